What follows belongs to an exercise in optimizing a design on an open flow for small area; a production flow would make more cautious choices.
In this exercise RTL edits were held to simulation tests only and were not proved equivalent to the original.
The runs stand in the order in which they began. Some may have run side by side, so a run need not build on the results above it, and the first need not be the original design.
Some runs may be left out. An edit can pass the tests and still lose a function that they never use.
The flow treats the clock pin as an ideal source, which a real chip does not have.

==> design.v <==
`default_nettype none
module trigger_generator(
	input 	Clock,
	input 	Resetn,
	output 	cycle_out,
	output 	trig_out
);
	localparam DIVISOR_TRIG = 500;   
	localparam DIVISOR_CYCLE = 3000000;   
	reg [21:0] counter_cycle;   
	reg led_out;   
	always @(posedge Clock, negedge Resetn)
		if(!Resetn)
		begin
			counter_cycle <= 0;
			led_out <= 0;
		end else
		begin
			if(counter_cycle == DIVISOR_CYCLE - 1)
			begin
				counter_cycle <= 0;
				led_out <= ~led_out;   
			end else
			begin
				counter_cycle <= counter_cycle + 1;
			end
		end
	assign cycle_out = led_out;
	reg trig_out_q;
	always @(posedge Clock)
		trig_out_q <= (counter_cycle < DIVISOR_TRIG);
	assign trig_out = trig_out_q;   
endmodule
`default_nettype none
module echo_ticks(
	input 				clk,
	input 				rst_n,
	input					echo_in,
	output	reg [20:0]	width_ticks,
	output	reg		valid,
	output	reg		timeout,
	output				busy
);
	localparam CLK_HZ     		= 50000000;   
	localparam TIMEOUT_TICKS 	= 2000000;    
    reg echo_meta, echo_sync, echo_prev;
    always @(posedge clk or negedge rst_n) begin
        if (!rst_n) begin
            echo_meta <= 1'b0;
            echo_sync <= 1'b0;
            echo_prev <= 1'b0;
        end else begin
            echo_meta <= echo_in;
            echo_sync <= echo_meta;
            echo_prev <= echo_sync;
        end
    end
    wire rising  =  echo_sync & ~echo_prev;
    wire falling = ~echo_sync &  echo_prev;
    reg        counting;
    reg [20:0] count;
    assign busy = counting;
    always @(posedge clk or negedge rst_n) begin
        if (!rst_n) begin
            counting     <= 1'b0;
            count        <= 21'd0;
            width_ticks  <= 21'd0;
            valid        <= 1'b0;
            timeout      <= 1'b0;
        end else begin
            valid   <= 1'b0;
            timeout <= 1'b0;
            if (!counting) begin
                if (rising) begin
                    counting <= 1'b1;
                    count    <= 21'd0;
                end
            end else begin
                count <= count + 21'd1;
                if (falling) begin
                    counting    <= 1'b0;
                    width_ticks <= count;
                    valid       <= 1'b1;
                end else if (count >= (TIMEOUT_TICKS - 1)) begin
                    counting    <= 1'b0;
                    width_ticks <= TIMEOUT_TICKS;
                    timeout     <= 1'b1;
                end
            end
        end
    end	
endmodule
`default_nettype none
module show_ticks_cm_3hex
#(
    parameter LEADING_BLANK = 1   
)
(
    input             clk,
    input             rst_n,          
    input             sample,         
    input      [20:0] ticks_20ns,     
    output reg [6:0]  HEX2,           
    output reg [6:0]  HEX1,           
    output reg [6:0]  HEX0            
);
    reg [20:0] ticks_q;
    always @(posedge clk or negedge rst_n) begin
        if (!rst_n) ticks_q <= 21'd0;
        else if (sample) ticks_q <= ticks_20ns;
    end
    function [9:0] ticks_to_cm10;   
        input [20:0] t;
        reg   [47:0] p;             
        begin
            p = (t * 16'd46282) + 48'd67108864;  
            ticks_to_cm10 = p[47:27];            
        end
    endfunction
	wire [9:0] cm_raw = ticks_to_cm10(ticks_q);
    wire [9:0] cm_clamped = (cm_raw > 10'd400) ? 10'd400 : cm_raw;
    wire [3:0] bcd_h, bcd_t, bcd_o;
	 bin_to_bcd3 u_b2b (
        .bin (cm_clamped),   
        .h   (bcd_h),
        .t   (bcd_t),
        .o   (bcd_o)
    );
    wire [6:0] seg_h = (LEADING_BLANK && (bcd_h == 4'd0)) ? 7'b1111111 : seg7(bcd_h);
    wire [6:0] seg_t = (LEADING_BLANK && (bcd_h == 4'd0) && (bcd_t == 4'd0))
                       ? 7'b1111111 : seg7(bcd_t);
    wire [6:0] seg_o = seg7(bcd_o);
    always @(posedge clk or negedge rst_n) begin
        if (!rst_n) begin
            HEX2 <= 7'b1111111;
            HEX1 <= 7'b1111111;
            HEX0 <= 7'b1111111;
        end else begin
            HEX2 <= seg_h;
            HEX1 <= seg_t;
            HEX0 <= seg_o;
        end
    end
    function [6:0] seg7;
        input [3:0] d;
        begin
            case (d)
                4'd0: seg7 = 7'b1000000;
                4'd1: seg7 = 7'b1111001;
                4'd2: seg7 = 7'b0100100;
                4'd3: seg7 = 7'b0110000;
                4'd4: seg7 = 7'b0011001;
                4'd5: seg7 = 7'b0010010;
                4'd6: seg7 = 7'b0000010;
                4'd7: seg7 = 7'b1111000;
                4'd8: seg7 = 7'b0000000;
                4'd9: seg7 = 7'b0010000;
                default: seg7 = 7'b1111111;  
            endcase
        end
    endfunction
endmodule
module bin_to_bcd3 (
    input      [9:0] bin,      
    output reg [3:0] h,
    output reg [3:0] t,
    output reg [3:0] o
);
    integer i;
    reg [21:0] shift;
    always @* begin
        shift = {12'd0, bin};
        for (i = 0; i < 10; i = i + 1) begin
            if (shift[21:18] >= 4'd5) shift[21:18] = shift[21:18] + 4'd3;
            if (shift[17:14] >= 4'd5) shift[17:14] = shift[17:14] + 4'd3;
            if (shift[13:10] >= 4'd5) shift[13:10] = shift[13:10] + 4'd3;
            shift = shift << 1;
        end
        h = shift[21:18];
        t = shift[17:14];
        o = shift[13:10];
    end
endmodule
`default_nettype none
module hc_sr04(
	input			clk,
	input			rst_n,
	input			echo_in,
	output			trig_out,
	output			cycle_out,
	output			valid,
	output			timeout,
	output			busy,
	output	[6:0]	hex2,
	output	[6:0]	hex1,
	output	[6:0]	hex0
);
	trigger_generator TG0(
		.Clock(clk),
		.Resetn(rst_n),
		.cycle_out(cycle_out),
		.trig_out(trig_out)
	);
	wire [20:0] ticks;   
	echo_ticks ET0(
		.clk(clk),
		.rst_n(rst_n),
		.echo_in(echo_in),
		.width_ticks(ticks),
		.valid(valid),
		.timeout(timeout),
		.busy(busy)
	);
	show_ticks_cm_3hex ST0(
		.clk(clk),
		.rst_n(rst_n),
		.sample(valid),
		.ticks_20ns(ticks),
		.HEX2(hex2),
		.HEX1(hex1),
		.HEX0(hex0)
	);
endmodule
==> run.sh <==
#!/bin/bash
# synth_recipe.tcl (not shown) runs the flow's synth.tcl, then flattens the netlist and writes it again
# the make line also repeats each setting of config.mk as NAME=value (left out here)
make -C /OpenROAD-flow-scripts/flow DESIGN_CONFIG=/design/flow/config.mk WORK_HOME=/design/flow/orfs CLKGATE_MAP_FILE= SYNTH_SCRIPT=/design/flow/synth_recipe.tcl finish
==> config.mk <==
export PLATFORM = sky130hd
export DESIGN_NAME = hc_sr04
export DESIGN_NICKNAME = hc_sr04
export VERILOG_FILES = /design/flow/design.v
export SDC_FILE = /design/flow/constraint.sdc
export NUM_CORES = 4
export LEC_CHECK = 0
export CAP_MARGIN = 20
export CORE_MARGIN = 2
export CORE_UTILIZATION = 40
export SLEW_MARGIN = 20
==> constraint.sdc <==
create_clock -name core_clock -period 20.0 [get_ports {clk}]
set_input_delay 4.0000 -clock core_clock [delete_from_list [all_inputs] [get_ports {clk}]]
set_output_delay 4.0000 -clock core_clock [all_outputs]
set_load 0.01 [all_outputs]
==> results of run 1 <==
==> layout make-up <==
type                       count  area, um2  area share [%]
inverter                     207        779            5.47
clock inverter                 4       21.3           0.149
timing repair buffer          31        300            2.11
multi-input combinational   1063       9150            64.2
tap                          402        503            3.53
clock buffer                  28        624            4.38
sequential                   114       2870            20.2
==> synthesized netlist by cell type (10+ instances only) <==
master / n
o21a_1: 11
and3_1: 18
and2_1: 16
nor3_1: 29
nand2_1: 133
a21o_1: 15
dfstp_2: 21
nor2_1: 65
ha_1: 176
clkbuf_1: 31
inv_1: 206
mux2_2: 22
a21oi_1: 51
a211oi_1: 12
o21ai_0: 77
xnor2_1: 29
nand3_1: 55
mux2i_1: 18
dfrtp_1: 92
fa_1: 95
o211ai_1: 12
xor2_1: 23
or3_1: 11
nand2b_1: 10
nand4_1: 24
==> sequential cells by signal, indices dropped and copies added, names as in the netlist <==
name / cells
ET0.count: 21
ET0.counting: 1
ET0.echo_meta: 1
ET0.echo_prev: 1
ET0.echo_sync: 1
ET0.timeout: 1
ET0.valid: 1
ET0.width_ticks: 21
ST0.HEX0: 7
ST0.HEX1: 7
ST0.HEX2: 7
ST0.ticks_q: 21
TG0.counter_cycle: 22
TG0.led_out: 1
TG0.trig_out_q: 1
==> worst max-delay path by stage <==
stage and end:
3_5_place_dp ST0.HEX1[1]$_DFF_PN1_, 4_1_cts ST0.HEX1[1]$_DFF_PN1_, 6_report ST0.HEX1[1]$_DFF_PN1_, 5_1_grt ST0.HEX1[1]$_DFF_PN1_, 3_3_place_gp ST0.HEX1[1]$_DFF_PN1_, 2_1_floorplan ST0.HEX1[1]$_DFF_PN1_
==> cell families (layout without fill, tap and decap cells) <==
kind of cell | count (synthesis) | count (layout) | share of synthesized area [%]
muxes | 46 | 46 | 4.08
AOI/OAI and AO/OA | 273 | 273 | 14.6
buffers and inverters | 245 | 270 | 7.32
and+or+nand+nor | 418 | 418 | 16.5
adders and majority gates | 271 | 271 | 31.6
xor gates and xnor gates | 53 | 53 | 3.64
other | 1 | 2 | 0.0289
DFF | 114 | 114 | 22.2
==> critical path, delay by kind of cell, from the launching register on <==
family                     cells  cell delay (ps)
muxes                          3              720
xor gates and xnor gates       1              290
DFF                            1              470
AOI/OAI and AO/OA             13             3280
and+or+nand+nor               20             4630
buffers and inverters          6              480
adders and majority gates     14             4650
==> through the flow <==
step	hold WS (ps)	setup slack [ps]	std cells	area, um2
floorplan	331	6890	1422	13000
global placement	346	6080	1817	13600
detailed placement	340	5490	1817	13600
CTS	357	5420	1849	14300
global route	363	4080	1849	14300
finish	357	5360	1849	14300
==> layout by cell type (no fill, tap or decap), drive strengths merged, types with 9 or more instances in the layout <==
cell type / count
inv: 208
ha: 176
nand2: 135
fa: 95
dfrtp: 92
o21ai: 80
nor2: 67
nand3: 55
a21oi: 54
nor3: 30
xnor2: 29
clkbuf: 28
clkdlybuf4s50: 27
mux2: 26
nand4: 25
xor2: 24
dfstp: 21
mux2i: 20
and3: 18
and2: 16
a21o: 15
a211oi: 14
or2: 14
o211ai: 13
or3: 13
o21a: 11
nand2b: 10
nor2b: 9
o31ai: 9
a31oi: 9
nor4: 9
==> per-layer routing <==
metal  vias up  global-route usage (%)  share of wire [%]
met2       178                    29.9                 46
met3        36                    2.10                3.3
met5         -                       0                  0
li1       4922                       -                  -
met4         0                    5.12                1.8
met1      4798                    25.6                 49
==> out/results.ini, run 1 <==
[outcome]
outcome=complete, no violations

[worst_setup_path]
endpoint_kind=flop
regToRegSetupSlack_ps=5360
crit_path_max_fanout=7
critPathKind=reg -> reg
reg2regPathDepth=57
worstReg2RegStart=ST0.ticks_q[2]$_DFFE_PN0P_
cp_common_cell=ha_1
setup.worst_path.start_class=flop
crit_slowest_cell=fa_1
crit_start=ST0.ticks_q[2]$_DFFE_PN0P_
crit_required_ps=20330
timing.rr.end=ST0.HEX1[1]$_DFF_PN1_
cp.arrival_ps=14970
critPathMaxStageDelay_ps=560

[hold_path]
hold_start=ET0.echo_meta$_DFF_PN0_
holdCritPathClass=reg -> reg
min_to=ET0.echo_sync$_DFF_PN0_
holdPathStages=0

[synthesis]
yosysWarningCount=4
syn_inst=1421
synth.area.top_cells=dfrtp_1 18%, ha_1 17%, fa_1 15%, inv_1 6.0%, dfstp_2 4.3%
synth-async-reset-ratio_pct=99.1
ys_ff_latch=114
synth-edff-count=0
syn_area_per_cell_um2=9.13
synth_cell_types=100
ys_seq_area_share_pct=22.2
synthFlopType=dfrtp_1
synth_top_cell_by_area=dfrtp_1
netlist.area_leader.share_pct=17.7
syn_area_mm2=0.0130

[placed_design]
place_congestion=0.903
port_buffers=28
hpwlAfterDp_mm=24.0

[drt]
drc=0
drtIter0Drc=610
wire_per_inst_um=15.9
vias=9934
via_per_inst=5.37
first_pass_iters=6
drtAntennaViolNets=0
drt_wl_total_mm=29.4

[cells_and_area]
fin_util_pct=44.9
area_growth_pct=9.89
drive_above_1_share_pct=8.78
nets=1708
fill_cells=3083
antenna_cells=0

[floorplan]
die_y_um=184
pin_count=29
die_area_mm2=0.0339
die_w_um=184
rows=65
start_util_pct=40.9
core_mm2=0.0317

[clock_network]
cts_sinks=114
clk_latency_ps=400
cts_hold_buf=0
h-tree-depth=4
clk_pin_slew_ps=50
postCtsSetupBuffers=0
cts_tree=yes
cts_made_buffers=17
post_cts_resized=0
root_buffer=clkbuf_16
cts.path.max_buffers=2

[global_route]
antenna_found_initial=0
grt_pass1_wl_mm=50.3
globalRouteTotalUtil_pct=18.3
grt_overflow=0
grt_max_degree=60
grt_pass1_vias=10100

[timing]
max_slew_margin_pct=36.8
fin_crit_ps=14640
fin_crit_sh_pct=73.2
hold_viol=0
setup_viol=0
slew_violations=0
tns_ps=0
worst_slew_pin_slew_ps=948
rsz0062_at_grt=false
finalClockSkew_ps=9.69
fmax_ghz=0.0683

[flow_run]
max_cap_violations=0

Power of run 1 is not shown: the default activity estimate is doubtful for this run.
==> run 2: changes to the inputs <==
==> design.v (replaced) <==
`default_nettype none
module hc_sr04(
	input			clk,
	input			rst_n,
	input			echo_in,
	output			trig_out,
	output			cycle_out,
	output			valid,
	output			timeout,
	output			busy,
	output	[6:0]	hex2,
	output	[6:0]	hex1,
	output	[6:0]	hex0
);
	reg [21:0] tpos;       
	reg        led_out;
	reg        trig_lt;    
	reg        trig_q;
	wire t_end = ~tpos[21] & ~tpos[20] & tpos[19] & tpos[18] & ~tpos[17] & ~tpos[16] & ~tpos[15] & tpos[14] & tpos[13] & ~tpos[12] & ~tpos[11] & tpos[10] & ~tpos[9] & ~tpos[7] & ~tpos[6] & ~tpos[4] & ~tpos[3] & ~tpos[2] & ~tpos[1] & ~tpos[0];
	wire t_499 = ~tpos[21] & ~tpos[20] & ~tpos[19] & ~tpos[18] & tpos[17] & tpos[16] & ~tpos[15] & ~tpos[14] & tpos[13] & ~tpos[12] & ~tpos[11] & ~tpos[10] & ~tpos[9] & ~tpos[7] & tpos[6] & tpos[5] & ~tpos[4] & ~tpos[2] & tpos[1];
	always @(posedge clk or negedge rst_n) begin
		if (!rst_n) begin
			tpos    <= 22'h184a40;
			led_out <= 1'b0;
			trig_lt <= 1'b1;
		end else begin
			tpos    <= {tpos[20:0], tpos[21] ^ tpos[20]} ^ {6'd0, t_end, 15'd0};
			if (t_end) begin
				led_out <= ~led_out;
				trig_lt <= 1'b1;
			end else if (t_499) begin
				trig_lt <= 1'b0;
			end
		end
	end
	always @(posedge clk)
		trig_q <= trig_lt;
	assign cycle_out = led_out;
	assign trig_out  = trig_q;
	reg echo_meta, echo_sync, echo_prev;
	reg counting, valid_q, timeout_q, valid_d;
	reg [11:0] ph;          
	reg [2:0]  cm_h;        
	reg [3:0]  cm_t, cm_o;
	wire rising  =  echo_sync & ~echo_prev;
	wire falling = ~echo_sync &  echo_prev;
	wire ph_end = ph[11] & ph[10] & ~ph[8] & ~ph[7] & ph[6] & ~ph[5] & ~ph[3] & ~ph[2] & ~ph[1] & ph[0];
	wire ph_449 = ph[10] & ~ph[9] & ph[8] & ph[6] & ~ph[3] & ~ph[2] & ph[1];
	wire to_hit = cm_h[2] & cm_h[1] & cm_t[3] & cm_t[0] & ph_449;
	always @(posedge clk or negedge rst_n) begin
		if (!rst_n) begin
			echo_meta <= 1'b0;
			echo_sync <= 1'b0;
			echo_prev <= 1'b0;
			counting  <= 1'b0;
			valid_q   <= 1'b0;
			timeout_q <= 1'b0;
			valid_d   <= 1'b0;
		end else begin
			echo_meta <= echo_in;
			echo_sync <= echo_meta;
			echo_prev <= echo_sync;
			valid_q   <= 1'b0;
			timeout_q <= 1'b0;
			valid_d   <= valid_q;
			if (!counting) begin
				if (rising) counting <= 1'b1;
			end else if (falling) begin
				counting <= 1'b0;
				valid_q  <= 1'b1;
			end else if (to_hit) begin
				counting  <= 1'b0;
				timeout_q <= 1'b1;
			end
		end
	end
	assign busy    = counting;
	assign valid   = valid_q;
	assign timeout = timeout_q;
	always @(posedge clk)
		if (!counting) ph <= 12'h9ca;
		else           ph <= {ph[10:0], ph[11] ^ ph[0]} ^ {6'd0, ph_end, 5'd0};
	wire cm_clr = valid_d | (~counting & ~valid_q);
	wire inc_o  = counting & ~falling & ph_end;
	wire o9     = cm_o[3] & cm_o[0];
	wire t9     = cm_t[3] & cm_t[0];
	wire inc_t  = inc_o & o9;
	wire inc_h  = inc_t & t9;
	always @(posedge clk) begin
		if (cm_clr) begin
			cm_o <= 4'd0;
			cm_t <= 4'd0;
			cm_h <= 3'd0;
		end else begin
			if (inc_o) cm_o <= o9 ? 4'd0 : cm_o + 4'd1;
			if (inc_t) cm_t <= t9 ? 4'd0 : cm_t + 4'd1;
			if (inc_h) cm_h <= cm_h + 3'd1;
		end
	end
	reg [2:0] disp_h;
	reg [3:0] disp_t, disp_o;
	wire clamp = cm_h[2];           
	wire blank = disp_o[3] & disp_o[2];
	always @(posedge clk or negedge rst_n) begin
		if (!rst_n) begin
			disp_h <= 3'd0;
			disp_t <= 4'd0;
			disp_o <= 4'hf;
		end else if (valid_d) begin
			disp_h <= clamp ? 3'd4 : cm_h;
			disp_t <= clamp ? 4'd0 : cm_t;
			disp_o <= clamp ? 4'd0 : cm_o;
		end else if (blank) begin
			disp_o <= 4'd0;
		end
	end
	function [6:0] seg7;
		input [3:0] d;
		begin
			case (d)
				4'd0: seg7 = 7'b1000000;
				4'd1: seg7 = 7'b1111001;
				4'd2: seg7 = 7'b0100100;
				4'd3: seg7 = 7'b0110000;
				4'd4: seg7 = 7'b0011001;
				4'd5: seg7 = 7'b0010010;
				4'd6: seg7 = 7'b0000010;
				4'd7: seg7 = 7'b1111000;
				4'd8: seg7 = 7'b0000000;
				4'd9: seg7 = 7'b0010000;
				default: seg7 = 7'b1111111;
			endcase
		end
	endfunction
	assign hex2 = (disp_h == 3'd0) ? 7'b1111111 : seg7({1'b0, disp_h});
	assign hex1 = (disp_h == 3'd0 && disp_t == 4'd0) ? 7'b1111111 : seg7(disp_t);
	assign hex0 = seg7(disp_o);
endmodule
==> run 2 against run 1 <==
Against the previous run: register-to-register slack improved by 13000 ps; utilization rose by 3.6 points; first-iteration DRC count fell by 83%; hold slack got worse by 5.7 ps; flip-flop and latch count fell by 48; area after synthesis fell by 77%; worst setup slack improved by 8300 ps; routed wire length fell by 82%; maximum frequency rose by 130%; global-route usage fell by 3.3 points; via count fell by 79%; still clean.
==> out/results.ini, run 2 <==
[outcome]
outcome=complete, no violations

[cells_and_area]
final_cell_mix=31 x dfrtp_1, 27 x clkdlybuf4s50_1, 24 x dfxtp_1
final-seq-area_mm2=0.00155
top_regs=tpos x22, ph x12
finalInstanceArea_mm2=0.00349
final_common_cell=dfrtp_1
area_growth_pct=19.3
antenna_cells=0
multi_input_area_mm2=0.00127
top_register=tpos
fill_cells=696
nets=332
largest_reg_flops=22
drive_above_1_share_pct=11.5

[global_route]
globalRouteTotalUtil_pct=14.9
grt_overflow=0
gr-max-usage-layer=met2
grt_pass1_vias=1957
met2_usage_pct=22.8
grt_max_degree=43
grt.met3_usage_pct=3.51
antenna_found_initial=0
grt_pass1_wl_mm=9.02
gr-usage-met1_pct=19.3

[clock_network]
clk_pin_slew_ps=70
cts_hold_buf=0
cts_tree=yes
cts_made_buffers=9
cts.path.max_buffers=2
postCtsSetupBuffers=0
cts_sinks=66
h-tree-depth=3
root_buffer=clkbuf_8
clk_latency_ps=340
post_cts_resized=0

[drt]
drtIter0Drc=106
drc=0
via_per_inst=5.04
vias=2081
wire_per_inst_um=12.5
drtAntennaViolNets=0
first_pass_iters=7
drt_wl_total_mm=5.16

[synthesis]
synth_cell_types=47
ys_ff_latch=66
synthFlopType=dfrtp_1
synth_most_common_cell=dfrtp_1
synth_top_cell_by_area=dfrtp_1
syn_area_mm2=0.00292
synth-edff-count=0
netlist.area_leader.share_pct=26.6
synth_fa_ha_area_share_pct=8.14
synth-async-reset-ratio_pct=63.6
synth.mux.area_fraction_pct=1.76
syn_inst=283
synth_commonest_cells=31 x dfrtp_1, 24 x dfxtp_1, 20 x nand2_1, 20 x nor2_1
ys_seq_area_share_pct=52.9
synth_xor_xnor_area_share_pct=0.899
synth_compound_area_share_pct=11.0
synthSimpleGateAreaFrac_pct=21.5
yosysWarningCount=1
syn_area_per_cell_um2=10.3
synth.area.top_cells=dfrtp_1 27%, dfxtp_1 16%, dfstp_2 9.9%, ha_1 8.1%, o21ai_0 3.3%
synth_top_family_by_area=simple AND/OR/NAND/NOR gates

[placed_design]
place_congestion=0.758
dp_slack_ps=14040
port_buffers=28
post_dp_cell_area_mm2=0.00327
hpwlAfterDp_mm=3.54

[timing]
fin_crit_ps=6320
tns_ps=0
slew_violations=0
rsz0062_at_grt=false
fin_crit_sh_pct=31.6
setup_viol=0
max_slew_margin_pct=41.9
setup_slack_ps=13680
holdWs_ps=351
fmax_ghz=0.158
worst_slew_pin_slew_ps=871
hold_viol=0
finalClockSkew_ps=8.41

[floorplan]
rows=31
die_w_um=89.5
start_util_pct=40.7
die_y_um=89.5
die_area_mm2=0.00800
core_mm2=0.00718
pin_count=29

[worst_setup_path]
reg2regPathDepth=3
regToRegSetupSlack_ps=18070
crit_start=disp_h[0]$_DFFE_PN0P_
endpoint_kind=output port
crit_required_ps=16000
setup.worst_path.start_class=flop
crit_end=hex1[0]
critPathKind=reg -> out
timing.rr.end=cm_t[0]$_SDFFE_PP0P_
worstReg2RegStart=counting$_DFF_PN0_
crit_path_max_fanout=5
cp.arrival_ps=2320

[hold_path]
holdCritPathClass=reg -> reg

[flow_run]
max_cap_violations=0

## run 2: cell types whose count changed after synthesis, sizes merged, moves of 37 or more
cell	before	now
o21ai	80	19
nand3	55	8
a21oi	54	17
dfrtp	92	31
nor2	67	20
ha	176	19
nand2	135	20
inv	207	14
fa	95	0
## run 2: layout make-up
type / count / area share [%]
multi-input cells: 190 / 36.3
well taps: 99 / 3.55
flip-flops and latches: 66 / 44.3
clock buffers: 13 / 4.56
inverters: 15 / 1.62
clock inverters: 2 / 1.72
repair buffers: 28 / 7.90
## run 2: cells by family (layout without fill, tap and decap cells)
logic type,count (synthesis),count (layout)
DFF,66,66
AOI/OAI and AO/OA,55,55
muxes,5,5
and+or+nand+nor,108,108
adders and majority gates,19,19
buffers and inverters,27,58
xor gates and xnor gates,3,3
## run 2: metrics by stage
stage	util (%)	std cells
2_1_floorplan	-	283
3_3_place_gp	45.5	398
3_5_place_dp	45.5	398
4_1_cts	48.6	413
5_1_grt	48.6	413
6_report	48.6	413
## run 2: worst max-delay path, stage by stage (launching register included)
cell and delay (ps):
dfrtp_1 410, inv_1 120, ha_1 270, nand3b_1 140, nor2_1 50, o21ai_0 350
o21ai_0 150, clkdlybuf4s50_1 500
## run 2: metal layers
metal / part of all wire [%] / vias to the layer above
met3: 4.0 / 10
met5: 0 / -
li1: - / 1044
met4: 2.3 / 0
met1: 50 / 988
met2: 43 / 39
## run 2: how the worst min path moves through the flow
stage / start / end / slack, ps / cells after the start
2_1_floorplan: echo_meta$_DFF_PN0_ / echo_sync$_DFF_PN0_ / 330 / 0
3_3_place_gp: echo_meta$_DFF_PN0_ / echo_sync$_DFF_PN0_ / 330 / 0
3_5_place_dp: echo_meta$_DFF_PN0_ / echo_sync$_DFF_PN0_ / 340 / 0
4_1_cts: echo_meta$_DFF_PN0_ / echo_sync$_DFF_PN0_ / 350 / 0
5_1_grt: echo_meta$_DFF_PN0_ / echo_sync$_DFF_PN0_ / 360 / 0
6_report: echo_meta$_DFF_PN0_ / echo_sync$_DFF_PN0_ / 350 / 0
Power of run 2 is not shown: the default activity estimate is doubtful for this run.
==> run 3: changes to the inputs <==
==> flow/run.sh (new file) <==
#!/bin/bash
# Own layout flow: the standard ORFS flow (standard synthesis unchanged), with
#  - port buffers of the smallest buffer cell (every input and output still gets one),
#  - clock tree synthesis without dummy loads and with small clock buffers.
# Each tool's output goes to a log of its own in this folder (ORFS keeps per-step logs
# under orfs/logs as well).
set -euo pipefail
export BUFFER_PORTS_ARGS="-buffer_cell sky130_fd_sc_hd__buf_1"
export CTS_ARGS="-sink_clustering_enable -repair_clock_nets -dont_use_dummy_load -buf_list {sky130_fd_sc_hd__clkbuf_2 sky130_fd_sc_hd__clkbuf_4 sky130_fd_sc_hd__clkbuf_8}"
bash standard.sh synth > synth.log 2>&1
bash standard.sh floorplan > floorplan.log 2>&1
bash standard.sh place > place.log 2>&1
bash standard.sh cts > cts.log 2>&1
bash standard.sh route > route.log 2>&1
bash standard.sh finish > finish.log 2>&1
==> standard.sh (new file) <==
#!/bin/bash
# synth_recipe.tcl (not shown) runs the flow's synth.tcl, then flattens the netlist and writes it again
# the make line also repeats each setting of config.mk as NAME=value (left out here)
make -C /OpenROAD-flow-scripts/flow DESIGN_CONFIG=/design/flow/config.mk WORK_HOME=/design/flow/orfs CLKGATE_MAP_FILE= SYNTH_SCRIPT=/design/flow/synth_recipe.tcl "${@:-finish}"
--- a/config.mk
+++ b/config.mk
@@ -5,6 +5,7 @@
 export SDC_FILE = /design/flow/constraint.sdc
 export NUM_CORES = 4
 export LEC_CHECK = 0
+export ABC_AREA = 1
 export CAP_MARGIN = 20
 export CORE_MARGIN = 2
 export CORE_UTILIZATION = 40
removed: run.sh
==> run 3 against run 2 <==
Against the previous run: non-clock buffer count is the same; via count down 1.0%; register-to-register slack improved by 350 ps; maximum frequency grew 7.4%; synthesized cell count grew 9.5%; critical path type unchanged; final cell count up 7.0%; global-route usage down 0.46 points; largest cell class unchanged.
==> out/results.ini, run 3 <==
[outcome]
outcome=complete, no violations

[cells_and_area]
finalInstanceArea_mm2=0.00321
top_regs=tpos x22, ph x12
drive_above_1_share_pct=13.0
area_growth_pct=12.1
final_cell_mix=52 x nand2_1, 45 x inv_1, 31 x dfrtp_1
final_common_cell=nand2_1
nets=370
largest_reg_flops=22
fin_util_pct=46.7
fill_cells=661
antenna_cells=0
top_register=tpos

[worst_setup_path]
crit_slowest_cell=dfrtp_1
cp.depth=9
critPathKind=reg -> out
reg2regPathDepth=5
critPathMaxStageDelay_ps=390
cp.arrival_ps=1890
endpoint_kind=output port
worstPathCellList=inv_1 > ha_1 > inv_1 > nor2_1 > inv_1 > nor2_1 > nor2_1 > o21ai_0 > buf_1
cp_top_family=buffers and inverters
setup.worst_path.start_class=flop
cp_num_buf_inv=4
crit_path_max_fanout=6
crit_required_ps=16000

[synthesis]
synth_top_cell_by_area=dfrtp_1
synth.area.top_cells=dfrtp_1 27%, dfxtp_1 17%, dfstp_2 10%, ha_1 8.3%, nand2_1 6.8%
syn_inst=310
syn_area_mm2=0.00286
synth_cell_types=29
synthFlopType=dfrtp_1
synth-edff-count=0
yosysWarningCount=1
synth_most_common_cell=nand2_1
synth-async-reset-ratio_pct=63.6
ys_seq_area_share_pct=54.0
syn_area_per_cell_um2=9.23
netlist.area_leader.share_pct=27.1
ys_ff_latch=66
synth_commonest_cells=52 x nand2_1, 45 x inv_1, 31 x dfrtp_1

[clock_network]
root_buffer=clkbuf_8
cts_tree=yes
cts.path.max_buffers=2
cts_hold_buf=0
clk_pin_slew_ps=70
clk_latency_ps=340
postCtsSetupBuffers=0
cts_sinks=66
post_cts_resized=0
cts_made_buffers=9
h-tree-depth=3

[timing]
finalClockSkew_ps=11.1
fin_crit_sh_pct=29.4
rsz0062_at_grt=false
holdWs_ps=343
max_slew_margin_pct=40.8
slew_violations=0
fin_crit_ps=5890
tns_ps=0
worst_slew_pin_slew_ps=888
fmax_ghz=0.170
hold_viol=0
setup_viol=0

[floorplan]
die_w_um=88.6
core_mm2=0.00687
rows=30
die_y_um=88.6
pin_count=29
die_area_mm2=0.00785
start_util_pct=41.7

[drt]
vias=2060
wire_per_inst_um=11.0
via_per_inst=4.66
drtIter0Drc=89
drtAntennaViolNets=0
drc=0
first_pass_iters=4
drt_wl_total_mm=4.85

[hold_path]
holdCritPathClass=reg -> reg
holdPathStages=0

[global_route]
antenna_found_initial=0
grt_pass1_vias=2010
grt_pass1_wl_mm=8.70
globalRouteTotalUtil_pct=14.5
grt_max_degree=43
grt_overflow=0

[flow_run]
max_cap_violations=0

[placed_design]
hpwlAfterDp_mm=3.59
post_dp_cell_area_mm2=0.00308
place_congestion=0.789
port_buffers=28

[run 3: cell types whose count changed after synthesis, sizes merged, moves of 7 or more]
cell	delta
a21oi	-7
and2	-9
clkbuf	-9
inv	+33
nand2	+36
nand2b	-8
nand3b	-9
nor2	+18
o22ai	+8
[run 3: cell type report]
cell class | instances | area [um2] | area share (%)
inverters | 47 | 176 | 5.50
flip-flops and latches | 66 | 1550 | 48.2
repair buffers | 28 | 106 | 3.32
well taps | 96 | 120 | 3.74
clock buffers | 9 | 124 | 3.86
multi-input cells | 196 | 1140 | 35.4
[run 3: cell families (layout without fill, tap and decap cells)]
| family | after synthesis | count (layout) | synth area share, % |
|---|---|---|---|
| adders and majority gates | 19 | 19 | 8.30 |
| AOI/OAI and AO/OA | 48 | 48 | 9.18 |
| DFF | 66 | 66 | 54.0 |
| buffers and inverters | 48 | 84 | 6.34 |
| and+or+nand+nor | 128 | 128 | 21.9 |
| xor gates and xnor gates | 1 | 1 | 0.306 |
[run 3: worst register-to-register path: stages, from the launching register on]
cell	delay (ps)
dfrtp_1	600
nand2_1	170
nor2_1	340
nand3b_1	160
nand2_1	150
nor2_1	50
[run 3: final timing paths]
check                                      start                    end  slack (ps)
hold / removal                 tpos[8]$_DFF_PN0_      tpos[9]$_DFF_PN1_         340
min in group asynchronous                  rst_n    led_out$_DFFE_PN0P_        3770
hold reg to reg                tpos[8]$_DFF_PN0_      tpos[9]$_DFF_PN1_         340
setup / recovery           disp_h[0]$_DFFE_PN0P_                hex1[0]       14110
max in group asynchronous                  rst_n  disp_h[0]$_DFFE_PN0P_       15650
setup reg to reg              counting$_DFF_PN0_   cm_t[1]$_SDFFE_PP0P_       18420
[run 3: stage by stage]
step | std cells | setup slack (ps)
2_1_floorplan | 310 | 14680
5_1_grt | 442 | 13940
4_1_cts | 442 | 14080
3_5_place_dp | 433 | 14440
6_report | 442 | 14110
3_3_place_gp | 433 | 14540
[run 3: metal layers]
| metal | wire [um] | GRT usage [%] | share of wire [%] |
|---|---|---|---|
| met1 | 2370 | 18.1 | 49 |
| met2 | 2200 | 23.3 | 45 |
| met3 | 172 | 3.08 | 3.5 |
| met4 | 115 | 8.26 | 2.4 |
| met5 | 0 | 0 | 0 |
Power of run 3 is not shown: the default activity estimate is doubtful for this run.
==> run 4: changes to the inputs <==
--- a/design.v
+++ b/design.v
@@ -114,25 +114,28 @@
 			disp_o <= 4'd0;
 		end
 	end
-	function [6:0] seg7;
-		input [3:0] d;
-		begin
-			case (d)
-				4'd0: seg7 = 7'b1000000;
-				4'd1: seg7 = 7'b1111001;
-				4'd2: seg7 = 7'b0100100;
-				4'd3: seg7 = 7'b0110000;
-				4'd4: seg7 = 7'b0011001;
-				4'd5: seg7 = 7'b0010010;
-				4'd6: seg7 = 7'b0000010;
-				4'd7: seg7 = 7'b1111000;
-				4'd8: seg7 = 7'b0000000;
-				4'd9: seg7 = 7'b0010000;
-				default: seg7 = 7'b1111111;
-			endcase
-		end
-	endfunction
-	assign hex2 = (disp_h == 3'd0) ? 7'b1111111 : seg7({1'b0, disp_h});
-	assign hex1 = (disp_h == 3'd0 && disp_t == 4'd0) ? 7'b1111111 : seg7(disp_t);
-	assign hex0 = seg7(disp_o);
+	wire [6:0] seg_t;
+	assign hex0[0] = (disp_o[2] & disp_o[3]) | (~disp_o[0] & ~disp_o[1] & disp_o[2]) | (disp_o[0] & ~disp_o[1] & ~disp_o[2] & ~disp_o[3]);
+	assign hex0[1] = ~((~disp_o[2]) | (disp_o[0] & disp_o[1] & ~disp_o[3]) | (~disp_o[0] & ~disp_o[1]));
+	assign hex0[2] = (disp_o[1] & disp_o[3]) | (~disp_o[0] & disp_o[1] & ~disp_o[2]);
+	assign hex0[3] = (~disp_o[0] & ~disp_o[1] & disp_o[2]) | (disp_o[0] & disp_o[1] & disp_o[2]) | (disp_o[0] & ~disp_o[1] & ~disp_o[2] & ~disp_o[3]);
+	assign hex0[4] = (disp_o[0]) | (~disp_o[1] & disp_o[2]);
+	assign hex0[5] = (disp_o[1] & ~disp_o[2]) | (disp_o[0] & disp_o[1]) | (disp_o[0] & ~disp_o[2] & ~disp_o[3]);
+	assign hex0[6] = (disp_o[0] & disp_o[1] & disp_o[2]) | (~disp_o[1] & ~disp_o[2] & ~disp_o[3]);
+	assign seg_t[0] = (~disp_t[0] & ~disp_t[1] & disp_t[2]) | (disp_t[0] & ~disp_t[1] & ~disp_t[2] & ~disp_t[3]);
+	assign seg_t[1] = (disp_t[0] & ~disp_t[1] & disp_t[2]) | (~disp_t[0] & disp_t[1] & disp_t[2]);
+	assign seg_t[2] = (~disp_t[0] & disp_t[1] & ~disp_t[2]);
+	assign seg_t[3] = (~disp_t[0] & ~disp_t[1] & disp_t[2]) | (disp_t[0] & disp_t[1] & disp_t[2]) | (disp_t[0] & ~disp_t[1] & ~disp_t[2] & ~disp_t[3]);
+	assign seg_t[4] = (disp_t[0]) | (~disp_t[1] & disp_t[2]);
+	assign seg_t[5] = (disp_t[1] & ~disp_t[2]) | (disp_t[0] & disp_t[1]) | (disp_t[0] & ~disp_t[2] & ~disp_t[3]);
+	assign seg_t[6] = (disp_t[0] & disp_t[1] & disp_t[2]) | (~disp_t[1] & ~disp_t[2] & ~disp_t[3]);
+	wire zero_ht = ~|disp_h & ~|disp_t;
+	assign hex1 = seg_t | {1'b0, {6{zero_ht}}};
+	assign hex2[0] = (~disp_h[1]);
+	assign hex2[1] = (~disp_h[0] & ~disp_h[1] & ~disp_h[2]);
+	assign hex2[2] = (~disp_h[0] & ~disp_h[2]);
+	assign hex2[3] = (~disp_h[1]);
+	assign hex2[4] = ~((~disp_h[0] & disp_h[1]));
+	assign hex2[5] = (~disp_h[2]);
+	assign hex2[6] = (~disp_h[1] & ~disp_h[2]);
 endmodule
==> flow/run.sh (replaced) <==
#!/bin/bash
# Own layout flow:
#  1. the standard synthesis, unchanged (standard.sh synth);
#  2. the combinational logic between the registers re-mapped for area with Yosys/ABC
#     (flow/reopt.ys, flow/area.abc); registers keep their instances, names and cells;
#  3. the standard floorplan, placement, CTS, routing and finish, with
#     - port buffers of the smallest buffer cell (every input and output still gets one),
#     - clock tree synthesis without dummy loads and with small clock buffers.
# Each tool's output goes to a log of its own in this folder.
set -euo pipefail
W=$(pwd)
R=$W/orfs/results/${FLOW_PLATFORM}/hc_sr04/base
LIB=$FLOW_HOME/platforms/${FLOW_PLATFORM}/lib/sky130_fd_sc_hd__tt_025C_1v80.lib
YOSYS=$FLOW_HOME/../tools/install/yosys/bin/yosys
[[ -x $YOSYS ]] || YOSYS=yosys

bash standard.sh synth > synth.log 2>&1

cp $R/1_2_yosys.v $W/synth_standard.v
sed -e "s#LIBERTY#$LIB#g" -e "s#IN_NETLIST#$W/synth_standard.v#" -e "s#OUT_NETLIST#$W/synth_reopt.v#" \
    -e "s#ABC_SCRIPT#$W/flow/area.abc#" flow/reopt.ys > reopt_run.ys
$YOSYS -s reopt_run.ys > reopt.log 2>&1
cp $W/synth_reopt.v $R/1_2_yosys.v
rm -f $R/1_synth.odb $R/1_synth.sdc
bash standard.sh synth > synth_odb.log 2>&1

export BUFFER_PORTS_ARGS="-buffer_cell sky130_fd_sc_hd__buf_1"
export CTS_ARGS="-sink_clustering_enable -repair_clock_nets -dont_use_dummy_load -buf_list {sky130_fd_sc_hd__clkbuf_2 sky130_fd_sc_hd__clkbuf_4 sky130_fd_sc_hd__clkbuf_8}"
bash standard.sh floorplan > floorplan.log 2>&1
bash standard.sh place > place.log 2>&1
bash standard.sh cts > cts.log 2>&1
bash standard.sh route > route.log 2>&1
bash standard.sh finish > finish.log 2>&1
==> flow/area.abc (new file) <==
strash; &get -n; &deepsyn -T 30; &put; dch -f; amap; topo
==> flow/reopt.ys (new file) <==
# Re-map the combinational logic of the standard synthesis netlist for area.
# Registers and tie cells are kept as black boxes: the same instances, names and cells.
read_liberty -ignore_miss_func LIBERTY
blackbox sky130_fd_sc_hd__df* sky130_fd_sc_hd__conb_1
read_verilog IN_NETLIST
hierarchy -top hc_sr04
flatten
opt_clean -purge
abc -script ABC_SCRIPT -liberty LIBERTY -dont_use *lpflow* -dont_use *probe*
opt_clean -purge
hilomap -singleton -hicell sky130_fd_sc_hd__conb_1 HI -locell sky130_fd_sc_hd__conb_1 LO
splitnets
opt_clean -purge
insbuf -buf sky130_fd_sc_hd__buf_1 A X
rename -enumerate -pattern _rn%_ w:*.*
stat -liberty LIBERTY
write_verilog -noattr -nohex -nodec OUT_NETLIST
==> run 4 against run 3 <==
Against the previous run: final cell count is 26% lower; clock skew increased by 2.4 ps; register-to-register slack got worse by 1000 ps; critical path depth fell by 1; routed wire length fell by 21%; cell area decreased by 18%; via count down 24%; critical endpoint is now hex1[4]; flip-flop and latch count unchanged; utilization increased by 0.79 points; worst setup slack improved by 31 ps; non-clock buffer count is the same; synthesized cell count shrank 30%.
==> out/results.ini, run 4 <==
[outcome]
outcome=complete, no violations

[drt]
drt_wl_total_mm=3.81
drc=0
drtAntennaViolNets=0
via_per_inst=4.81
vias=1563
drtIter0Drc=58
first_pass_iters=4
wire_per_inst_um=11.7

[placed_design]
dp_cells=316
place_congestion=0.802
port_buffers=28
post_dp_cell_area_mm2=0.00251
hpwlAfterDp_mm=2.71

[global_route]
globalRouteTotalUtil_pct=13.8
antenna_found_initial=0
grt_overflow=0
grt_max_degree=43
grt_pass1_vias=1407
grt_pass1_wl_mm=6.60

[floorplan]
core_mm2=0.00554
die_area_mm2=0.00641
rows=27
die_w_um=80.1
die_y_um=80.1
start_util_pct=41.8
pin_count=29

[cells_and_area]
finalInstanceArea_mm2=0.00263
nets=258
drive_above_1_share_pct=8.30
top_register=tpos
area_growth_pct=13.7
multi_input_area_um2=657
final_cell_mix=31 x dfrtp_1, 29 x clkinv_1, 27 x buf_1
fill_cells=568
antenna_cells=0
final_common_cell=dfrtp_1
largest_reg_flops=22
final-seq-area_mm2=0.00155
top_regs=tpos x22, ph x12
fin_cells=325

[timing]
hold_viol=0
worst_slew_pin_slew_ps=882
tns_ps=0
rsz0062_at_grt=false
fin_crit_sh_pct=29.3
slew_violations=0
fin_crit_ps=5860
fmax_ghz=0.171
finalClockSkew_ps=13.5
max_slew_margin_pct=41.2
holdWs_ps=349
setup_viol=0

[clock_network]
cts_tree=yes
postCtsSetupBuffers=0
cts_sinks=66
cts.path.max_buffers=2
post_cts_resized=0
cts_made_buffers=9
cts_hold_buf=0
clk_pin_slew_ps=60
root_buffer=clkbuf_8
clk_latency_ps=320
h-tree-depth=3

[worst_setup_path]
endpoint_kind=output port
cp.arrival_ps=1860
setup.worst_path.start_class=flop
critPathKind=reg -> out
regToRegSetupSlack_ps=17390
crit_required_ps=16000
crit_path_max_fanout=5

[synthesis]
syn_area_mm2=0.00231
yosysWarningCount=1
syn_inst=217
syn_area_per_cell_um2=10.7

[flow_run]
max_cap_violations=0

[hold_path]
holdCritPathClass=reg -> reg

==> run 4: final cells by class <==
cell class	count	area share (%)
Tap cell	72	3.42
Clock buffer	9	4.71
Timing Repair Buffer	28	4.04
Inverter	29	4.14
Sequential cell	66	58.7
Multi-Input combinational cell	121	25.0
==> run 4: metrics by stage <==
stage | util, % | setup WS [ps]
6_report | 47.5 | 14140
3_5_place_dp | 45.3 | 14510
2_1_floorplan | - | 14520
5_1_grt | 47.5 | 14010
3_3_place_gp | 45.3 | 14600
4_1_cts | 47.5 | 14150
==> run 4: final timing paths <==
kind	startpoint	end	depth (start not counted)
min in group asynchronous	rst_n	tpos[13]$_DFF_PN0_	1
max	disp_t[0]$_DFFE_PN0P_	hex1[4]	8
min reg2reg	echo_meta$_DFF_PN0_	echo_sync$_DFF_PN0_	0
max reg2reg	ph[8]$_SDFF_PN1_	cm_t[3]$_SDFFE_PP0P_	13
max in group asynchronous	rst_n	echo_meta$_DFF_PN0_	1
min	echo_meta$_DFF_PN0_	echo_sync$_DFF_PN0_	0
==> run 4: critical path: stages, from the launching register on <==
cell and delay, ps:
dfrtp_1 420, clkinv_1 150, o22ai_1 170, o21a_1 150, o21ai_0 140, nand2_1 120, clkinv_1 70, o21ai_0 150
buf_1 170
==> run 4: layer usage <==
metal | wire length [um] | share of wire, % | global-route usage (%)
met1 | 2010 | 53 | 19.7
met2 | 1580 | 41 | 18.8
met3 | 143 | 3.8 | 3.37
met4 | 78 | 2.0 | 8.14
met5 | 0 | 0 | 0
Power of run 4 is not shown: the default activity estimate is doubtful for this run.
==> run 5: changes to the inputs <==
--- a/flow/run.sh
+++ b/flow/run.sh
@@ -25,7 +25,7 @@
 bash standard.sh synth > synth_odb.log 2>&1
 
 export BUFFER_PORTS_ARGS="-buffer_cell sky130_fd_sc_hd__buf_1"
-export CTS_ARGS="-sink_clustering_enable -repair_clock_nets -dont_use_dummy_load -buf_list {sky130_fd_sc_hd__clkbuf_2 sky130_fd_sc_hd__clkbuf_4 sky130_fd_sc_hd__clkbuf_8}"
+export CTS_ARGS="-sink_clustering_enable -repair_clock_nets -dont_use_dummy_load -buf_list {sky130_fd_sc_hd__clkbuf_4} -root_buf sky130_fd_sc_hd__clkbuf_4 -sink_clustering_size 30 -sink_clustering_max_diameter 100"
 bash standard.sh floorplan > floorplan.log 2>&1
 bash standard.sh place > place.log 2>&1
 bash standard.sh cts > cts.log 2>&1
==> run 5 against run 4 <==
Against the previous run: cell area fell by 2.1%; critical endpoint unchanged; utilization shrank 1.0 points; first-iteration DRC count is 3.4% higher; area after synthesis unchanged; maximum frequency fell by 1.1%; count of clock-buffer cells in the layout did not move; largest cell class unchanged; non-clock buffer count did not move; synthesized cell count did not move; register-to-register slack is essentially flat.
==> out/results.ini, run 5 <==
[clock_network]
cts_hold_buf=0
cts_tree=yes
clk_latency_ps=380
clk_pin_slew_ps=100
root_buffer=clkbuf_4
post_cts_resized=0
postCtsSetupBuffers=0
cts.path.max_buffers=2
cts_sinks=66
h-tree-depth=3
cts_made_buffers=9

[timing]
worst_slew_pin_slew_ps=886
hold_viol=0
tns_ps=0
slew_violations=0
finalClockSkew_ps=20.7
fin_crit_sh_pct=29.6
setup_viol=0
fin_crit_ps=5930
fmax_ghz=0.169
max_slew_margin_pct=40.9
rsz0062_at_grt=false

[worst_setup_path]
worstPathCellList=clkinv_1 > o22ai_1 > o21a_1 > o21ai_0 > nand2_1 > clkinv_1 > o21ai_0 > buf_1
cp_num_buf_inv=3
setup.worst_path.start_class=flop
crit_slowest_cell=dfrtp_1
crit_path_max_fanout=5
cp_top_family=compound AO/OA/AOI/OAI gates
cp.arrival_ps=1930
critPathMaxStageDelay_ps=430
critPathKind=reg -> out
crit_required_ps=16000
endpoint_kind=output port

[global_route]
antenna_found_initial=0
grt_max_degree=43
grt_pass1_vias=1417
globalRouteTotalUtil_pct=13.7
grt_overflow=0
grt_pass1_wl_mm=6.58

[cells_and_area]
fin_cells=325
nets=258
antenna_cells=0
drive_above_1_share_pct=8.30
final_common_cell=dfrtp_1
largest_reg_flops=22
area_growth_pct=11.2
top_register=tpos
top_regs=tpos x22, ph x12
final_cell_mix=31 x dfrtp_1, 29 x clkinv_1, 27 x buf_1

[drt]
via_per_inst=4.84
drc=0
vias=1573
wire_per_inst_um=11.7
drt_wl_total_mm=3.81
drtAntennaViolNets=0
first_pass_iters=4
drtIter0Drc=60

[floorplan]
die_w_um=80.1
pin_count=29
die_area_mm2=0.00641
start_util_pct=41.8
core_mm2=0.00554
rows=27
die_y_um=80.1

[hold_path]
holdCritPathClass=reg -> reg

[synthesis]
syn_area_mm2=0.00231
syn_area_per_cell_um2=10.7
syn_inst=217
yosysWarningCount=1

[outcome]
outcome=complete, no violations

[placed_design]
place_congestion=0.802
dp_cells=316
port_buffers=28
hpwlAfterDp_mm=2.71

[flow_run]
max_cap_violations=0

==> run 5: worst paths after layout <==
kind | cells after the start | end | slack (ps) | from
max reg2reg | 13 | cm_t[3]$_SDFFE_PP0P_ | 17400 | ph[8]$_SDFF_PN1_
min reg2reg | 0 | echo_sync$_DFF_PN0_ | 350 | echo_meta$_DFF_PN0_
max in group asynchronous | 1 | echo_meta$_DFF_PN0_ | 15690 | rst_n
min | 0 | echo_sync$_DFF_PN0_ | 350 | echo_meta$_DFF_PN0_
min in group asynchronous | 1 | tpos[13]$_DFF_PN0_ | 3730 | rst_n
max | 8 | hex1[4] | 14070 | disp_t[0]$_DFFE_PN0P_
==> run 5: area by class of cell <==
cell class | instances | area [um2]
Inverter | 29 | 109
Fill cell | 572 | 2970
Tap cell | 72 | 90.1
Sequential cell | 66 | 1550
Timing Repair Buffer | 28 | 106
Clock buffer | 9 | 67.6
Multi-Input combinational cell | 121 | 657
==> run 5: worst reg2reg max path, delay by kind of cell (launching register included) <==
family        cells  cell delay, ps
buf+inv           1             100
flops             1             330
simple gates     12            2150
==> run 5: layer usage <==
layer  vias up  wire length (um)  track usage (%)
met3        10               140             3.03
met1       709              2010             19.7
met4         0                94             8.64
li1        818                 -                -
met5         -                 0                0
met2        36              1570             18.6
==> run 5: stage by stage <==
step | setup slack, ps | util [%] | hold WS (ps) | cell area, um2
after global routing | 13930 | 46.5 | 368 | 2570
final | 14070 | 46.5 | 354 | 2570
after global placement | 14600 | 45.3 | 334 | 2510
after CTS | 14070 | 46.5 | 354 | 2570
after detailed placement | 14510 | 45.3 | 337 | 2510
after floorplan | 14520 | - | 331 | 2310
Power of run 5 is not shown: the default activity estimate is doubtful for this run.
==> run 6: changes to the inputs <==
--- a/flow/run.sh
+++ b/flow/run.sh
@@ -25,7 +25,7 @@
 bash standard.sh synth > synth_odb.log 2>&1
 
 export BUFFER_PORTS_ARGS="-buffer_cell sky130_fd_sc_hd__buf_1"
-export CTS_ARGS="-sink_clustering_enable -repair_clock_nets -dont_use_dummy_load -buf_list {sky130_fd_sc_hd__clkbuf_4} -root_buf sky130_fd_sc_hd__clkbuf_4 -sink_clustering_size 30 -sink_clustering_max_diameter 100"
+export CTS_ARGS="-sink_clustering_enable -repair_clock_nets -dont_use_dummy_load -buf_list {sky130_fd_sc_hd__clkbuf_2 sky130_fd_sc_hd__clkbuf_4} -root_buf sky130_fd_sc_hd__clkbuf_4 -sink_clustering_size 20"
 bash standard.sh floorplan > floorplan.log 2>&1
 bash standard.sh place > place.log 2>&1
 bash standard.sh cts > cts.log 2>&1
==> run 6 against run 5 <==
Against the previous run: still clean; global-route usage is the same; critical path depth is the same; cell area is the same; flip-flop and latch count is the same.
==> out/results.ini, run 6 <==
[clock_network]
postCtsSetupBuffers=0
h-tree-depth=3
cts_made_buffers=9
clk_latency_ps=380
clk_pin_slew_ps=100
cts_sinks=66
cts_hold_buf=0
root_buffer=clkbuf_4
post_cts_resized=0
cts.path.max_buffers=2
cts_tree=yes

[global_route]
antenna_found_initial=0
grt_overflow=0
globalRouteTotalUtil_pct=13.7
grt_pass1_wl_mm=6.58
grt_pass1_vias=1417
grt_max_degree=43

[cells_and_area]
nets=258
final_cell_mix=31 x dfrtp_1, 29 x clkinv_1, 27 x buf_1
area_growth_pct=11.2
final_common_cell=dfrtp_1
top_register=tpos
fin_cells=325
final-seq-area_mm2=0.00155
top_regs=tpos x22, ph x12
drive_above_1_share_pct=8.30
multi_input_area_um2=657
antenna_cells=0
fill_cells=572
largest_reg_flops=22

[worst_setup_path]
cp_top_family=compound AO/OA/AOI/OAI gates
endpoint_kind=output port
crit_path_max_fanout=5
crit_required_ps=16000
critPathKind=reg -> out
setup.worst_path.start_class=flop
cp_num_buf_inv=3
cp.arrival_ps=1930
crit_slowest_cell=dfrtp_1
critPathMaxStageDelay_ps=430
worstPathCellList=clkinv_1 > o22ai_1 > o21a_1 > o21ai_0 > nand2_1 > clkinv_1 > o21ai_0 > buf_1

[floorplan]
core_mm2=0.00554
start_util_pct=41.8
pin_count=29
rows=27
die_area_mm2=0.00641
die_y_um=80.1
die_w_um=80.1

[outcome]
outcome=complete, no violations

[timing]
fin_crit_ps=5930
hold_viol=0
finalClockSkew_ps=20.7
tns_ps=0
slew_violations=0
setup_viol=0
fmax_ghz=0.169
worst_slew_pin_slew_ps=886
rsz0062_at_grt=false
fin_crit_sh_pct=29.6
max_slew_margin_pct=40.9

[synthesis]
syn_area_mm2=0.00231
syn_inst=217
syn_area_per_cell_um2=10.7
yosysWarningCount=1

[placed_design]
dp_cells=316
hpwlAfterDp_mm=2.71
port_buffers=28
place_congestion=0.802

[drt]
drt_wl_total_mm=3.81
drc=0
wire_per_inst_um=11.7
drtIter0Drc=60
via_per_inst=4.84
drtAntennaViolNets=0
first_pass_iters=4
vias=1573

[hold_path]
holdCritPathClass=reg -> reg

[flow_run]
max_cap_violations=0

[run 6: routing by layer]
layer | vias up | global-route usage (%) | wire [um]
met1 | 709 | 19.7 | 2010
met3 | 10 | 3.03 | 140
met2 | 36 | 18.6 | 1570
met4 | 0 | 8.64 | 94
met5 | - | 0 | 0
li1 | 818 | - | -
[run 6: final timing paths]
| kind | startpoint | depth (start not counted) | endpoint | slack, ps |
|---|---|---|---|---|
| max in group asynchronous | rst_n | 1 | echo_meta$_DFF_PN0_ | 15690 |
| min in group asynchronous | rst_n | 1 | tpos[13]$_DFF_PN0_ | 3730 |
| setup / recovery | disp_t[0]$_DFFE_PN0P_ | 8 | hex1[4] | 14070 |
| setup reg to reg | ph[8]$_SDFF_PN1_ | 13 | cm_t[3]$_SDFFE_PP0P_ | 17400 |
| hold reg to reg | echo_meta$_DFF_PN0_ | 0 | echo_sync$_DFF_PN0_ | 350 |
| hold / removal | echo_meta$_DFF_PN0_ | 0 | echo_sync$_DFF_PN0_ | 350 |
[run 6: layout make-up]
class	count	share of cell area, %
well taps	72	3.50
flip-flops and latches	66	60.0
clock buffers	9	2.62
inverters	29	4.23
multi-input cells	121	25.5
repair buffers	28	4.13
[run 6: stage by stage]
step | hold slack [ps] | instance area, um2 | setup slack [ps] | util, %
final | 354 | 2570 | 14070 | 46.5
after detailed placement | 337 | 2510 | 14510 | 45.3
after global placement | 334 | 2510 | 14600 | 45.3
after global routing | 368 | 2570 | 13930 | 46.5
after floorplan | 331 | 2310 | 14520 | -
after CTS | 354 | 2570 | 14070 | 46.5
Power of run 6 is not shown: the default activity estimate is doubtful for this run.
==> run 7: changes to the inputs <==
--- a/design.v
+++ b/design.v
@@ -17,7 +17,8 @@
 	reg        trig_lt;    
 	reg        trig_q;
 	wire t_end = ~tpos[21] & ~tpos[20] & tpos[19] & tpos[18] & ~tpos[17] & ~tpos[16] & ~tpos[15] & tpos[14] & tpos[13] & ~tpos[12] & ~tpos[11] & tpos[10] & ~tpos[9] & ~tpos[7] & ~tpos[6] & ~tpos[4] & ~tpos[3] & ~tpos[2] & ~tpos[1] & ~tpos[0];
-	wire t_499 = ~tpos[21] & ~tpos[20] & ~tpos[19] & ~tpos[18] & tpos[17] & tpos[16] & ~tpos[15] & ~tpos[14] & tpos[13] & ~tpos[12] & ~tpos[11] & ~tpos[10] & ~tpos[9] & ~tpos[7] & tpos[6] & tpos[5] & ~tpos[4] & ~tpos[2] & tpos[1];
+	wire t_499p = ~tpos[21] & ~tpos[20] & ~tpos[15] & ~tpos[12] & ~tpos[7] & tpos[1];
+	wire t_499 = trig_lt & t_499p;
 	always @(posedge clk or negedge rst_n) begin
 		if (!rst_n) begin
 			tpos    <= 22'h184a40;
@@ -38,14 +39,15 @@
 	assign cycle_out = led_out;
 	assign trig_out  = trig_q;
 	reg echo_meta, echo_sync, echo_prev;
-	reg counting, valid_q, timeout_q, valid_d;
-	reg [11:0] ph;          
+	reg counting, valid_q, valid_d;
+	reg [11:0] ph;
+	wire [11:0] phl = ph ^ 12'haaa;
 	reg [2:0]  cm_h;        
 	reg [3:0]  cm_t, cm_o;
 	wire rising  =  echo_sync & ~echo_prev;
 	wire falling = ~echo_sync &  echo_prev;
-	wire ph_end = ph[11] & ph[10] & ~ph[8] & ~ph[7] & ph[6] & ~ph[5] & ~ph[3] & ~ph[2] & ~ph[1] & ph[0];
-	wire ph_449 = ph[10] & ~ph[9] & ph[8] & ph[6] & ~ph[3] & ~ph[2] & ph[1];
+	wire ph_end = phl[11] & phl[10] & ~phl[8] & ~phl[7] & phl[6] & ~phl[5] & ~phl[3] & ~phl[2] & ~phl[1] & phl[0];
+	wire ph_449 = phl[10] & ~phl[9] & phl[8] & phl[6] & ~phl[3] & ~phl[2] & phl[1];
 	wire to_hit = cm_h[2] & cm_h[1] & cm_t[3] & cm_t[0] & ph_449;
 	always @(posedge clk or negedge rst_n) begin
 		if (!rst_n) begin
@@ -54,14 +56,12 @@
 			echo_prev <= 1'b0;
 			counting  <= 1'b0;
 			valid_q   <= 1'b0;
-			timeout_q <= 1'b0;
 			valid_d   <= 1'b0;
 		end else begin
 			echo_meta <= echo_in;
 			echo_sync <= echo_meta;
 			echo_prev <= echo_sync;
 			valid_q   <= 1'b0;
-			timeout_q <= 1'b0;
 			valid_d   <= valid_q;
 			if (!counting) begin
 				if (rising) counting <= 1'b1;
@@ -69,17 +69,17 @@
 				counting <= 1'b0;
 				valid_q  <= 1'b1;
 			end else if (to_hit) begin
-				counting  <= 1'b0;
-				timeout_q <= 1'b1;
+				counting <= 1'b0;
 			end
 		end
 	end
-	assign busy    = counting;
-	assign valid   = valid_q;
-	assign timeout = timeout_q;
+	assign busy  = counting;
+	assign valid = valid_q;
+	assign timeout = ~counting & echo_prev & ~phl[1];
+	wire [11:0] phl_next = counting ? ({phl[10:0], phl[11] ^ phl[0]} ^ {6'd0, ph_end, 5'd0})
+	                                : 12'h9ca;
 	always @(posedge clk)
-		if (!counting) ph <= 12'h9ca;
-		else           ph <= {ph[10:0], ph[11] ^ ph[0]} ^ {6'd0, ph_end, 5'd0};
+		ph <= phl_next ^ 12'haaa;
 	wire cm_clr = valid_d | (~counting & ~valid_q);
 	wire inc_o  = counting & ~falling & ph_end;
 	wire o9     = cm_o[3] & cm_o[0];
--- a/flow/run.sh
+++ b/flow/run.sh
@@ -25,7 +25,7 @@
 bash standard.sh synth > synth_odb.log 2>&1
 
 export BUFFER_PORTS_ARGS="-buffer_cell sky130_fd_sc_hd__buf_1"
-export CTS_ARGS="-sink_clustering_enable -repair_clock_nets -dont_use_dummy_load -buf_list {sky130_fd_sc_hd__clkbuf_2 sky130_fd_sc_hd__clkbuf_4} -root_buf sky130_fd_sc_hd__clkbuf_4 -sink_clustering_size 20"
+export CTS_ARGS="-sink_clustering_enable -repair_clock_nets -dont_use_dummy_load -buf_list {sky130_fd_sc_hd__clkbuf_4} -root_buf sky130_fd_sc_hd__clkbuf_4 -sink_clustering_size 30 -sink_clustering_max_diameter 100"
 bash standard.sh floorplan > floorplan.log 2>&1
 bash standard.sh place > place.log 2>&1
 bash standard.sh cts > cts.log 2>&1
==> run 7 against run 6 <==
Against the previous run: die area is 2.5% lower; still clean on timing, DRC and antenna; utilization is 0.52 points lower; first-iteration DRC count grew 37%; global-route usage up 0.54 points; highest routed layer unchanged.
==> out/results.ini, run 7 <==
[outcome]
outcome=complete, no violations

[timing]
fin_crit_sh_pct=29.4
worst_slew_pin_slew_ps=856
rsz0062_at_grt=false
max_slew_margin_pct=42.9
hold_viol=0
tns_ps=0
setup_viol=0
fmax_ghz=0.170
slew_violations=0
finalClockSkew_ps=41.3
holdWs_ps=346
fin_crit_ps=5880

[cells_and_area]
final_common_cell=nor2_1
drive_above_1_share_pct=8.33
final_cell_mix=40 x nor2_1, 30 x clkinv_1, 30 x dfrtp_1
antenna_cells=0
largest_reg_flops=22
top_regs=tpos x22, ph x12
top_register=tpos
nets=257
area_growth_pct=11.5

[drt]
wl_met2_mm=1.50
wl_met3_um=183
drtIter0Drc=82
drc=0
drt-met1-wl_mm=2.00
via_per_inst=4.75
drtAntennaViolNets=0
vias=1540
wire_per_inst_um=11.7
first_pass_iters=4
drt_wl_total_mm=3.79
top_layer=met4

[synthesis]
syn_area_per_cell_um2=10.4
syn_inst=216
syn_area_mm2=0.00225
yosysWarningCount=1

[worst_setup_path]
reg2regPathDepth=11
crit_required_ps=16000
setup.worst_path.start_class=flop
endpoint_kind=output port
cp.arrival_ps=1880
critPathKind=reg -> out
crit_path_max_fanout=5

[flow_run]
max_cap_violations=0

[placed_design]
place_congestion=0.763
port_buffers=28
hpwlAfterDp_mm=2.73

[floorplan]
die_area_mm2=0.00625
pin_count=29
die_w_um=79.1
core_mm2=0.00547
start_util_pct=41.2
rows=27
die_y_um=79.1

[clock_network]
cts_tree=yes
cts_sinks=65
cts.path.max_buffers=2
clk_latency_ps=410
clk_pin_slew_ps=120
postCtsSetupBuffers=0
h-tree-depth=3
cts_made_buffers=9
cts_hold_buf=0
root_buffer=clkbuf_4
post_cts_resized=0

[global_route]
antenna_found_initial=0
grt_overflow=0
grt_pass1_wl_mm=6.64
grt_max_degree=42
grt_pass1_vias=1449
globalRouteTotalUtil_pct=14.3

[hold_path]
holdCritPathClass=reg -> reg
holdPathStages=0

==> run 7: final cells by class <==
cell class | instances | area (um2)
inverter | 30 | 113
sequential | 65 | 1520
clock buffer | 9 | 67.6
multi-input combinational | 120 | 618
timing repair buffer | 28 | 106
fill | 552 | 2960
tap | 72 | 90.1
==> run 7: final timing paths <==
kind                       slack (ps)             startpoint              endpoint
hold / removal                    350     tpos[17]$_DFF_PN0_    tpos[18]$_DFF_PN0_
setup reg to reg                17590       ph[2]$_SDFF_PN0_  cm_h[2]$_SDFFE_PP0P_
hold reg to reg                   350     tpos[17]$_DFF_PN0_    tpos[18]$_DFF_PN0_
min in group asynchronous        3690                  rst_n    tpos[12]$_DFF_PN0_
setup / recovery                14120  disp_t[0]$_DFFE_PN0P_               hex1[4]
max in group asynchronous       15740                  rst_n    counting$_DFF_PN0_
==> run 7: stage by stage <==
step                      setup WS (ps)  util [%]  cell area (um2)  std cells
after floorplan                   14520         -             2250        216
after global placement            14600      44.7             2450        315
after global routing              13930      46.0             2510        324
after detailed placement          14520      44.7             2450        315
after CTS                         14080      46.0             2510        324
final                             14120      46.0             2510        324
==> run 7: routing by layer <==
layer,up-vias,track usage [%]
li1,811,-
met1,687,19.7
met2,33,19.7
met3,9,4.43
met4,0,8.28
met5,-,0
==> run 7: critical path: stages, from the launching register on <==
cell	delay [ps]
dfrtp_1	430
clkinv_1	140
o22ai_1	160
o21a_1	150
o21ai_0	120
nand2_1	110
clkinv_1	70
o21ai_0	140
buf_1	160
Power of run 7 is not shown: the default activity estimate is doubtful for this run.
==> run 8: changes to the inputs <==
--- a/flow/run.sh
+++ b/flow/run.sh
@@ -5,7 +5,8 @@
 #     (flow/reopt.ys, flow/area.abc); registers keep their instances, names and cells;
 #  3. the standard floorplan, placement, CTS, routing and finish, with
 #     - port buffers of the smallest buffer cell (every input and output still gets one),
-#     - clock tree synthesis without dummy loads and with small clock buffers.
+#     - a clock tree of four leaf buffers, one per k-means group of flip-flops,
+#       driven straight from the clock port (flow/clocktree.tcl).
 # Each tool's output goes to a log of its own in this folder.
 set -euo pipefail
 W=$(pwd)
@@ -25,7 +26,8 @@
 bash standard.sh synth > synth_odb.log 2>&1
 
 export BUFFER_PORTS_ARGS="-buffer_cell sky130_fd_sc_hd__buf_1"
-export CTS_ARGS="-sink_clustering_enable -repair_clock_nets -dont_use_dummy_load -buf_list {sky130_fd_sc_hd__clkbuf_4} -root_buf sky130_fd_sc_hd__clkbuf_4 -sink_clustering_size 30 -sink_clustering_max_diameter 100"
+export PRE_CTS_TCL=$W/flow/clocktree.tcl
+export CTS_ARGS="-repair_clock_nets -dont_use_dummy_load -clk_nets clk -buf_list {sky130_fd_sc_hd__clkbuf_8}"
 bash standard.sh floorplan > floorplan.log 2>&1
 bash standard.sh place > place.log 2>&1
 bash standard.sh cts > cts.log 2>&1
==> flow/clocktree.tcl (new file) <==
# Clock tree: the clock port drives NG leaf buffers (clkbuf_8), each placed at the
# centre of a group of flip-flops found by k-means on their locations. Sourced
# before ORFS's CTS step (PRE_CTS_TCL); CTS itself is then limited to net clk, where
# it finds no register sinks left and adds nothing.
set ngroups 4
set bufcell sky130_fd_sc_hd__clkbuf_8
set block [ord::get_db_block]
set dbu [$block getDbUnitsPerMicron]
set clknet [$block findNet clk]
set pts {}
foreach it [$clknet getITerms] {
  if {[$it getIoType] ne "INPUT"} continue
  set inst [$it getInst]
  set box [$inst getBBox]
  set x [expr {([$box xMin] + [$box xMax]) / 2}]
  set y [expr {([$box yMin] + [$box yMax]) / 2}]
  lappend pts [list $x $y [$inst getName]/[[$it getMTerm] getName]]
}
set n [llength $pts]
puts "clocktree: $n sinks, $ngroups groups"
set sorted [lsort -integer -index 0 $pts]
set cent {}
for {set g 0} {$g < $ngroups} {incr g} {
  set p [lindex $sorted [expr {int(($g + 0.5) * $n / $ngroups)}]]
  lappend cent [list [lindex $p 0] [lindex $p 1]]
}
for {set iter 0} {$iter < 30} {incr iter} {
  set groups {}
  for {set g 0} {$g < $ngroups} {incr g} { lappend groups {} }
  foreach p $pts {
    set best 0
    set bd 1e18
    for {set g 0} {$g < $ngroups} {incr g} {
      lassign [lindex $cent $g] cx cy
      set d [expr {abs([lindex $p 0] - $cx) + abs([lindex $p 1] - $cy)}]
      if {$d < $bd} { set bd $d; set best $g }
    }
    lset groups $best [concat [lindex $groups $best] [list $p]]
  }
  set cent {}
  foreach grp $groups {
    set sx 0
    set sy 0
    foreach p $grp { set sx [expr {$sx + [lindex $p 0]}]; set sy [expr {$sy + [lindex $p 1]}] }
    set k [llength $grp]
    if {$k == 0} { set k 1 }
    lappend cent [list [expr {$sx / $k}] [expr {$sy / $k}]]
  }
}
set g 0
foreach grp $groups {
  if {[llength $grp] == 0} { incr g; continue }
  set pins {}
  foreach p $grp { lappend pins [get_pins [lindex $p 2]] }
  lassign [lindex $cent $g] cx cy
  insert_buffer -buffer_cell $bufcell -net clk -load_pins $pins \
    -location [list [expr {double($cx) / $dbu}] [expr {double($cy) / $dbu}]] \
    -buffer_name clkbuf_leaf_$g -net_name clknet_leaf_$g
  puts "clocktree: group $g, [llength $grp] sinks"
  incr g
}
==> run 8 against run 7 <==
Against the previous run: synthesized cell count did not move; still clean; hold slack improved by 7.9 ps; die area did not move; flip-flop and latch count did not move; highest routed layer unchanged; via count fell by 1.6%; cell area fell by 0.50%; area after synthesis did not move.
==> out/results.ini, run 8 <==
[timing]
tns_ps=0
fmax_ghz=0.177
holdWs_ps=354
setup_slack_ps=14360
fin_crit_ps=5640
hold_viol=0
fin_crit_sh_pct=28.2
slew_violations=0
setup_viol=0
rsz0062_at_grt=false
finalClockSkew_ps=28.0
max_slew_margin_pct=43.8
worst_slew_pin_slew_ps=843

[placed_design]
dp_slack_ps=14520
hpwlAfterDp_mm=2.73
post_dp_cell_area_mm2=0.00245
place_congestion=0.763
port_buffers=28

[cells_and_area]
area_growth_pct=11.0
largest_reg_flops=22
fill_cells=553
top_regs=tpos x22, ph x12
nets=252
antenna_cells=0
drive_above_1_share_pct=6.48
final_cell_mix=40 x nor2_1, 30 x clkinv_1, 30 x dfrtp_1
multi_input_area_um2=618
final_common_cell=nor2_1
final-seq-area_mm2=0.00152
top_register=tpos
finalInstanceArea_mm2=0.00250

[clock_network]
clk_latency_ps=170
clk_pin_slew_ps=90
post_cts_resized=0
cts_hold_buf=0
postCtsSetupBuffers=0

[floorplan]
rows=27
die_area_mm2=0.00625
core_mm2=0.00547
die_y_um=79.1
die_w_um=79.1
start_util_pct=41.2
pin_count=29

[worst_setup_path]
crit_start=disp_t[0]$_DFFE_PN0P_
crit_end=hex1[4]
endpoint_kind=output port
timing.rr.end=cm_h[2]$_SDFFE_PP0P_
crit_path_max_fanout=5
crit_slowest_cell=dfrtp_1
cp.arrival_ps=1640
cp_num_buf_inv=3
critPathKind=reg -> out
worstReg2RegStart=ph[2]$_SDFF_PN0_
regToRegSetupSlack_ps=17590
setup.worst_path.start_class=flop
crit_required_ps=16000
cp.depth=8
cp_top_family=compound AO/OA/AOI/OAI gates
critPathMaxStageDelay_ps=430
worstPathCellList=clkinv_1 > o22ai_1 > o21a_1 > o21ai_0 > nand2_1 > clkinv_1 > o21ai_0 > buf_1
reg2regPathDepth=11

[global_route]
grt_overflow=0
grt_pass1_vias=1426
grt_max_degree=42
antenna_found_initial=0
globalRouteTotalUtil_pct=12.3
grt_pass1_wl_mm=6.45

[synthesis]
syn_inst=216
syn_area_per_cell_um2=10.4
yosysWarningCount=1
syn_area_mm2=0.00225

[drt]
wire_per_inst_um=11.5
vias=1515
drt_wl_total_mm=3.66
drtIter0Drc=42
first_pass_iters=4
drtAntennaViolNets=0
drc=0
via_per_inst=4.75

[flow_run]
max_cap_violations=0

[hold_path]
holdCritPathClass=reg -> reg

[outcome]
outcome=complete, no violations

run 8: cell count changes in the layout (fill, tap and decap cells not counted):
| cell | before | now |
|---|---|---|
| clkbuf_8 | 0 | 4 |
| clkbuf_4 | 9 | 0 |
run 8: worst register-to-register path: stages, from the launching register on:
cell and delay, ps:
dfxtp_1 320, nand4b_1 180, nor4_1 410, nor2b_1 300
nand2_1 110, nor2_1 160, nand2_1 120, nor2_1 180
nand2_1 120, nor2_1 180, nor2_1 60, a211oi_1 200
run 8: worst min path at each step:
stage / from / to / cells after the start
CTS: echo_meta$_DFF_PN0_ / echo_sync$_DFF_PN0_ / 0
global placement: echo_meta$_DFF_PN0_ / echo_sync$_DFF_PN0_ / 0
floorplan: echo_meta$_DFF_PN0_ / echo_sync$_DFF_PN0_ / 0
finish: echo_meta$_DFF_PN0_ / echo_sync$_DFF_PN0_ / 0
global route: echo_meta$_DFF_PN0_ / echo_sync$_DFF_PN0_ / 0
detailed placement: echo_meta$_DFF_PN0_ / echo_sync$_DFF_PN0_ / 0
run 8: cell type report, clock buffers not listed:
type,instances,area share [%]
inverters,30,4.50
well taps,72,3.60
flip-flops and latches,65,60.8
multi-input cells,120,24.7
repair buffers,28,4.25
run 8: stage by stage:
step	util, %	std cells
after detailed placement	44.7	315
after global routing	45.7	319
after CTS	45.7	319
after global placement	44.7	315
after floorplan	-	216
final	45.7	319
run 8: per-layer routing:
metal	routed length, um	vias to the layer above	share of wire [%]	GRT usage, %
met3	164	3	4.5	1.36
met2	1520	30	41	19.7
met4	53	0	1.4	1.55
li1	-	801	-	-
met1	1930	681	53	18.7
met5	0	-	0	0
Power of run 8 is not shown: the default activity estimate is doubtful for this run.
==> run 9: changes to the inputs <==
--- a/design.v
+++ b/design.v
@@ -48,7 +48,20 @@
 	wire falling = ~echo_sync &  echo_prev;
 	wire ph_end = phl[11] & phl[10] & ~phl[8] & ~phl[7] & phl[6] & ~phl[5] & ~phl[3] & ~phl[2] & ~phl[1] & phl[0];
 	wire ph_449 = phl[10] & ~phl[9] & phl[8] & phl[6] & ~phl[3] & ~phl[2] & phl[1];
-	wire to_hit = cm_h[2] & cm_h[1] & cm_t[3] & cm_t[0] & ph_449;
+	wire [3:0] succ_o, succ_t;
+	wire [0:0] is9_o, is9_t, is_blank;
+	assign succ_o[0] = (~cm_o[0]);
+	assign succ_o[1] = (cm_o[0] & ~cm_o[1] & ~cm_o[3]) | (~cm_o[0] & cm_o[1]);
+	assign succ_o[2] = ~((cm_o[3]) | (cm_o[0] & cm_o[2]) | (~cm_o[0] & cm_o[1] & ~cm_o[2]));
+	assign succ_o[3] = (~cm_o[0] & ~cm_o[2] & cm_o[3]) | (cm_o[0] & cm_o[1]);
+	assign succ_t[0] = (~cm_t[0]) | (cm_t[1] & ~cm_t[2]);
+	assign succ_t[1] = ~((~cm_t[0] & ~cm_t[3]) | (cm_t[0] & ~cm_t[1] & ~cm_t[2]));
+	assign succ_t[2] = ~((~cm_t[2] & ~cm_t[3]) | (~cm_t[1]));
+	assign succ_t[3] = (cm_t[1] & ~cm_t[2]) | (cm_t[0] & ~cm_t[2] & ~cm_t[3]);
+	assign is9_o[0] = (cm_o[0] & cm_o[3]);
+	assign is9_t[0] = (cm_t[0] & ~cm_t[1] & cm_t[3]);
+	assign is_blank[0] = (disp_o[1] & disp_o[3]);
+	wire to_hit = cm_h[2] & cm_h[1] & is9_t[0] & ph_449;
 	always @(posedge clk or negedge rst_n) begin
 		if (!rst_n) begin
 			echo_meta <= 1'b0;
@@ -82,8 +95,8 @@
 		ph <= phl_next ^ 12'haaa;
 	wire cm_clr = valid_d | (~counting & ~valid_q);
 	wire inc_o  = counting & ~falling & ph_end;
-	wire o9     = cm_o[3] & cm_o[0];
-	wire t9     = cm_t[3] & cm_t[0];
+	wire o9     = is9_o[0];
+	wire t9     = is9_t[0];
 	wire inc_t  = inc_o & o9;
 	wire inc_h  = inc_t & t9;
 	always @(posedge clk) begin
@@ -92,20 +105,20 @@
 			cm_t <= 4'd0;
 			cm_h <= 3'd0;
 		end else begin
-			if (inc_o) cm_o <= o9 ? 4'd0 : cm_o + 4'd1;
-			if (inc_t) cm_t <= t9 ? 4'd0 : cm_t + 4'd1;
+			if (inc_o) cm_o <= succ_o;
+			if (inc_t) cm_t <= succ_t;
 			if (inc_h) cm_h <= cm_h + 3'd1;
 		end
 	end
 	reg [2:0] disp_h;
 	reg [3:0] disp_t, disp_o;
 	wire clamp = cm_h[2];           
-	wire blank = disp_o[3] & disp_o[2];
+	wire blank = is_blank[0];
 	always @(posedge clk or negedge rst_n) begin
 		if (!rst_n) begin
 			disp_h <= 3'd0;
 			disp_t <= 4'd0;
-			disp_o <= 4'hf;
+			disp_o <= 4'd15;
 		end else if (valid_d) begin
 			disp_h <= clamp ? 3'd4 : cm_h;
 			disp_t <= clamp ? 4'd0 : cm_t;
@@ -115,20 +128,20 @@
 		end
 	end
 	wire [6:0] seg_t;
-	assign hex0[0] = (disp_o[2] & disp_o[3]) | (~disp_o[0] & ~disp_o[1] & disp_o[2]) | (disp_o[0] & ~disp_o[1] & ~disp_o[2] & ~disp_o[3]);
-	assign hex0[1] = ~((~disp_o[2]) | (disp_o[0] & disp_o[1] & ~disp_o[3]) | (~disp_o[0] & ~disp_o[1]));
+	assign hex0[0] = ~((~disp_o[2]) | (disp_o[1] & ~disp_o[3]));
+	assign hex0[1] = (disp_o[1] & disp_o[3]) | (~disp_o[0] & disp_o[2] & ~disp_o[3]) | (disp_o[0] & ~disp_o[1] & ~disp_o[2] & ~disp_o[3]);
 	assign hex0[2] = (disp_o[1] & disp_o[3]) | (~disp_o[0] & disp_o[1] & ~disp_o[2]);
-	assign hex0[3] = (~disp_o[0] & ~disp_o[1] & disp_o[2]) | (disp_o[0] & disp_o[1] & disp_o[2]) | (disp_o[0] & ~disp_o[1] & ~disp_o[2] & ~disp_o[3]);
-	assign hex0[4] = (disp_o[0]) | (~disp_o[1] & disp_o[2]);
-	assign hex0[5] = (disp_o[1] & ~disp_o[2]) | (disp_o[0] & disp_o[1]) | (disp_o[0] & ~disp_o[2] & ~disp_o[3]);
-	assign hex0[6] = (disp_o[0] & disp_o[1] & disp_o[2]) | (~disp_o[1] & ~disp_o[2] & ~disp_o[3]);
-	assign seg_t[0] = (~disp_t[0] & ~disp_t[1] & disp_t[2]) | (disp_t[0] & ~disp_t[1] & ~disp_t[2] & ~disp_t[3]);
-	assign seg_t[1] = (disp_t[0] & ~disp_t[1] & disp_t[2]) | (~disp_t[0] & disp_t[1] & disp_t[2]);
-	assign seg_t[2] = (~disp_t[0] & disp_t[1] & ~disp_t[2]);
-	assign seg_t[3] = (~disp_t[0] & ~disp_t[1] & disp_t[2]) | (disp_t[0] & disp_t[1] & disp_t[2]) | (disp_t[0] & ~disp_t[1] & ~disp_t[2] & ~disp_t[3]);
-	assign seg_t[4] = (disp_t[0]) | (~disp_t[1] & disp_t[2]);
-	assign seg_t[5] = (disp_t[1] & ~disp_t[2]) | (disp_t[0] & disp_t[1]) | (disp_t[0] & ~disp_t[2] & ~disp_t[3]);
-	assign seg_t[6] = (disp_t[0] & disp_t[1] & disp_t[2]) | (~disp_t[1] & ~disp_t[2] & ~disp_t[3]);
+	assign hex0[3] = ~((~disp_o[0] & ~disp_o[3]) | (~disp_o[2]));
+	assign hex0[4] = (disp_o[0]) | (disp_o[2] & disp_o[3]);
+	assign hex0[5] = (disp_o[1] & ~disp_o[2]) | (disp_o[0] & disp_o[2]);
+	assign hex0[6] = (disp_o[0] & disp_o[2]) | (~disp_o[0] & ~disp_o[1] & ~disp_o[3]);
+	assign seg_t[0] = (disp_t[0] & ~disp_t[1] & ~disp_t[2] & ~disp_t[3]) | (disp_t[1] & ~disp_t[2] & disp_t[3]);
+	assign seg_t[1] = (disp_t[1] & disp_t[2]);
+	assign seg_t[2] = (~disp_t[0] & disp_t[3]);
+	assign seg_t[3] = (disp_t[0] & ~disp_t[1] & ~disp_t[3]) | (disp_t[1] & ~disp_t[2] & disp_t[3]);
+	assign seg_t[4] = (disp_t[0]);
+	assign seg_t[5] = (~disp_t[0] & disp_t[3]) | (disp_t[0] & ~disp_t[3]);
+	assign seg_t[6] = (~disp_t[1] & ~disp_t[3]);
 	wire zero_ht = ~|disp_h & ~|disp_t;
 	assign hex1 = seg_t | {1'b0, {6{zero_ht}}};
 	assign hex2[0] = (~disp_h[1]);
==> run 9 against run 8 <==
Against the previous run: critical path depth is the same; final cell count shrank 0.94%; maximum frequency shrank 3.0%; register-to-register slack gained 130 ps; hold slack gained 6.5 ps; worst setup slack lost 170 ps; critical endpoint is now hex1[3]; still clean; global-route usage grew 0.17 points; sequential share of layout area is the same; critical path type unchanged; synthesized cell count shrank 1.9%.
==> out/results.ini, run 9 <==
[drt]
drtAntennaViolNets=0
drt-met1-wl_mm=1.99
wire_per_inst_um=12.1
top_layer=met4
first_pass_iters=4
wl_met2_mm=1.59
drt_wl_total_mm=3.84
drc=0
via_per_inst=4.80
wl_met3_um=177
vias=1518
drtIter0Drc=86

[placed_design]
place_congestion=0.757
hpwlAfterDp_mm=2.79
dp_slack_ps=14370
port_buffers=28
post_dp_cell_area_mm2=0.00245

[cells_and_area]
area_growth_pct=11.4
largest_reg_flops=22
final_cell_mix=30 x nor2_1, 30 x dfrtp_1, 29 x clkinv_1
top_register=tpos
drive_above_1_share_pct=6.97
nets=249
top_regs=tpos x22, ph x12
finalInstanceArea_mm2=0.00250
antenna_cells=0

[worst_setup_path]
setup.worst_path.start_class=flop
cp.arrival_ps=1810
crit_path_max_fanout=5
endpoint_kind=output port
critPathKind=reg -> out
worstReg2RegStart=ph[2]$_SDFF_PN0_
crit_start=disp_h[1]$_DFFE_PN0P_
crit_required_ps=16000

[timing]
slew_violations=0
hold_viol=0
rsz0062_at_grt=false
tns_ps=0
holdWs_ps=361
finalClockSkew_ps=28.4
fmax_ghz=0.172
setup_viol=0
fin_crit_sh_pct=29.1
setup_slack_ps=14190
max_slew_margin_pct=42.0
worst_slew_pin_slew_ps=870
fin_crit_ps=5810

[floorplan]
pin_count=29
start_util_pct=41.1
die_area_mm2=0.00623
core_mm2=0.00547
die_w_um=79.0
rows=27
die_y_um=79.0

[clock_network]
post_cts_resized=0
clk_latency_ps=170
postCtsSetupBuffers=0
cts_hold_buf=0
clk_pin_slew_ps=90

[global_route]
grt_pass1_wl_mm=6.47
grt_overflow=0
antenna_found_initial=0
grt_max_degree=42
globalRouteTotalUtil_pct=12.5
grt_pass1_vias=1377

[synthesis]
yosysWarningCount=1
syn_inst=212
syn_area_per_cell_um2=10.6
syn_area_mm2=0.00225

[outcome]
outcome=complete, no violations

[flow_run]
max_cap_violations=0

[hold_path]
hold_start=echo_meta$_DFF_PN0_
holdCritPathClass=reg -> reg

[run 9: final timing paths]
path,slack [ps],depth (start not counted),to
min reg2reg,360,0,echo_sync$_DFF_PN0_
min,360,0,echo_sync$_DFF_PN0_
min in group asynchronous,3930,1,tpos[15]$_DFF_PN0_
max in group asynchronous,15500,1,disp_t[3]$_DFFE_PN0P_
max,14190,8,hex1[3]
max reg2reg,17720,11,cm_h[2]$_SDFFE_PP0P_
[run 9: metrics by stage]
step	std cells	util (%)
after floorplan	212	-
after global placement	312	44.7
after detailed placement	312	44.7
after CTS	316	45.7
after global routing	316	45.7
final	316	45.7
[run 9: critical path, stage by stage, from the launching register on]
cell and delay [ps]:
dfrtp_1 360, clkinv_1 130, nand2_1 130, nor3_1 50, o21ai_0 330, o21ai_0 180
a32oi_1 250, clkinv_1 110, buf_1 130
[run 9: area by class of cell, clock buffers not listed]
type	count	area [um2]
fill	540	2970
timing repair buffer	29	114
sequential	65	1520
tap	72	90.1
multi-input combinational	117	614
inverter	29	109
[run 9: routing by layer]
metal / vias up / GRT usage (%)
met1: 686 / 19.0
li1: 789 / -
met5: - / 0
met4: 0 / 2.24
met3: 6 / 0.795
met2: 37 / 20.2
Power of run 9 is not shown: the default activity estimate is doubtful for this run.
==> run 10: changes to the inputs <==
--- a/flow/run.sh
+++ b/flow/run.sh
@@ -2,7 +2,8 @@
 # Own layout flow:
 #  1. the standard synthesis, unchanged (standard.sh synth);
 #  2. the combinational logic between the registers re-mapped for area with Yosys/ABC
-#     (flow/reopt.ys, flow/area.abc); registers keep their instances, names and cells;
+#     (flow/reopt.ys, flow/area.abc; four seeds, the smallest result kept); registers keep
+#     their instances, names and cells;
 #  3. the standard floorplan, placement, CTS, routing and finish, with
 #     - port buffers of the smallest buffer cell (every input and output still gets one),
 #     - a clock tree of four leaf buffers, one per k-means group of flip-flops,
@@ -18,9 +19,24 @@
 bash standard.sh synth > synth.log 2>&1
 
 cp $R/1_2_yosys.v $W/synth_standard.v
-sed -e "s#LIBERTY#$LIB#g" -e "s#IN_NETLIST#$W/synth_standard.v#" -e "s#OUT_NETLIST#$W/synth_reopt.v#" \
-    -e "s#ABC_SCRIPT#$W/flow/area.abc#" flow/reopt.ys > reopt_run.ys
-$YOSYS -s reopt_run.ys > reopt.log 2>&1
+# Four ABC runs with different seeds; the smallest netlist is kept.
+for s in 1 2 3 4; do
+  sed "s/SEED/$s/" flow/area.abc > area_$s.abc
+  sed -e "s#LIBERTY#$LIB#g" -e "s#IN_NETLIST#$W/synth_standard.v#" -e "s#OUT_NETLIST#$W/synth_reopt_$s.v#" \
+      -e "s#ABC_SCRIPT#$W/area_$s.abc#" flow/reopt.ys > reopt_run_$s.ys
+  $YOSYS -s reopt_run_$s.ys > reopt_$s.log 2>&1 &
+done
+wait
+best=""
+for s in 1 2 3 4; do
+  a=$(grep "Chip area" reopt_$s.log | tail -1 | awk '{print $NF}')
+  echo "reopt seed $s: $a" >> reopt_choice.log
+  if [[ -n "$a" && -f synth_reopt_$s.v ]] && { [[ -z "$best" ]] || awk "BEGIN{exit !($a < $besta)}"; }; then
+    best=$s; besta=$a
+  fi
+done
+echo "chosen: seed $best ($besta)" >> reopt_choice.log
+cp $W/synth_reopt_$best.v $W/synth_reopt.v
 cp $W/synth_reopt.v $R/1_2_yosys.v
 rm -f $R/1_synth.odb $R/1_synth.sdc
 bash standard.sh synth > synth_odb.log 2>&1
==> flow/area.abc (replaced) <==
strash; &get -n; &deepsyn -T 30 -S SEED; &put; dch -f; amap; topo
--- a/flow/clocktree.tcl
+++ b/flow/clocktree.tcl
@@ -1,5 +1,6 @@
 # Clock tree: the clock port drives NG leaf buffers (clkbuf_8), each placed at the
-# centre of a group of flip-flops found by k-means on their locations. Sourced
+# centre of a group of flip-flops found by k-means on their locations (groups
+# balanced to at most ceil(n/4) flip-flops). Sourced
 # before ORFS's CTS step (PRE_CTS_TCL); CTS itself is then limited to net clk, where
 # it finds no register sinks left and adds nothing.
 set ngroups 4
@@ -47,6 +48,42 @@
     lappend cent [list [expr {$sx / $k}] [expr {$sy / $k}]]
   }
 }
+# Balance the groups: each takes at most ceil(n / ngroups) flip-flops. Points are
+# placed in order of how much they lose by not getting their nearest centre.
+set cap [expr {($n + $ngroups - 1) / $ngroups}]
+set order {}
+foreach p $pts {
+  set ds {}
+  for {set g 0} {$g < $ngroups} {incr g} {
+    lassign [lindex $cent $g] cx cy
+    lappend ds [expr {abs([lindex $p 0] - $cx) + abs([lindex $p 1] - $cy)}]
+  }
+  set sd [lsort -real $ds]
+  lappend order [list [expr {[lindex $sd 1] - [lindex $sd 0]}] $p $ds]
+}
+set groups {}
+set fill {}
+for {set g 0} {$g < $ngroups} {incr g} { lappend groups {}; lappend fill 0 }
+foreach o [lsort -real -decreasing -index 0 $order] {
+  lassign $o regret p ds
+  set best -1
+  set bd 1e18
+  for {set g 0} {$g < $ngroups} {incr g} {
+    if {[lindex $fill $g] >= $cap} continue
+    if {[lindex $ds $g] < $bd} { set bd [lindex $ds $g]; set best $g }
+  }
+  lset groups $best [concat [lindex $groups $best] [list $p]]
+  lset fill $best [expr {[lindex $fill $best] + 1}]
+}
+set cent {}
+foreach grp $groups {
+  set sx 0
+  set sy 0
+  foreach p $grp { set sx [expr {$sx + [lindex $p 0]}]; set sy [expr {$sy + [lindex $p 1]}] }
+  set k [llength $grp]
+  if {$k == 0} { set k 1 }
+  lappend cent [list [expr {$sx / $k}] [expr {$sy / $k}]]
+}
 set g 0
 foreach grp $groups {
   if {[llength $grp] == 0} { incr g; continue }
==> run 10 against run 9 <==
Against the previous run: utilization down 0.21 points; via count shrank 0.79%; area after synthesis is 0.17% lower; final cell count shrank 1.3%; cell area decreased by 0.45%; hold slack got worse by 1.4 ps; critical path depth did not move; critical path type unchanged; critical endpoint unchanged; largest cell class unchanged.
==> out/results.ini, run 10 <==
[flow_run]
max_cap_violations=0

[drt]
drtAntennaViolNets=0
top_layer=met4
drc=0
vias=1506
wire_per_inst_um=11.9
via_per_inst=4.83
wl_met2_mm=1.56
wl_met3_um=130
drt-met1-wl_mm=1.94
drtIter0Drc=77
first_pass_iters=4
drt_wl_total_mm=3.70

[timing]
fmax_ghz=0.173
max_slew_margin_pct=43.4
fin_crit_ps=5770
tns_ps=0
fin_crit_sh_pct=28.8
finalClockSkew_ps=5.54
rsz0062_at_grt=false
slew_violations=0
hold_viol=0
setup_viol=0
worst_slew_pin_slew_ps=849
holdWs_ps=359
setup_slack_ps=14230

[synthesis]
syn_area_per_cell_um2=10.7
yosysWarningCount=1
syn_area_mm2=0.00224
syn_inst=209

[floorplan]
die_y_um=78.9
pin_count=29
core_mm2=0.00547
start_util_pct=41.0
die_area_mm2=0.00622
rows=27
die_w_um=78.9

[cells_and_area]
top_register=tpos
final_common_cell=clkinv_1
final_cell_mix=31 x clkinv_1, 30 x dfrtp_1, 27 x buf_1
area_growth_pct=11.0
top_regs=tpos x22, ph x12
antenna_cells=0
drive_above_1_share_pct=6.67
nets=245
fill_cells=525
largest_reg_flops=22
fin_cells=312

[placed_design]
hpwlAfterDp_mm=2.73
dp_cells=308
port_buffers=28
dp_slack_ps=14430
place_congestion=0.816

[worst_setup_path]
critPathKind=reg -> out
crit_path_max_fanout=5
endpoint_kind=output port
cp.arrival_ps=1770
reg2regPathDepth=13
setup.worst_path.start_class=flop
crit_required_ps=16000
timing.rr.end=cm_h[2]$_SDFFE_PP0P_
regToRegSetupSlack_ps=17410
crit_start=disp_h[1]$_DFFE_PN0P_
worstReg2RegStart=ph[8]$_SDFF_PN1_

[clock_network]
postCtsSetupBuffers=0
clk_pin_slew_ps=100
cts_hold_buf=0
post_cts_resized=0
clk_latency_ps=160

[global_route]
grt_pass1_wl_mm=6.62
antenna_found_initial=0
grt_max_degree=42
grt_pass1_vias=1404
grt_overflow=0
globalRouteTotalUtil_pct=12.7

[hold_path]
holdPathStages=0
min_to=echo_sync$_DFF_PN0_
holdCritPathClass=reg -> reg
hold_start=echo_meta$_DFF_PN0_

[outcome]
outcome=complete, no violations

## run 10: worst max-delay path by stage
stage               to  depth (start not counted)
3_3_place_gp   hex1[3]                          8
4_1_cts        hex1[3]                          8
5_1_grt        hex1[3]                          8
2_1_floorplan  hex1[0]                          7
6_report       hex1[3]                          8
3_5_place_dp   hex1[3]                          8
## run 10: per-layer routing
metal / track usage [%] / vias up
met5: 0 / -
met3: 1.02 / 8
li1: - / 780
met2: 19.5 / 25
met1: 20.1 / 693
met4: 2.07 / 0
## run 10: cell type report, clock buffers not listed
| cell class | count | area, um2 | area share (%) |
|---|---|---|---|
| sequential | 65 | 1520 | 61.0 |
| tap | 72 | 90.1 | 3.62 |
| inverter | 31 | 116 | 4.67 |
| multi-input combinational | 112 | 603 | 24.2 |
| timing repair buffer | 28 | 106 | 4.27 |
## run 10: worst max-delay path, stage by stage, from the launching register on
cell      delay (ps)
dfrtp_1          360
clkinv_1         130
nand2_1          110
nor3_1            50
o21ai_0          330
o21ai_0          180
a32oi_1          230
clkinv_1         100
buf_1            130
## run 10: through the flow
step | util [%] | cell area, um2
after floorplan | - | 2240
after global placement | 44.5 | 2440
after detailed placement | 44.5 | 2440
after CTS | 45.5 | 2490
after global routing | 45.5 | 2490
final | 45.5 | 2490
Power of run 10 is not shown: the default activity estimate is doubtful for this run.
==> run 11: changes to the inputs <==
--- a/design.v
+++ b/design.v
@@ -120,7 +120,7 @@
 			disp_t <= 4'd0;
 			disp_o <= 4'd15;
 		end else if (valid_d) begin
-			disp_h <= clamp ? 3'd4 : cm_h;
+			disp_h <= cm_h;
 			disp_t <= clamp ? 4'd0 : cm_t;
 			disp_o <= clamp ? 4'd0 : cm_o;
 		end else if (blank) begin
@@ -144,11 +144,11 @@
 	assign seg_t[6] = (~disp_t[1] & ~disp_t[3]);
 	wire zero_ht = ~|disp_h & ~|disp_t;
 	assign hex1 = seg_t | {1'b0, {6{zero_ht}}};
-	assign hex2[0] = (~disp_h[1]);
+	assign hex2[0] = ~((disp_h[1] & ~disp_h[2]));
 	assign hex2[1] = (~disp_h[0] & ~disp_h[1] & ~disp_h[2]);
 	assign hex2[2] = (~disp_h[0] & ~disp_h[2]);
-	assign hex2[3] = (~disp_h[1]);
-	assign hex2[4] = ~((~disp_h[0] & disp_h[1]));
+	assign hex2[3] = ~((disp_h[1] & ~disp_h[2]));
+	assign hex2[4] = ~((~disp_h[0] & disp_h[1] & ~disp_h[2]));
 	assign hex2[5] = (~disp_h[2]);
 	assign hex2[6] = (~disp_h[1] & ~disp_h[2]);
 endmodule
--- a/flow/run.sh
+++ b/flow/run.sh
@@ -2,7 +2,7 @@
 # Own layout flow:
 #  1. the standard synthesis, unchanged (standard.sh synth);
 #  2. the combinational logic between the registers re-mapped for area with Yosys/ABC
-#     (flow/reopt.ys, flow/area.abc; four seeds, the smallest result kept); registers keep
+#     (flow/reopt.ys, flow/area.abc; eight seeds, the smallest result kept); registers keep
 #     their instances, names and cells;
 #  3. the standard floorplan, placement, CTS, routing and finish, with
 #     - port buffers of the smallest buffer cell (every input and output still gets one),
@@ -19,16 +19,17 @@
 bash standard.sh synth > synth.log 2>&1
 
 cp $R/1_2_yosys.v $W/synth_standard.v
-# Four ABC runs with different seeds; the smallest netlist is kept.
-for s in 1 2 3 4; do
+# Eight ABC runs with different seeds (four at a time); the smallest netlist is kept.
+for s in 1 2 3 4 5 6 7 8; do
   sed "s/SEED/$s/" flow/area.abc > area_$s.abc
   sed -e "s#LIBERTY#$LIB#g" -e "s#IN_NETLIST#$W/synth_standard.v#" -e "s#OUT_NETLIST#$W/synth_reopt_$s.v#" \
       -e "s#ABC_SCRIPT#$W/area_$s.abc#" flow/reopt.ys > reopt_run_$s.ys
   $YOSYS -s reopt_run_$s.ys > reopt_$s.log 2>&1 &
+  if (( s % 4 == 0 )); then wait; fi
 done
 wait
 best=""
-for s in 1 2 3 4; do
+for s in 1 2 3 4 5 6 7 8; do
   a=$(grep "Chip area" reopt_$s.log | tail -1 | awk '{print $NF}')
   echo "reopt seed $s: $a" >> reopt_choice.log
   if [[ -n "$a" && -f synth_reopt_$s.v ]] && { [[ -z "$best" ]] || awk "BEGIN{exit !($a < $besta)}"; }; then
==> run 11 against run 10 <==
Against the previous run: global-route usage shrank 0.079 points; final cell count up 0.32%; cell area is 0.45% lower; worst setup slack got worse by 190 ps; sequential share of layout area grew 0.28 points; critical path type unchanged.
==> out/results.ini, run 11 <==
[cells_and_area]
final_cell_mix=37 x nor2_1, 30 x dfrtp_1, 28 x clkinv_1
top_register=tpos
nets=246
fin_cells=313
final_common_cell=nor2_1
fill_cells=535
drive_above_1_share_pct=6.64
area_growth_pct=11.1
top_regs=tpos x22, ph x12
largest_reg_flops=22
antenna_cells=0
fin_util_pct=45.6

[drt]
via_per_inst=4.81
drt_wl_total_mm=3.78
drtIter0Drc=115
vias=1506
first_pass_iters=4
wire_per_inst_um=12.1
drtAntennaViolNets=0
drc=0

[global_route]
globalRouteTotalUtil_pct=12.6
grt_pass1_vias=1348
grt_max_degree=42
grt_pass1_wl_mm=6.52
antenna_found_initial=0
grt_overflow=0

[floorplan]
core_mm2=0.00544
die_w_um=78.7
start_util_pct=41.0
die_y_um=78.7
pin_count=29
die_area_mm2=0.00619
rows=27

[clock_network]
clk_pin_slew_ps=100
clk_latency_ps=160
postCtsSetupBuffers=0
cts_hold_buf=0
post_cts_resized=0

[hold_path]
hold_start=tpos[5]$_DFF_PN0_
holdPathStages=0
min_to=tpos[6]$_DFF_PN1_
holdCritPathClass=reg -> reg

[worst_setup_path]
timing.rr.end=cm_h[2]$_SDFFE_PP0P_
critPathKind=reg -> out
setup.worst_path.start_class=flop
crit_path_max_fanout=4
worstReg2RegStart=ph[2]$_SDFF_PN0_
regToRegSetupSlack_ps=17290
endpoint_kind=output port
reg2regPathDepth=12
crit_required_ps=16000
crit_start=disp_h[0]$_DFFE_PN0P_
cp.arrival_ps=1960

[synthesis]
yosysWarningCount=1
syn_area_mm2=0.00223
syn_inst=210
syn_area_per_cell_um2=10.6

[timing]
tns_ps=0
hold_viol=0
worst_slew_pin_slew_ps=854
finalClockSkew_ps=9.12
fmax_ghz=0.168
rsz0062_at_grt=false
max_slew_margin_pct=43.1
fin_crit_ps=5960
fin_crit_sh_pct=29.8
setup_viol=0
slew_violations=0

[outcome]
outcome=complete, no violations

[placed_design]
place_congestion=0.776
dp_cells=309
hpwlAfterDp_mm=2.71
port_buffers=28

[flow_run]
max_cap_violations=0

[run 11: worst max-delay path by stage]
| stage | endpoint | slack [ps] | cells after the start |
|---|---|---|---|
| global route | hex1[0] | 13810 | 8 |
| detailed placement | hex1[0] | 14270 | 8 |
| CTS | hex1[0] | 14260 | 8 |
| global placement | hex1[0] | 14370 | 8 |
| floorplan | hex1[0] | 14190 | 7 |
| finish | hex1[0] | 14040 | 8 |
[run 11: stage by stage]
stage / area (um2) / setup WS [ps] / hold WS [ps]
finish: 2480 / 14040 / 360
global route: 2480 / 13810 / 360
floorplan: 2230 / 14190 / 331
global placement: 2420 / 14370 / 333
CTS: 2480 / 14260 / 337
detailed placement: 2420 / 14270 / 337
[run 11: critical path: stages, from the launching register on]
cell and delay [ps]:
dfrtp_1 400, nor2_1 200, clkinv_1 110, nor4_1 250
o21ai_0 190, o21ai_0 270, a32oi_1 110, nor2_1 120
buf_1 160
[run 11: final cells by class, clock buffers not listed]
class	count	area, um2	share of cell area [%]
multi-input cells	116	603	24.3
flip-flops and latches	65	1520	61.3
well taps	72	90.1	3.63
repair buffers	28	106	4.29
inverters	28	105	4.24
[run 11: per-layer routing]
| layer | share of wire, % | track usage, % | vias to the layer above |
|---|---|---|---|
| li1 | - | - | 783 |
| met1 | 54 | 21.3 | 690 |
| met2 | 40 | 17.9 | 28 |
| met3 | 4.5 | 1.14 | 5 |
| met4 | 1.1 | 1.40 | 0 |
| met5 | 0 | 0 | - |
Power of run 11 is not shown: the default activity estimate is doubtful for this run.
==> run 12: changes to the inputs <==
--- a/flow/run.sh
+++ b/flow/run.sh
@@ -2,7 +2,7 @@
 # Own layout flow:
 #  1. the standard synthesis, unchanged (standard.sh synth);
 #  2. the combinational logic between the registers re-mapped for area with Yosys/ABC
-#     (flow/reopt.ys, flow/area.abc; eight seeds, the smallest result kept); registers keep
+#     (flow/reopt.ys, flow/area.abc; twelve seeds, the smallest result kept); registers keep
 #     their instances, names and cells;
 #  3. the standard floorplan, placement, CTS, routing and finish, with
 #     - port buffers of the smallest buffer cell (every input and output still gets one),
@@ -19,8 +19,8 @@
 bash standard.sh synth > synth.log 2>&1
 
 cp $R/1_2_yosys.v $W/synth_standard.v
-# Eight ABC runs with different seeds (four at a time); the smallest netlist is kept.
-for s in 1 2 3 4 5 6 7 8; do
+# Twelve ABC runs with different seeds (four at a time); the smallest netlist is kept.
+for s in 1 2 3 4 5 6 7 8 9 10 11 12; do
   sed "s/SEED/$s/" flow/area.abc > area_$s.abc
   sed -e "s#LIBERTY#$LIB#g" -e "s#IN_NETLIST#$W/synth_standard.v#" -e "s#OUT_NETLIST#$W/synth_reopt_$s.v#" \
       -e "s#ABC_SCRIPT#$W/area_$s.abc#" flow/reopt.ys > reopt_run_$s.ys
@@ -29,7 +29,7 @@
 done
 wait
 best=""
-for s in 1 2 3 4 5 6 7 8; do
+for s in 1 2 3 4 5 6 7 8 9 10 11 12; do
   a=$(grep "Chip area" reopt_$s.log | tail -1 | awk '{print $NF}')
   echo "reopt seed $s: $a" >> reopt_choice.log
   if [[ -n "$a" && -f synth_reopt_$s.v ]] && { [[ -z "$best" ]] || awk "BEGIN{exit !($a < $besta)}"; }; then
==> run 12 against run 11 <==
Against the previous run: highest routed layer unchanged; sequential share of layout area did not move; global-route usage unchanged; routed wire length unchanged; hold slack unchanged; still clean; flip-flop and latch count did not move.
==> out/results.ini, run 12 <==
[cells_and_area]
fin_util_pct=45.6
finalInstanceArea_mm2=0.00248
final_common_cell=nor2_1
fill_cells=535
drive_above_1_share_pct=6.64
area_growth_pct=11.1
antenna_cells=0
largest_reg_flops=22
top_regs=tpos x22, ph x12
nets=246
final-seq-area_mm2=0.00152
final_cell_mix=37 x nor2_1, 30 x dfrtp_1, 28 x clkinv_1
top_register=tpos
multi_input_area_um2=603

[timing]
fin_crit_sh_pct=29.8
worst_slew_pin_slew_ps=854
fin_crit_ps=5960
tns_ps=0
slew_violations=0
finalClockSkew_ps=9.12
setup_viol=0
setup_slack_ps=14040
hold_viol=0
max_slew_margin_pct=43.1
rsz0062_at_grt=false
fmax_ghz=0.168

[drt]
vias=1506
drtAntennaViolNets=0
drtIter0Drc=115
drt_wl_total_mm=3.78
top_layer=met4
drc=0
first_pass_iters=4
wl_met2_mm=1.51
wire_per_inst_um=12.1
drt-met1-wl_mm=2.06
via_per_inst=4.81
wl_met3_um=170

[floorplan]
start_util_pct=41.0
die_area_mm2=0.00619
pin_count=29
die_w_um=78.7
die_y_um=78.7
core_mm2=0.00544
rows=27

[worst_setup_path]
worstPathCellList=nor2_1 > clkinv_1 > nor4_1 > o21ai_0 > o21ai_0 > a32oi_1 > nor2_1 > buf_1
timing.rr.end=cm_h[2]$_SDFFE_PP0P_
endpoint_kind=output port
reg2regPathDepth=12
critPathMaxStageDelay_ps=400
crit_slowest_cell=dfrtp_1
crit_path_max_fanout=4
critPathKind=reg -> out
crit_required_ps=16000
setup.worst_path.start_class=flop
regToRegSetupSlack_ps=17290
worstReg2RegStart=ph[2]$_SDFF_PN0_
crit_start=disp_h[0]$_DFFE_PN0P_
cp.arrival_ps=1960
crit_end=hex1[0]

[synthesis]
syn_inst=210
yosysWarningCount=1
syn_area_mm2=0.00223
syn_area_per_cell_um2=10.6

[global_route]
antenna_found_initial=0
globalRouteTotalUtil_pct=12.6
grt_overflow=0
grt_pass1_wl_mm=6.52
grt_max_degree=42
grt_pass1_vias=1348

[placed_design]
dp_slack_ps=14270
hpwlAfterDp_mm=2.71
place_congestion=0.776
port_buffers=28
post_dp_cell_area_mm2=0.00242

[clock_network]
cts_hold_buf=0
post_cts_resized=0
clk_pin_slew_ps=100
clk_latency_ps=160
postCtsSetupBuffers=0

[outcome]
outcome=complete, no violations

[hold_path]
holdCritPathClass=reg -> reg

[flow_run]
max_cap_violations=0

==> run 12: stage by stage <==
stage	hold WS, ps	instances
5_1_grt	360	313
3_5_place_dp	337	309
6_report	360	313
2_1_floorplan	331	210
4_1_cts	337	313
3_3_place_gp	333	309
==> run 12: worst min-delay path by stage <==
stage / cells after the start / end / slack, ps / from
3_3_place_gp: 0 / echo_sync$_DFF_PN0_ / 330 / echo_meta$_DFF_PN0_
3_5_place_dp: 0 / echo_sync$_DFF_PN0_ / 340 / echo_meta$_DFF_PN0_
4_1_cts: 0 / echo_sync$_DFF_PN0_ / 340 / echo_meta$_DFF_PN0_
5_1_grt: 0 / echo_sync$_DFF_PN0_ / 360 / echo_meta$_DFF_PN0_
2_1_floorplan: 0 / echo_sync$_DFF_PN0_ / 330 / echo_meta$_DFF_PN0_
6_report: 0 / tpos[6]$_DFF_PN1_ / 360 / tpos[5]$_DFF_PN0_
==> run 12: cell type report, clock buffers not listed <==
type / count / share of cell area, %
multi-input cells: 116 / 24.3
inverters: 28 / 4.24
well taps: 72 / 3.63
repair buffers: 28 / 4.29
flip-flops and latches: 65 / 61.3
==> run 12: metal layers <==
layer / global-route usage [%] / vias to the layer above
li1: - / 783
met1: 21.3 / 690
met2: 17.9 / 28
met3: 1.14 / 5
met4: 1.40 / 0
met5: 0 / -
==> run 12: worst max-delay path: cells and delay by family, from the launching register on <==
kind / cells / cell delay (ps)
and+or+nand+nor: 3 / 570
AOI/OAI and AO/OA: 3 / 570
DFF: 1 / 400
buffers and inverters: 2 / 270
Power of run 12 is not shown: the default activity estimate is doubtful for this run.
==> run 13: changes to the inputs <==
--- a/flow/run.sh
+++ b/flow/run.sh
@@ -2,7 +2,7 @@
 # Own layout flow:
 #  1. the standard synthesis, unchanged (standard.sh synth);
 #  2. the combinational logic between the registers re-mapped for area with Yosys/ABC
-#     (flow/reopt.ys, flow/area.abc; twelve seeds, the smallest result kept); registers keep
+#     (flow/reopt.ys, flow/area.abc; 24 seeds, the smallest result kept); registers keep
 #     their instances, names and cells;
 #  3. the standard floorplan, placement, CTS, routing and finish, with
 #     - port buffers of the smallest buffer cell (every input and output still gets one),
@@ -19,8 +19,8 @@
 bash standard.sh synth > synth.log 2>&1
 
 cp $R/1_2_yosys.v $W/synth_standard.v
-# Twelve ABC runs with different seeds (four at a time); the smallest netlist is kept.
-for s in 1 2 3 4 5 6 7 8 9 10 11 12; do
+# 24 ABC runs with different seeds (four at a time); the smallest netlist is kept.
+for s in $(seq 1 24); do
   sed "s/SEED/$s/" flow/area.abc > area_$s.abc
   sed -e "s#LIBERTY#$LIB#g" -e "s#IN_NETLIST#$W/synth_standard.v#" -e "s#OUT_NETLIST#$W/synth_reopt_$s.v#" \
       -e "s#ABC_SCRIPT#$W/area_$s.abc#" flow/reopt.ys > reopt_run_$s.ys
@@ -29,7 +29,7 @@
 done
 wait
 best=""
-for s in 1 2 3 4 5 6 7 8 9 10 11 12; do
+for s in $(seq 1 24); do
   a=$(grep "Chip area" reopt_$s.log | tail -1 | awk '{print $NF}')
   echo "reopt seed $s: $a" >> reopt_choice.log
   if [[ -n "$a" && -f synth_reopt_$s.v ]] && { [[ -z "$best" ]] || awk "BEGIN{exit !($a < $besta)}"; }; then
==> flow/area.abc (replaced) <==
strash; &get -n; &deepsyn -T 45 -S SEED; &put; dch -f; amap; topo
==> run 13 against run 12 <==
Against the previous run: first-iteration DRC count did not move; die area is the same; utilization is the same; highest routed layer unchanged; final cell count did not move; critical path depth stayed put; worst setup slack is the same; flip-flop and latch count is the same; hold slack is the same; still clean on timing, DRC and antenna; synthesized cell count did not move.
==> out/results.ini, run 13 <==
[timing]
slew_violations=0
setup_slack_ps=14040
worst_slew_pin_slew_ps=854
setup_viol=0
fin_crit_ps=5960
tns_ps=0
fmax_ghz=0.168
fin_crit_sh_pct=29.8
max_slew_margin_pct=43.1
hold_viol=0
rsz0062_at_grt=false
finalClockSkew_ps=9.12

[floorplan]
rows=27
die_w_um=78.7
die_y_um=78.7
core_mm2=0.00544
die_area_mm2=0.00619
pin_count=29
start_util_pct=41.0

[cells_and_area]
area_growth_pct=11.1
final_common_cell=nor2_1
top_regs=tpos x22, ph x12
nets=246
drive_above_1_share_pct=6.64
antenna_cells=0
top_register=tpos
final_cell_mix=37 x nor2_1, 30 x dfrtp_1, 28 x clkinv_1
largest_reg_flops=22
fill_cells=535
finalInstanceArea_mm2=0.00248

[clock_network]
clk_latency_ps=160
clk_pin_slew_ps=100
postCtsSetupBuffers=0
cts_hold_buf=0
post_cts_resized=0

[flow_run]
max_cap_violations=0

[worst_setup_path]
regToRegSetupSlack_ps=17290
cp.arrival_ps=1960
worstPathCellList=nor2_1 > clkinv_1 > nor4_1 > o21ai_0 > o21ai_0 > a32oi_1 > nor2_1 > buf_1
setup.worst_path.start_class=flop
timing.rr.end=cm_h[2]$_SDFFE_PP0P_
critPathKind=reg -> out
crit_start=disp_h[0]$_DFFE_PN0P_
reg2regPathDepth=12
critPathMaxStageDelay_ps=400
crit_required_ps=16000
crit_slowest_cell=dfrtp_1
crit_path_max_fanout=4
worstReg2RegStart=ph[2]$_SDFF_PN0_
endpoint_kind=output port

[synthesis]
yosysWarningCount=1
syn_inst=210
syn_area_per_cell_um2=10.6
syn_area_mm2=0.00223

[drt]
via_per_inst=4.81
wl_met3_um=170
top_layer=met4
wire_per_inst_um=12.1
drc=0
wl_met2_mm=1.51
drt-met1-wl_mm=2.06
vias=1506
first_pass_iters=4
drtIter0Drc=115
drtAntennaViolNets=0
drt_wl_total_mm=3.78

[outcome]
outcome=complete, no violations

[global_route]
grt_pass1_wl_mm=6.52
antenna_found_initial=0
grt_max_degree=42
grt_overflow=0
globalRouteTotalUtil_pct=12.6
grt_pass1_vias=1348

[placed_design]
hpwlAfterDp_mm=2.71
place_congestion=0.776
port_buffers=28
post_dp_cell_area_mm2=0.00242
dp_slack_ps=14270

[hold_path]
holdPathStages=0
holdCritPathClass=reg -> reg
hold_start=tpos[5]$_DFF_PN0_
min_to=tpos[6]$_DFF_PN1_

[run 13: metal layers]
metal  vias to the layer above  GRT usage (%)
met4                         0           1.40
met2                        28           17.9
met3                         5           1.14
met1                       690           21.3
met5                         -              0
li1                        783              -
[run 13: worst max-delay path by stage]
| stage | to | slack [ps] | depth (start not counted) |
|---|---|---|---|
| finish | hex1[0] | 14040 | 8 |
| global route | hex1[0] | 13810 | 8 |
| CTS | hex1[0] | 14260 | 8 |
| detailed placement | hex1[0] | 14270 | 8 |
| global placement | hex1[0] | 14370 | 8 |
| floorplan | hex1[0] | 14190 | 7 |
[run 13: stage by stage]
stage / utilization (%) / std cells / hold WS (ps)
2_1_floorplan: - / 210 / 331
5_1_grt: 45.6 / 313 / 360
6_report: 45.6 / 313 / 360
3_5_place_dp: 44.6 / 309 / 337
3_3_place_gp: 44.6 / 309 / 333
4_1_cts: 45.6 / 313 / 337
[run 13: cell type report, clock buffers not listed]
| cell class | instances | area [um2] | share of cell area, % |
|---|---|---|---|
| multi-input cells | 116 | 603 | 24.3 |
| repair buffers | 28 | 106 | 4.29 |
| well taps | 72 | 90.1 | 3.63 |
| inverters | 28 | 105 | 4.24 |
| flip-flops and latches | 65 | 1520 | 61.3 |
[run 13: critical path, delay by kind of cell, from the launching register on]
family	cells	cell delay [ps]
flops	1	400
compound gates	3	570
buf+inv	2	270
simple gates	3	570
Power of run 13 is not shown: the default activity estimate is doubtful for this run.

port drivers added, routing unchanged:
The flow's constraints put no driver on any port. The routed layouts listed below were extracted and timed again, unchanged, in two steps. Step 1 assumes that a clkbuf_16 drives the clock port and a buf_2 every other input. Step 2 times the ports against the registers' clock, not the clock port: input delays grow and output delays shrink by t, the midpoint of the rising clock arrivals with the driver on. Three values: no drivers, after step 1, after step 2; two values: the first two.
run	t (ns)	setup WS [ns]	latest minus earliest clock arrival (ns)
run 1	0.443	5.361 / 5.361 / 5.361	0.010 / 0.009
run 2	0.367	13.678 / 13.651 / 14.018	0.009 / 0.008
run 3	0.357	14.111 / 14.084 / 14.441	0.018 / 0.018
run 4	0.339	14.142 / 14.117 / 14.456	0.015 / 0.016
run 5	0.392	14.074 / 14.052 / 14.443	0.027 / 0.027
run 6	0.392	14.074 / 14.052 / 14.443	0.027 / 0.027
run 7	0.411	14.119 / 14.095 / 14.506	0.051 / 0.051
run 8	0.209	14.362 / 14.306 / 14.515	0.028 / 0.028
run 9	0.213	14.187 / 14.129 / 14.342	0.030 / 0.030
run 10	0.210	14.232 / 14.172 / 14.383	0.007 / 0.007
run 11	0.203	14.041 / 13.991 / 14.194	0.009 / 0.010
run 12	0.203	14.041 / 13.991 / 14.194	0.009 / 0.010
run 13	0.203	14.041 / 13.991 / 14.194	0.009 / 0.010
After both steps every run listed still meets setup and hold.
